This is an optimization exercise on Yosys and OpenROAD, whose aim is small area, not a production implementation. Only simulation tests tie the RTL to the original design; equivalence was not proved. Order is by start time. A run may have started before the one above it ended, and the first run may already hold edits. The series may have gaps, and a smaller design here may also do less where the tests do not look.

$ cat design/flow/config.mk
export PLATFORM = sky130hd
export DESIGN_NAME = DE1_SoC
export DESIGN_NICKNAME = DE1_SoC
export VERILOG_FILES = /design/flow/design.v
export SDC_FILE = /design/flow/constraint.sdc
export NUM_CORES = 4
export LEC_CHECK = 0
export CAP_MARGIN = 20
export CORE_MARGIN = 2
export CORE_UTILIZATION = 40
export SLEW_MARGIN = 20
$ cat design/flow/constraint.sdc
create_clock -name core_clock -period 10.0 [get_ports {CLOCK_50}]
set_input_delay 2.0000 -clock core_clock [delete_from_list [all_inputs] [get_ports {CLOCK_50}]]
set_output_delay 2.0000 -clock core_clock [all_outputs]
set_load 0.01 [all_outputs]
$ cat design/flow/design.v
package game_types;
    typedef enum logic [3:0] {
        S_IDLE,
        S_SET_D3, S_SET_D2, S_SET_D1, S_SET_D0,
        S_GUESS_D3, S_GUESS_D2, S_GUESS_D1, S_GUESS_D0,
        S_SHOW_RESULT,
        S_WIN,
        S_LOSE
    } state_t;
endpackage
module debouncer(clk, reset_n, key_in, key_pulse);
	input logic clk, reset_n, key_in;
	output logic key_pulse;
	logic [2:0] btn_sync;
	logic btn_stable, btn_prev;
	always_ff @(posedge clk or negedge reset_n) begin
		if(!reset_n) begin
			btn_sync <= 3'b111;
			btn_prev <= 1'b0;
		end else begin
			btn_sync <= {btn_sync[1:0], key_in};
			btn_prev <= btn_stable;
		end
	end
	assign btn_stable = (btn_sync == 3'b000);
	assign key_pulse = btn_stable && !btn_prev;
endmodule
module priority_encoder (
    input  logic [9:0] sw,
    output logic [3:0] hex_val,
    output logic valid
);
    always_comb begin
        valid = 1'b1;
        hex_val = 4'd0;
        if      (sw[9]) hex_val = 4'd9;
        else if (sw[8]) hex_val = 4'd8;
        else if (sw[7]) hex_val = 4'd7;
        else if (sw[6]) hex_val = 4'd6;
        else if (sw[5]) hex_val = 4'd5;
        else if (sw[4]) hex_val = 4'd4;
        else if (sw[3]) hex_val = 4'd3;
        else if (sw[2]) hex_val = 4'd2;
        else if (sw[1]) hex_val = 4'd1;
        else if (sw[0]) hex_val = 4'd0;
        else begin
            valid = 1'b0;
            hex_val = 4'd0;
        end
    end
endmodule
module lfsr_generator (
    input  logic        clk,
    input  logic        reset_n,
    output logic [3:0]  rand_digit
);
    logic [15:0] lfsr_reg;
    always_ff @(posedge clk or negedge reset_n) begin
        if (!reset_n) begin
            lfsr_reg <= 16'hACE1;
        end else begin
            logic feedback;
            feedback = lfsr_reg[0] ^ lfsr_reg[2] ^ lfsr_reg[3] ^ lfsr_reg[5];
            lfsr_reg <= {feedback, lfsr_reg[15:1]};
        end
    end
    assign rand_digit = lfsr_reg[3:0] % 10; 
endmodule
module hex_decoder (
    input  logic [3:0] hex_in,
    output logic [6:0] hex_out
);
    always_comb begin
        case (hex_in)
            4'h0: hex_out = 7'b1000000;  
            4'h1: hex_out = 7'b1111001;  
            4'h2: hex_out = 7'b0100100;  
            4'h3: hex_out = 7'b0110000;  
            4'h4: hex_out = 7'b0011001;  
            4'h5: hex_out = 7'b0010010;  
            4'h6: hex_out = 7'b0000010;  
            4'h7: hex_out = 7'b1111000;  
            4'h8: hex_out = 7'b0000000;  
            4'h9: hex_out = 7'b0010000;  
            4'hA: hex_out = 7'b0001000;  
            4'hB: hex_out = 7'b0000011;  
            4'hC: hex_out = 7'b1110111;  
            4'hD: hex_out = 7'b1000111;  
            4'hE: hex_out = 7'b0000110;  
            4'hF: hex_out = 7'b1111111;  
            default: hex_out = 7'b1111111;
        endcase
    end
endmodule
import game_types::*;
module game_core (
    input logic clk,
    input logic reset_n,
    input logic p0_pulse,
    input logic p1_pulse,
    input logic [3:0] sw_val,
    input logic sw_valid,
    input logic [3:0] lfsr_val,
    output game_types::state_t current_state,
    output logic [3:0][3:0] target,
    output logic [3:0][3:0] guess,
    output logic [3:0] candidate,
    output logic [2:0] chances,
    output logic [3:0] is_random
);
    logic is_duplicate;
    assign candidate = sw_valid ? sw_val : lfsr_val;
    always_comb begin
        is_duplicate = 1'b0;
        case (current_state)
            S_SET_D2:   if (candidate == target[3]) is_duplicate = 1'b1;
            S_SET_D1:   if (candidate == target[3] || candidate == target[2]) is_duplicate = 1'b1;
            S_SET_D0:   if (candidate == target[3] || candidate == target[2] || candidate == target[1]) is_duplicate = 1'b1;
            S_GUESS_D2: if (candidate == guess[3]) is_duplicate = 1'b1;
            S_GUESS_D1: if (candidate == guess[3] || candidate == guess[2]) is_duplicate = 1'b1;
            S_GUESS_D0: if (candidate == guess[3] || candidate == guess[2] || candidate == guess[1]) is_duplicate = 1'b1;
            default:    is_duplicate = 1'b0;
        endcase
    end
    always_ff @(posedge clk or negedge reset_n) begin
        if (!reset_n) begin
            current_state <= S_IDLE;
            chances <= 5;
            is_random <= 4'b0000;
            for(int i=0; i<4; i++) begin target[i] <= 0; guess[i] <= 0; end
        end else begin
            case (current_state)
                S_IDLE: begin
                    if (p0_pulse) begin 
                        current_state <= S_SET_D3; 
                        chances <= 5;
                        is_random <= 4'b0000;
                    end
                end
                S_SET_D3: if (p0_pulse) begin 
                    target[3] <= candidate; 
                    is_random[3] <= !sw_valid;
                    current_state <= S_SET_D2; 
                end
                S_SET_D2: begin
                    if (p0_pulse && !is_duplicate) begin 
                        target[2] <= candidate; 
                        is_random[2] <= !sw_valid;
                        current_state <= S_SET_D1; 
                    end
                    else if (p1_pulse) current_state <= S_SET_D3;
                end
                S_SET_D1: begin
                    if (p0_pulse && !is_duplicate) begin 
                        target[1] <= candidate; 
                        is_random[1] <= !sw_valid;
                        current_state <= S_SET_D0; 
                    end
                    else if (p1_pulse) current_state <= S_SET_D2;
                end
                S_SET_D0: begin
                    if (p0_pulse && !is_duplicate) begin 
                        target[0] <= candidate; 
                        is_random[0] <= !sw_valid;
                        current_state <= S_GUESS_D3; 
                    end
                    else if (p1_pulse) current_state <= S_SET_D1;
                end
                S_GUESS_D3: begin
                    if (p0_pulse && sw_valid) begin guess[3] <= candidate; current_state <= S_GUESS_D2; end
                end
                S_GUESS_D2: begin
                    if (p0_pulse && sw_valid && !is_duplicate) begin guess[2] <= candidate; current_state <= S_GUESS_D1; end
                    else if (p1_pulse) current_state <= S_GUESS_D3;
                end
                S_GUESS_D1: begin
                    if (p0_pulse && sw_valid && !is_duplicate) begin guess[1] <= candidate; current_state <= S_GUESS_D0; end
                    else if (p1_pulse) current_state <= S_GUESS_D2;
                end
                S_GUESS_D0: begin
                    if (p0_pulse && sw_valid && !is_duplicate) begin
                        guess[0] <= candidate;
                        if ( (guess[3] == target[3] ? 1:0) + 
                             (guess[2] == target[2] ? 1:0) + 
                             (guess[1] == target[1] ? 1:0) + 
                             (candidate == target[0] ? 1:0) == 4 ) begin
                            current_state <= S_WIN;
                        end else begin
                            if (chances == 1) begin
                                chances <= 0;
                                current_state <= S_LOSE;
                            end else begin
                                chances <= chances - 1;
                                current_state <= S_SHOW_RESULT;
                            end
                        end
                    end 
                    else if (p1_pulse) current_state <= S_GUESS_D1;
                end
                S_SHOW_RESULT: if (p0_pulse) current_state <= S_GUESS_D3;
                S_WIN: ;
                S_LOSE: ;
            endcase
        end
    end
endmodule
import game_types::*;
module display_ctrl (
    input game_types::state_t state,
    input logic blink_on,
    input logic [3:0][3:0] target,
    input logic [3:0][3:0] guess,
    input logic [3:0] candidate,
    input logic sw_valid,
    input logic [2:0] chances,
    input logic [3:0] is_random,
    output logic [6:0] HEX5, HEX4, HEX3, HEX2,
    output logic [9:0] LEDR
);
    logic [3:0] char_val [3:0];
    localparam C_L = 4'hD;
    localparam C_O = 4'h0;
    localparam C_S = 4'h5;
    localparam C_E = 4'hE;
    localparam C_A = 4'hA;
    localparam C_b = 4'hB;
    localparam C_U = 4'hC;
    localparam C_BLK = 4'hF;
    always_comb begin
        char_val[3] = C_BLK; char_val[2] = C_BLK; 
        char_val[1] = C_BLK; char_val[0] = C_BLK;
        LEDR = 10'd0;
        if (state == S_GUESS_D3 || state == S_GUESS_D2 || state == S_GUESS_D1 || state == S_GUESS_D0) begin
            case (chances)
                5: begin LEDR[4] = blink_on; LEDR[3:0] = 4'b1111; end
                4: begin LEDR[3] = blink_on; LEDR[2:0] = 3'b111; end
                3: begin LEDR[2] = blink_on; LEDR[1:0] = 2'b11; end
                2: begin LEDR[1] = blink_on; LEDR[0] = 1'b1; end
                1: begin LEDR[0] = blink_on; end
                default: LEDR[4:0] = 5'b0;
            endcase
        end else if (state == S_SHOW_RESULT) begin
            case (chances)
                5: LEDR[4:0] = 5'b11111;
                4: LEDR[4:0] = 5'b01111;
                3: LEDR[4:0] = 5'b00111;
                2: LEDR[4:0] = 5'b00011;
                1: LEDR[4:0] = 5'b00001;
                default: LEDR[4:0] = 5'b0;
            endcase
        end
        case (state)
            S_IDLE: begin
                char_val[3] = 4'd1; char_val[2] = C_A; 
                char_val[1] = 4'd2; char_val[0] = C_b;
                if (blink_on) LEDR = 10'b1111111111;
            end
            S_SET_D3: begin
                char_val[3] = blink_on ? (sw_valid ? candidate : C_U) : C_BLK;
                char_val[2] = C_U; char_val[1] = C_U; char_val[0] = C_U;
            end
            S_SET_D2: begin
                char_val[3] = is_random[3] ? C_U : target[3];
                char_val[2] = blink_on ? (sw_valid ? candidate : C_U) : C_BLK;
                char_val[1] = C_U; char_val[0] = C_U;
            end
            S_SET_D1: begin
                char_val[3] = is_random[3] ? C_U : target[3];
                char_val[2] = is_random[2] ? C_U : target[2];
                char_val[1] = blink_on ? (sw_valid ? candidate : C_U) : C_BLK;
                char_val[0] = C_U;
            end
            S_SET_D0: begin
                char_val[3] = is_random[3] ? C_U : target[3];
                char_val[2] = is_random[2] ? C_U : target[2];
                char_val[1] = is_random[1] ? C_U : target[1];
                char_val[0] = blink_on ? (sw_valid ? candidate : C_U) : C_BLK;
            end
            S_GUESS_D3: begin
                char_val[3] = blink_on ? (sw_valid ? candidate : C_U) : C_BLK;
                char_val[2] = C_U; char_val[1] = C_U; char_val[0] = C_U;
            end
            S_GUESS_D2: begin
                char_val[3] = guess[3];
                char_val[2] = blink_on ? (sw_valid ? candidate : C_U) : C_BLK;
                char_val[1] = C_U; char_val[0] = C_U;
            end
            S_GUESS_D1: begin
                char_val[3] = guess[3]; char_val[2] = guess[2];
                char_val[1] = blink_on ? (sw_valid ? candidate : C_U) : C_BLK;
                char_val[0] = C_U;
            end
            S_GUESS_D0: begin
                char_val[3] = guess[3]; char_val[2] = guess[2]; char_val[1] = guess[1];
                char_val[0] = blink_on ? (sw_valid ? candidate : C_U) : C_BLK;
            end
            S_SHOW_RESULT: begin
                char_val[3] = guess[3]; char_val[2] = guess[2];
                char_val[1] = guess[1]; char_val[0] = guess[0];
                if (guess[3] == target[3]) LEDR[9] = 1'b1;
                else if (guess[3] == target[2] || guess[3] == target[1] || guess[3] == target[0]) LEDR[9] = blink_on;
                if (guess[2] == target[2]) LEDR[8] = 1'b1;
                else if (guess[2] == target[3] || guess[2] == target[1] || guess[2] == target[0]) LEDR[8] = blink_on;
                if (guess[1] == target[1]) LEDR[7] = 1'b1;
                else if (guess[1] == target[3] || guess[1] == target[2] || guess[1] == target[0]) LEDR[7] = blink_on;
                if (guess[0] == target[0]) LEDR[6] = 1'b1;
                else if (guess[0] == target[3] || guess[0] == target[2] || guess[0] == target[1]) LEDR[6] = blink_on;
            end
            S_WIN: begin
                char_val[3] = 4'd4; char_val[2] = C_A; 
                char_val[1] = 4'd0; char_val[0] = C_b;
                if (blink_on) LEDR = 10'b1111111111;
            end
            S_LOSE: begin
                char_val[3] = C_L; char_val[2] = C_O; 
                char_val[1] = C_S; char_val[0] = C_E;
                if (blink_on) LEDR = 10'b1111111111;
            end
        endcase
    end
    hex_decoder h5(char_val[3], HEX5);
    hex_decoder h4(char_val[2], HEX4);
    hex_decoder h3(char_val[1], HEX3);
    hex_decoder h2(char_val[0], HEX2);
endmodule
import game_types::*;
module DE1_SoC (
    input logic CLOCK_50,
    input logic [3:0] KEY,
    input logic [9:0] SW,
    output logic [6:0] HEX5, HEX4, HEX3, HEX2, HEX1, HEX0,
    output logic [9:0] LEDR
);
    assign HEX1 = 7'b1111111;
    assign HEX0 = 7'b1111111;
    logic reset_n;
    logic p0_pulse, p1_pulse;
    logic [3:0] sw_val;
    logic sw_valid;
    logic [3:0] lfsr_val;
    logic blink_on;
    game_types::state_t current_state;
    logic [3:0][3:0] target;
    logic [3:0][3:0] guess;
    logic [3:0] candidate;
    logic [2:0] chances;
    logic [3:0] is_random;
    assign reset_n = KEY[3];
    debouncer db0 (CLOCK_50, reset_n, KEY[0], p0_pulse);
    debouncer db1 (CLOCK_50, reset_n, KEY[1], p1_pulse);
    priority_encoder enc0 (SW, sw_val, sw_valid);
    lfsr_generator lfsr0 (CLOCK_50, reset_n, lfsr_val);
    logic [14:0] cnt_blink;
    always_ff @(posedge CLOCK_50 or negedge reset_n) begin
        if (!reset_n) begin cnt_blink <= 0; blink_on <= 0; end
        else begin
            if (cnt_blink == 25000-1) begin
                cnt_blink <= 0;
                blink_on <= ~blink_on;
            end else cnt_blink <= cnt_blink + 1;
        end
    end
    game_core core_inst (
        .clk(CLOCK_50),
        .reset_n(reset_n),
        .p0_pulse(p0_pulse),
        .p1_pulse(p1_pulse),
        .sw_val(sw_val),
        .sw_valid(sw_valid),
        .lfsr_val(lfsr_val),
        .current_state(current_state),
        .target(target),
        .guess(guess),
        .candidate(candidate),
        .chances(chances),
        .is_random(is_random)
    );
    display_ctrl disp_inst (
        .state(current_state),
        .blink_on(blink_on),
        .target(target),
        .guess(guess),
        .candidate(candidate),
        .sw_valid(sw_valid),
        .chances(chances),
        .is_random(is_random),
        .HEX5(HEX5), .HEX4(HEX4), .HEX3(HEX3), .HEX2(HEX2),
        .LEDR(LEDR)
    );
endmodule
$ cat design/flow/run.sh
#!/bin/bash
# synth_recipe.tcl (not shown) runs the flow's synth.tcl, then flattens the netlist and writes it again
# the make line also repeats each setting of config.mk as NAME=value (left out here)
make -C /OpenROAD-flow-scripts/flow DESIGN_CONFIG=/design/flow/config.mk WORK_HOME=/design/flow/orfs CLKGATE_MAP_FILE= SYNTH_SCRIPT=/design/flow/synth_recipe.tcl finish
==> results.sh, run 1 <==
export IMPL_outcome="no timing/DRC/antenna violations"
export IMPL_cts_htree_levels=3
export IMPL_post_place_ws_ns=1.690
export IMPL_setup_ws_ns=1.543
export IMPL_hold_buffers=0
export IMPL_worstHoldPathCells=0
export IMPL_synth_commonest_cells="xnor2_1, nand2_1, dfrtp_1"
export IMPL_core_area_um2=16640
export IMPL_ys_async_sr_fraction_pct=100.0
export IMPL_netlist_area_um2=6858
export IMPL_critical_path_class="input port to output port"
export IMPL_synthFlopType="dfrtp_1"
export IMPL_clk_latency_ns=0.35
export IMPL_synth_top_cells_by_area="dfrtp_1, xnor2_1, dfstp_2"
export IMPL_min_period_over_period_pct=84.57
export IMPL_dp_hpwl_um=13170
export IMPL_grt_ovfl_total=0
export IMPL_numPortBuffers=51
export IMPL_routed_wl_um=18550
export IMPL_final_util_pct=46.62
export IMPL_root_buffer="clkbuf_16"
export IMPL_critPathRequiredTime_ns=8.00
export IMPL_die_x_um=134.9
export IMPL_clkTransAtPathRegs_ns=0.06
export IMPL_grt_max_degree=83
export IMPL_cp_max_fo=7
export IMPL_grt_pass1_vias=5446
export IMPL_cts_sinks=82
export IMPL_grt_usage_pct=20.66
export IMPL_vias_per_cell=5.693
export IMPL_final_cells=1047
export IMPL_avgSynthCellArea_um2=8.435
export IMPL_period_needed_ns=8.457
export IMPL_initial_core_util_pct=41.21
export IMPL_first_iter_violations=608
export IMPL_hold_viol_final=0
export IMPL_yosysTopAreaCellShare_pct=24.08
export IMPL_syn2layout_area_growth_pct=13.14
export IMPL_ff2ff_path_depth=10
export IMPL_fin_nets=867
export IMPL_arrival_ns=6.46
export IMPL_drive_gt1_share_pct=11.00
export IMPL_cts_made_buffers=9
export IMPL_synth_warnings=9
export IMPL_vias=5961
export IMPL_wl_per_cell_um=17.72
export IMPL_ys_types=85
export IMPL_yosysTopAreaCell="dfrtp_1"
export IMPL_antenna_left=0
export IMPL_routabilityCongestion=0.9298
export IMPL_relSlewSlack_pct=32.24
export IMPL_antenna_cells=0
export IMPL_cts_setup_buffers=0
export IMPL_ys_seq_area_share_pct=30.21
export IMPL_post_route_drc_count=0
export IMPL_rr_endpoint="core_inst.target[6]"
export IMPL_rsz0062_at_grt="no"
export IMPL_slew_violations=0
export IMPL_setup_tns_ns=0
export IMPL_ctsResizeCount=0
export IMPL_synth_most_common_cell="xnor2_1"
export IMPL_fmax_mhz=118.2
export IMPL_rows=47
export IMPL_tightestPinTransition_ns=1.016
export IMPL_drv_cap=0
export IMPL_clk_path_buf_depth=2
export IMPL_dp_cells=1030
export IMPL_fp_dieH_um=134.9
export IMPL_finalSetupViolations=0
export IMPL_tritoncts="built"
export IMPL_ff2ff_setup_slack_ns=5.70
export IMPL_regToRegStartpoint="core_inst.current_state[2]"
export IMPL_synth_edf_count=0
export IMPL_worstSetupStartpointType="input port"
export IMPL_die_area_um2=18210
export IMPL_synth_cells=813
export IMPL_synth_seq_cells=82
export IMPL_worstSetupEndpointType="output port"
export IMPL_worst_hold_path_endpoint="lfsr0.lfsr_reg[11]"
export IMPL_clock_skew_ns=0.005639
export IMPL_antenna_found_initial=0
export IMPL_min_path_type="flop to flop"
export IMPL_detail_route_first_pass_iterations=5
export IMPL_grt_pass1_wl_um=29520
export IMPL_io_pins=67
export IMPL_hp_start="lfsr0.lfsr_reg[12]"
==> routing by layer <==
| metal | global-route usage (%) | part of all wire [%] | vias to the layer above |
|---|---|---|---|
| met1 | 30.40 | 47 | 2808 |
| met4 | 6.887 | 2.4 | 0 |
| li1 | - | - | 2867 |
| met2 | 29.70 | 42 | 253 |
| met3 | 4.880 | 8.7 | 33 |
| met5 | 0 | 0 | - |
==> worst max-delay path, stage by stage <==
cell             delay (ns)
clkdlybuf4s50_1        0.44
or4_1                  0.71
nor3_1                 0.82
o31ai_1                0.37
a21boi_0               0.70
inv_1                  0.23
ha_1                   0.29
nor2_1                 0.15
a21oi_1                0.06
o22ai_1                0.12
clkdlybuf4s50_1        0.56
==> metrics by stage <==
step	cell area [um^2]	hold slack, ns
after floorplan	6907	0.3312
after global placement	7396	0.3350
after detailed placement	7396	0.3364
after CTS	7731	0.3498
after global routing	7759	0.3556
final	7759	0.3467
==> cells in the final DEF, fill, tap and decap left out, types with 8 or more instances in the layout <==
master / instances
xnor2_1: 80
nand2_1: 75
dfrtp_1: 66
o21ai_0: 56
nor2_1: 55
clkdlybuf4s50_1: 50
a21oi_1: 42
inv_1: 37
ha_1: 29
nand3_1: 27
nand4_1: 22
xor2_1: 20
nor3_1: 19
mux2_2: 18
dfstp_2: 16
conb_1: 14
o22ai_1: 12
nor4_1: 11
clkbuf_16: 9
nor2b_1: 8
a21boi_0: 8
==> worst max-delay path by stage <==
stage                          to  startpoint  slack (ns)
after floorplan           HEX2[3]       SW[4]        3.45
after global placement    HEX5[6]       SW[1]        1.75
after detailed placement  HEX5[3]       SW[0]        1.69
after CTS                 HEX5[3]       SW[0]        1.68
after global routing      HEX5[3]       SW[0]        1.29
final                     HEX5[6]       SW[0]        1.54
==> cell families after synthesis <==
family	after synthesis	synth area share [%]
DFF	82	30.21
and+or+nand+nor	262	19.36
other	1	0.05468
xor gates and xnor gates	100	12.77
AOI/OAI and AO/OA	197	19.36
muxes	31	5.692
adders and majority gates	30	5.583
buffers and inverters	110	6.969
==> layout make-up <==
cell class	count	area (um^2)
multi-input combinational	634	4373
sequential	82	2072
inverter	37	138.9
clock buffer	10	239.0
fill	1602	8884
clock inverter	6	96.34
timing repair buffer	58	564.3
tap	220	275.3
Power of run 1 is not shown: the default activity estimate is doubtful for this run.
==> run 2: changes to the inputs <==
==> design/flow/design.v (replaced) <==
module debouncer(clk, reset_n, key_in, key_pulse);
	input logic clk, reset_n, key_in;
	output logic key_pulse;
	logic [2:0] s;
	always_ff @(posedge clk or negedge reset_n) begin
		if (!reset_n) s <= 3'b000;
		else begin
			s[0] <= ~key_in & ~s[2];
			s[1] <= ~key_in & (s[1] | s[0]);
			s[2] <= ~key_in & s[1];
		end
	end
	assign key_pulse = s[2] & s[0];
endmodule
module priority_encoder (
    input  logic [9:0] sw,
    output logic [3:0] hex_val,
    output logic valid
);
    always_comb begin
        valid = 1'b1;
        hex_val = 4'd0;
        if      (sw[9]) hex_val = 4'd9;
        else if (sw[8]) hex_val = 4'd8;
        else if (sw[7]) hex_val = 4'd7;
        else if (sw[6]) hex_val = 4'd6;
        else if (sw[5]) hex_val = 4'd5;
        else if (sw[4]) hex_val = 4'd4;
        else if (sw[3]) hex_val = 4'd3;
        else if (sw[2]) hex_val = 4'd2;
        else if (sw[1]) hex_val = 4'd1;
        else if (sw[0]) hex_val = 4'd0;
        else valid = 1'b0;
    end
endmodule
module lfsr_generator (
    input  logic        clk,
    input  logic        reset_n,
    output logic [3:0]  rand_digit
);
    logic [15:0] lfsr_reg;
    always_ff @(posedge clk or negedge reset_n) begin
        if (!reset_n) lfsr_reg <= 16'hACE1;
        else lfsr_reg <= {lfsr_reg[0] ^ lfsr_reg[2] ^ lfsr_reg[3] ^ lfsr_reg[5], lfsr_reg[15:1]};
    end
    assign rand_digit = lfsr_reg[3:0] % 10;
endmodule
module hex_decoder (
    input  logic [3:0] hex_in,
    output logic [6:0] hex_out
);
    always_comb begin
        case (hex_in)
            4'h0: hex_out = 7'b1000000;  
            4'h1: hex_out = 7'b1111001;  
            4'h2: hex_out = 7'b0100100;  
            4'h3: hex_out = 7'b0110000;  
            4'h4: hex_out = 7'b0011001;  
            4'h5: hex_out = 7'b0010010;  
            4'h6: hex_out = 7'b0000010;  
            4'h7: hex_out = 7'b1111000;  
            4'h8: hex_out = 7'b0000000;  
            4'h9: hex_out = 7'b0010000;  
            4'hA: hex_out = 7'b0001000;  
            4'hB: hex_out = 7'b0000011;  
            4'hC: hex_out = 7'b1110111;  
            4'hD: hex_out = 7'b1000111;  
            4'hE: hex_out = 7'b0000110;  
            default: hex_out = 7'b1111111;  
        endcase
    end
endmodule
module game_core (
    input  logic             clk,
    input  logic             reset_n,
    input  logic             p0_pulse,
    input  logic             p1_pulse,
    input  logic [3:0]       sw_val,
    input  logic             sw_valid,
    input  logic [3:0]       lfsr_val,
    output logic [1:0]       phase,
    output logic [1:0]       pos,
    output logic [2:0]       chances,
    output logic [3:0][3:0]  guess,
    output logic [3:0]       bull,
    output logic [3:0]       cow,
    output logic [3:0]       wdat
);
    localparam [1:0] P_IDLE = 2'd0, P_SET = 2'd1, P_GUESS = 2'd2, P_SHOW = 2'd3;
    logic [3:0][3:0] target;
    logic [3:0] candidate;
    logic [3:0] match, gmatch, later;
    logic set_ph, gs_ph, dup, accept, back, win;
    assign candidate = sw_valid ? sw_val : lfsr_val;
    assign wdat      = sw_valid ? sw_val : 4'hC;
    assign set_ph    = (phase == P_SET);
    assign gs_ph     = (phase == P_GUESS);
    always_comb begin
        for (int j = 0; j < 4; j++) begin
            match[j]  = (candidate == target[j]);
            gmatch[j] = (candidate == guess[j]);
            later[j]  = (j > pos);
        end
    end
    assign dup    = |((set_ph ? match : gmatch) & later);
    assign accept = p0_pulse & (set_ph | (gs_ph & sw_valid)) & ~dup;
    assign back   = p1_pulse & (set_ph | gs_ph) & ~accept & (pos != 2'd3);
    assign win    = bull[3] & bull[2] & bull[1] & match[0];
    always_ff @(posedge clk or negedge reset_n) begin
        if (!reset_n) begin
            phase   <= P_IDLE;
            pos     <= 2'd3;
            chances <= 3'd5;
        end else begin
            if (accept) pos <= pos - 2'd1;
            else if (back) pos <= pos + 2'd1;
            case (phase)
                P_IDLE:  if (p0_pulse) phase <= P_SET;
                P_SET:   if (accept && pos == 2'd0) phase <= P_GUESS;
                P_GUESS: if (accept && pos == 2'd0) begin
                    phase <= P_SHOW;
                    chances <= win ? 3'd7 : chances - 3'd1;
                end
                P_SHOW:  if (p0_pulse && chances != 3'd0 && chances != 3'd7) phase <= P_GUESS;
            endcase
        end
    end
    always_ff @(posedge clk) begin
        for (int k = 0; k < 4; k++) begin
            if (accept && pos == k) begin
                guess[k] <= wdat;
                bull[k]  <= match[k];
                cow[k]   <= |match;
                if (set_ph) target[k] <= candidate;
            end
        end
    end
endmodule
module display_ctrl (
    input  logic [1:0]      phase,
    input  logic [1:0]      pos,
    input  logic [2:0]      chances,
    input  logic            blink_on,
    input  logic [3:0][3:0] guess,
    input  logic [3:0]      bull,
    input  logic [3:0]      cow,
    input  logic [3:0]      wdat,
    output logic [6:0]      HEX5, HEX4, HEX3, HEX2,
    output logic [9:0]      LEDR
);
    localparam [1:0] P_IDLE = 2'd0, P_SET = 2'd1, P_GUESS = 2'd2, P_SHOW = 2'd3;
    localparam [3:0] C_L = 4'hD, C_O = 4'h0, C_S = 4'h5, C_E = 4'hE, C_A = 4'hA,
                     C_b = 4'hB, C_U = 4'hC, C_BLK = 4'hF;
    logic [3:0][3:0] char_val;
    logic lose, won, result;
    assign lose   = (phase == P_SHOW) && chances == 3'd0;
    assign won    = (phase == P_SHOW) && chances == 3'd7;
    assign result = (phase == P_SHOW) && !lose && !won;
    always_comb begin
        LEDR = 10'd0;
        if (phase == P_IDLE || lose || won) begin
            LEDR = {10{blink_on}};
        end else if (phase == P_GUESS) begin
            for (int i = 0; i < 5; i++)
                LEDR[i] = (chances > i + 1) || (chances == i + 1 && blink_on);
        end else if (result) begin
            for (int i = 0; i < 5; i++) LEDR[i] = (chances > i);
            for (int k = 0; k < 4; k++) LEDR[6 + k] = bull[k] | (cow[k] & blink_on);
        end
        case (phase)
            P_IDLE: char_val = {4'd1, C_A, 4'd2, C_b};
            P_SHOW: begin
                if (lose)     char_val = {C_L, C_O, C_S, C_E};
                else if (won) char_val = {4'd4, C_A, 4'd0, C_b};
                else          char_val = guess;
            end
            default: begin
                for (int k = 0; k < 4; k++) begin
                    if (k > pos)       char_val[k] = guess[k];
                    else if (k == pos) char_val[k] = blink_on ? wdat : C_BLK;
                    else               char_val[k] = C_U;
                end
            end
        endcase
    end
    hex_decoder h5(char_val[3], HEX5);
    hex_decoder h4(char_val[2], HEX4);
    hex_decoder h3(char_val[1], HEX3);
    hex_decoder h2(char_val[0], HEX2);
endmodule
module DE1_SoC (
    input  logic       CLOCK_50,
    input  logic [3:0] KEY,
    input  logic [9:0] SW,
    output logic [6:0] HEX5, HEX4, HEX3, HEX2, HEX1, HEX0,
    output logic [9:0] LEDR
);
    assign HEX1 = 7'b1111111;
    assign HEX0 = 7'b1111111;
    logic reset_n;
    logic p0_pulse, p1_pulse;
    logic [3:0] sw_val;
    logic sw_valid;
    logic [3:0] lfsr_val;
    logic blink_on;
    logic [1:0] phase, pos;
    logic [2:0] chances;
    logic [3:0][3:0] guess;
    logic [3:0] bull, cow, wdat;
    assign reset_n = KEY[3];
    debouncer db0 (CLOCK_50, reset_n, KEY[0], p0_pulse);
    debouncer db1 (CLOCK_50, reset_n, KEY[1], p1_pulse);
    priority_encoder enc0 (SW, sw_val, sw_valid);
    lfsr_generator lfsr0 (CLOCK_50, reset_n, lfsr_val);
    logic [14:0] cnt_blink;
    logic wrap;
    assign wrap = (cnt_blink == 15'h2DD5);
    always_ff @(posedge CLOCK_50 or negedge reset_n) begin
        if (!reset_n) begin
            cnt_blink <= 15'h16EA;
            blink_on  <= 1'b0;
        end else begin
            cnt_blink <= {cnt_blink[0] ^ cnt_blink[1] ^ wrap, cnt_blink[14:1]};
            if (wrap) blink_on <= ~blink_on;
        end
    end
    game_core core_inst (
        .clk(CLOCK_50), .reset_n(reset_n),
        .p0_pulse(p0_pulse), .p1_pulse(p1_pulse),
        .sw_val(sw_val), .sw_valid(sw_valid), .lfsr_val(lfsr_val),
        .phase(phase), .pos(pos), .chances(chances),
        .guess(guess), .bull(bull), .cow(cow), .wdat(wdat)
    );
    display_ctrl disp_inst (
        .phase(phase), .pos(pos), .chances(chances), .blink_on(blink_on),
        .guess(guess), .bull(bull), .cow(cow), .wdat(wdat),
        .HEX5(HEX5), .HEX4(HEX4), .HEX3(HEX3), .HEX2(HEX2),
        .LEDR(LEDR)
    );
endmodule
--- a/design/flow/config.mk
+++ b/design/flow/config.mk
@@ -8,4 +8,5 @@
 export CAP_MARGIN = 20
 export CORE_MARGIN = 2
 export CORE_UTILIZATION = 40
+export CTS_BUF_LIST = sky130_fd_sc_hd__clkbuf_2 sky130_fd_sc_hd__clkbuf_4 sky130_fd_sc_hd__clkbuf_8
 export SLEW_MARGIN = 20
==> results.sh, run 2 <==
export IMPL_outcome="no timing/DRC/antenna violations"
export IMPL_ctsResizeCount=0
export IMPL_cp_max_fo=6
export IMPL_rsz0062_at_grt="no"
export IMPL_regToRegStartpoint="lfsr0.lfsr_reg[1]"
export IMPL_routed_wl_um=12880
export IMPL_synth_top_cells_by_area="edfxtp_1, dfrtp_1, dfstp_2"
export IMPL_fmax_mhz=125.0
export IMPL_die_area_um2=14780
export IMPL_synth_commonest_cells="nand2_1, nor2_1, a21oi_1"
export IMPL_fin_nets=659
export IMPL_period_needed_ns=8.002
export IMPL_grt_usage_pct=17.95
export IMPL_cts_setup_buffers=0
export IMPL_cts_sinks=85
export IMPL_tritoncts="built"
export IMPL_ys_types=74
export IMPL_rr_endpoint="core_inst.bull[3]"
export IMPL_avgSynthCellArea_um2=9.806
export IMPL_ys_seq_area_share_pct=42.53
export IMPL_clock_skew_ns=0.01040
export IMPL_first_iter_violations=339
export IMPL_ff2ff_setup_slack_ns=6.68
export IMPL_synth_most_common_cell="nand2_1"
export IMPL_clk_latency_ns=0.34
export IMPL_slew_violations=0
export IMPL_initial_core_util_pct=41.43
export IMPL_tightestPinTransition_ns=0.9263
export IMPL_yosysTopAreaCell="edfxtp_1"
export IMPL_synth_edf_count=40
export IMPL_detail_route_first_pass_iterations=5
export IMPL_fp_dieH_um=121.6
export IMPL_layout_commonest_cell="clkdlybuf4s50_1"
export IMPL_numPortBuffers=51
export IMPL_layout_common_cells="clkdlybuf4s50_1, nand2_1, nor2_1, a21oi_1, edfxtp_1"
export IMPL_clk_path_buf_depth=2
export IMPL_critical_path_class="input port to output port"
export IMPL_antenna_cells=0
export IMPL_min_period_over_period_pct=80.02
export IMPL_synth_seq_cells=85
export IMPL_rows=42
export IMPL_yosysTopAreaCellShare_pct=21.72
export IMPL_dp_hpwl_um=9765
export IMPL_ff2ff_path_depth=10
export IMPL_wl_per_cell_um=16.32
export IMPL_drv_cap=0
export IMPL_arrival_ns=6.00
export IMPL_setup_tns_ns=0
export IMPL_routabilityCongestion=0.8624
export IMPL_hold_buffers=0
export IMPL_grt_pass1_wl_um=21160
export IMPL_grt_pass1_vias=4217
export IMPL_die_x_um=121.6
export IMPL_antenna_found_initial=0
export IMPL_netlist_area_um2=5530
export IMPL_min_path_type="flop to flop"
export IMPL_critPathRequiredTime_ns=8.00
export IMPL_synthFlopType="edfxtp_1"
export IMPL_grt_ovfl_total=0
export IMPL_ys_async_sr_fraction_pct=52.94
export IMPL_crit_end="HEX3[6]"
export IMPL_finalSetupViolations=0
export IMPL_hold_viol_final=0
export IMPL_crit_start="SW[4]"
export IMPL_root_buffer="clkbuf_8"
export IMPL_clkTransAtPathRegs_ns=0.08
export IMPL_syn2layout_area_growth_pct=14.77
export IMPL_post_route_drc_count=0
export IMPL_core_area_um2=13350
export IMPL_worstSetupStartpointType="input port"
export IMPL_synth_cells=564
export IMPL_worstSetupEndpointType="output port"
export IMPL_vias=4384
export IMPL_cts_htree_levels=3
export IMPL_drive_gt1_share_pct=9.788
export IMPL_cts_made_buffers=9
export IMPL_vias_per_cell=5.556
export IMPL_grt_max_degree=46
export IMPL_synth_warnings=7
export IMPL_antenna_left=0
export IMPL_io_pins=67
export IMPL_relSlewSlack_pct=38.24
run 2: critical path, cell delays in order:
cell and delay [ns]:
clkdlybuf4s50_1 0.50, or4_4 0.60, o21ai_0 0.60, o21ai_0 0.38, a211oi_1 0.36, a211o_1 0.25
inv_1 0.12, ha_1 0.25, nor2_1 0.14, a21oi_1 0.06, o22ai_1 0.16, clkdlybuf4s50_1 0.57
run 2: how the worst min path moves through the flow:
stage                                 start                end  slack, ns  cells past startpoint
after floorplan           lfsr0.lfsr_reg[4]  lfsr0.lfsr_reg[3]       0.33                      0
after global placement    lfsr0.lfsr_reg[4]  lfsr0.lfsr_reg[3]       0.34                      0
after detailed placement  lfsr0.lfsr_reg[4]  lfsr0.lfsr_reg[3]       0.34                      0
after CTS                 lfsr0.lfsr_reg[9]  lfsr0.lfsr_reg[8]       0.36                      0
after global routing           cnt_blink[6]       cnt_blink[5]       0.36                      0
final                     lfsr0.lfsr_reg[9]  lfsr0.lfsr_reg[8]       0.35                      0
run 2: per-layer routing:
metal	global-route usage (%)	vias to the layer above	routed length [um]
li1	-	2126	-
met1	23.83	2072	5765
met2	30.20	166	6150
met3	2.996	20	693
met4	5.532	0	266
met5	0	-	0
run 2: cells by family (layout without fill, tap and decap cells):
group | Yosys count | after routing | synth area share [%]
simple gates | 172 | 172 | 16.61
xor+xnor | 23 | 23 | 3.642
buf+inv | 70 | 106 | 5.724
mux | 21 | 21 | 4.547
flops | 85 | 85 | 42.53
fa+ha+maj | 36 | 36 | 8.145
other cells | 1 | 14 | 0.06781
compound gates | 156 | 156 | 18.73
run 2: final cells by class:
| class | count | area [um^2] |
|---|---|---|
| well taps | 176 | 220.2 |
| clock inverters | 5 | 58.81 |
| inverters | 39 | 146.4 |
| clock buffers | 11 | 145.1 |
| flip-flops and latches | 85 | 2352 |
| repair buffers | 51 | 508.0 |
| multi-input cells | 422 | 2917 |
| fillers | 1218 | 7000 |
run 2: metrics by stage:
step                      utilization (%)  cells  cell area, um^2  worst slack, ns  hold WS, ns
final                               47.55    789             6347            1.998       0.3526
after global routing                47.55    789             6347            1.764       0.3609
after CTS                           47.49    789             6339            2.048       0.3556
after detailed placement            45.96    773             6135            2.069       0.3364
after global placement              45.96    773             6135            2.133       0.3352
after floorplan                         -    577             5579            3.728       0.3312
Power of run 2 is not shown: the default activity estimate is doubtful for this run.
==> run 3: changes to the inputs <==
==> design/flow/flow/run.sh (new file) <==
#!/bin/bash
# Own layout flow: the standard ORFS flow (standard.sh) with these changes:
#  - synthesis without half/full-adder cell extraction and with ABC's area script
#    (registers are mapped exactly as in the standard synthesis);
#  - input/output port buffers use the smallest buffer cell (buf_1);
#  - the clock tree uses small clock buffers.
set -uo pipefail
bash standard.sh ADDER_MAP_FILE= ABC_AREA=1 synth > synth.log 2>&1 || exit 1
bash standard.sh \
  "BUFFER_PORTS_ARGS=-buffer_cell sky130_fd_sc_hd__buf_1" \
  "CTS_BUF_LIST=sky130_fd_sc_hd__clkbuf_2 sky130_fd_sc_hd__clkbuf_4 sky130_fd_sc_hd__clkbuf_8" \
  finish > layout.log 2>&1
==> design/flow/standard.sh (new file) <==
#!/bin/bash
# synth_recipe.tcl (not shown) runs the flow's synth.tcl, then flattens the netlist and writes it again
# the make line also repeats each setting of config.mk as NAME=value (left out here)
make -C /OpenROAD-flow-scripts/flow DESIGN_CONFIG=/design/flow/config.mk WORK_HOME=/design/flow/orfs CLKGATE_MAP_FILE= SYNTH_SCRIPT=/design/flow/synth_recipe.tcl "${@:-finish}"
--- a/design/flow/config.mk
+++ b/design/flow/config.mk
@@ -8,5 +8,4 @@
 export CAP_MARGIN = 20
 export CORE_MARGIN = 2
 export CORE_UTILIZATION = 40
-export CTS_BUF_LIST = sky130_fd_sc_hd__clkbuf_2 sky130_fd_sc_hd__clkbuf_4 sky130_fd_sc_hd__clkbuf_8
 export SLEW_MARGIN = 20
removed: design/flow/run.sh
==> results.sh, run 3 <==
export IMPL_timing_hold_ws_ns=0.3602
export IMPL_worstHoldPathCells=0
export IMPL_worstSetupStartpointType="input port"
export IMPL_hold_viol_final=0
export IMPL_synth_commonest_cells="nand2_1, inv_1, nor2_1"
export IMPL_synthFlopType="edfxtp_1"
export IMPL_avgSynthCellArea_um2=8.159
export IMPL_ff2ff_path_depth=13
export IMPL_die_area_um2=13200
export IMPL_numPortBuffers=51
export IMPL_regToRegStartpoint="lfsr0.lfsr_reg[3]"
export IMPL_final_util_pct=45.04
export IMPL_routabilityCongestion=0.8976
export IMPL_vias_per_cell=5.170
export IMPL_fp_dieH_um=114.9
export IMPL_ctsResizeCount=0
export IMPL_tritoncts="built"
export IMPL_rsz0062_at_grt="no"
export IMPL_yosysTopAreaCell="edfxtp_1"
export IMPL_cpPeakStageDelay_ns=0.43
export IMPL_grt_usage_pct=18.31
export IMPL_critPathRequiredTime_ns=8.00
export IMPL_ys_seq_area_share_pct=47.81
export IMPL_cts_made_buffers=9
export IMPL_finalSetupViolations=0
export IMPL_ys_async_sr_fraction_pct=52.94
export IMPL_first_iter_violations=308
export IMPL_antenna_found_initial=0
export IMPL_root_buffer="clkbuf_8"
export IMPL_multi_input_area_um2=2087
export IMPL_cp_common_cell="nand2_1"
export IMPL_routed_wl_um=11500
export IMPL_grt_pass1_vias=3968
export IMPL_clock_skew_ns=0.01436
export IMPL_fmax_mhz=161.9
export IMPL_seqCellArea_um2=2352
export IMPL_dp_hpwl_um=8673
export IMPL_setup_tns_ns=0
export IMPL_crit_family="simple AND/OR/NAND/NOR gates"
export IMPL_ys_types=46
export IMPL_hp_start="lfsr0.lfsr_reg[9]"
export IMPL_path_buf_inv=3
export IMPL_cp_max_fo=7
export IMPL_fillers=1193
export IMPL_cts_htree_levels=3
export IMPL_fin_nets=675
export IMPL_path_cells="buf_1 -> inv_1 -> nand2_1 -> nand2_1 -> nand2_1 -> nand2_1 -> nand2_1 -> nand2_1 -> nand2_2 -> nand2_1 -> nor2_1 -> o21ai_1 -> nand2_1 -> nand2_1 -> nand2_1 -> nand2_1 -> nor2_1 -> a31oi_1 -> buf_1"
export IMPL_synth_edf_count=40
export IMPL_min_path_type="flop to flop"
export IMPL_period_needed_ns=6.177
export IMPL_yosysTopAreaCellShare_pct=24.42
export IMPL_clk_latency_ns=0.36
export IMPL_initial_core_util_pct=40.96
export IMPL_grt_ovfl_total=0
export IMPL_rr_endpoint="core_inst.target[11]"
export IMPL_rows=40
export IMPL_wl_per_cell_um=14.16
export IMPL_final_cells=812
export IMPL_cts_sinks=85
export IMPL_core_area_um2=12010
export IMPL_post_route_drc_count=0
export IMPL_relSlewSlack_pct=39.94
export IMPL_cpMaxStageDelayCell="o21ai_1"
export IMPL_synth_most_common_cell="nand2_1"
export IMPL_grt_max_degree=46
export IMPL_dp_cells=796
export IMPL_ff2ff_setup_slack_ns=7.32
export IMPL_worst_hold_path_endpoint="lfsr0.lfsr_reg[8]"
export IMPL_clkTransAtPathRegs_ns=0.09
export IMPL_synth_cells=603
export IMPL_cts_setup_buffers=0
export IMPL_antenna_cells=0
export IMPL_netlist_area_um2=4920
export IMPL_detail_route_first_pass_iterations=5
export IMPL_arrival_ns=4.18
export IMPL_slew_violations=0
export IMPL_worstSetupEndpointType="output port"
export IMPL_layout_common_cells="nand2_1, inv_1, nor2_1, buf_1, edfxtp_1"
export IMPL_hold_buffers=0
export IMPL_synth_top_cells_by_area="edfxtp_1, dfrtp_1, dfstp_2"
export IMPL_grt_pass1_wl_um=19080
export IMPL_layout_commonest_cell="nand2_1"
export IMPL_synth_warnings=7
export IMPL_syn2layout_area_growth_pct=9.970
export IMPL_antenna_left=0
export IMPL_drive_gt1_share_pct=12.63
export IMPL_outcome="no timing/DRC/antenna violations"
export IMPL_tightestPinTransition_ns=0.9008
export IMPL_synth_seq_cells=85
export IMPL_drv_cap=0
export IMPL_critical_path_class="input port to output port"
export IMPL_vias=4198
export IMPL_clk_path_buf_depth=2
export IMPL_io_pins=67
export IMPL_die_x_um=114.9
export IMPL_min_period_over_period_pct=61.77
==> run 3: cell count changes after synthesis, moves of 13 or more <==
cell,change
clkbuf_1,-15
nand3_1,+33
nand2_1,+89
mux2i_1,-15
ha_1,-36
nor2_1,+16
inv_1,+59
a21oi_1,-13
==> run 3: area by class of cell <==
| cell class | count | area share, % |
|---|---|---|
| clock buffer | 9 | 2.290 |
| multi-input combinational | 405 | 38.58 |
| clock inverter | 7 | 1.203 |
| tap | 147 | 3.400 |
| timing repair buffer | 51 | 3.562 |
| inverter | 108 | 7.493 |
| sequential | 85 | 43.48 |
==> run 3: logic make-up after synthesis <==
family                    share of synthesized area (%)
and+or+nand+nor                                   26.86
buffers and inverters                             10.76
AOI/OAI and AO/OA                                 11.65
DFF                                               47.81
xor gates and xnor gates                          2.849
other                                           0.07622
==> run 3: layer usage <==
layer / vias to the layer above / track usage (%) / share of wire, %
li1: 2052 / - / -
met1: 1967 / 24.91 / 46
met2: 155 / 29.65 / 46
met3: 24 / 2.425 / 5.9
met4: 0 / 7.550 / 2.4
met5: - / 0 / 0
==> run 3: worst max path at each step <==
stage / startpoint / slack (ns) / cells past startpoint / endpoint
finish: SW[2] / 3.82 / 19 / HEX3[3]
global route: SW[4] / 3.49 / 17 / HEX4[4]
CTS: SW[4] / 3.84 / 16 / HEX2[4]
detailed placement: SW[2] / 3.84 / 19 / HEX3[3]
global placement: SW[2] / 3.90 / 19 / HEX3[3]
floorplan: SW[4] / 4.39 / 15 / HEX3[3]
==> run 3: worst reg2reg max path, stage by stage, from the launching register on <==
cell,delay (ns)
dfrtp_1,0.44
o21ai_0,0.22
nand3_2,0.20
nand2_4,0.22
nand2_1,0.08
nand2_1,0.08
nor2_2,0.04
nand2_1,0.11
nand2_1,0.06
nand2_1,0.08
nor2_2,0.06
nor2_4,0.12
nand2_4,0.09
nor3_1,0.51
==> run 3: per-stage QoR <==
step / instance area (um^2) / setup slack, ns
detailed placement: 5221 / 3.843
global route: 5410 / 3.493
global placement: 5221 / 3.895
finish: 5410 / 3.823
floorplan: 4969 / 4.390
CTS: 5410 / 3.836
Power of run 3 is not shown: the default activity estimate is doubtful for this run.
==> run 4: changes to the inputs <==
--- a/design/flow/design.v
+++ b/design/flow/design.v
@@ -1,3 +1,9 @@
+package game_types;
+    localparam logic [3:0] C_0 = 4'd7,  C_1 = 4'd10, C_2 = 4'd1,  C_3 = 4'd9,
+                           C_4 = 4'd4,  C_5 = 4'd2,  C_6 = 4'd0,  C_7 = 4'd8,
+                           C_8 = 4'd5,  C_9 = 4'd6,  C_A = 4'd11, C_b = 4'd15,
+                           C_U = 4'd14, C_L = 4'd3,  C_E = 4'd13, C_BLK = 4'd12;
+endpackage
 module debouncer(clk, reset_n, key_in, key_pulse);
 	input logic clk, reset_n, key_in;
 	output logic key_pulse;
@@ -19,18 +25,20 @@
 );
     always_comb begin
         valid = 1'b1;
-        hex_val = 4'd0;
-        if      (sw[9]) hex_val = 4'd9;
-        else if (sw[8]) hex_val = 4'd8;
-        else if (sw[7]) hex_val = 4'd7;
-        else if (sw[6]) hex_val = 4'd6;
-        else if (sw[5]) hex_val = 4'd5;
-        else if (sw[4]) hex_val = 4'd4;
-        else if (sw[3]) hex_val = 4'd3;
-        else if (sw[2]) hex_val = 4'd2;
-        else if (sw[1]) hex_val = 4'd1;
-        else if (sw[0]) hex_val = 4'd0;
-        else valid = 1'b0;
+        if      (sw[9]) hex_val = game_types::C_9;
+        else if (sw[8]) hex_val = game_types::C_8;
+        else if (sw[7]) hex_val = game_types::C_7;
+        else if (sw[6]) hex_val = game_types::C_6;
+        else if (sw[5]) hex_val = game_types::C_5;
+        else if (sw[4]) hex_val = game_types::C_4;
+        else if (sw[3]) hex_val = game_types::C_3;
+        else if (sw[2]) hex_val = game_types::C_2;
+        else if (sw[1]) hex_val = game_types::C_1;
+        else if (sw[0]) hex_val = game_types::C_0;
+        else begin
+            valid = 1'b0;
+            hex_val = game_types::C_U;
+        end
     end
 endmodule
 module lfsr_generator (
@@ -43,7 +51,20 @@
         if (!reset_n) lfsr_reg <= 16'hACE1;
         else lfsr_reg <= {lfsr_reg[0] ^ lfsr_reg[2] ^ lfsr_reg[3] ^ lfsr_reg[5], lfsr_reg[15:1]};
     end
-    assign rand_digit = lfsr_reg[3:0] % 10;
+    always_comb begin
+        case (lfsr_reg[3:0])
+            4'd0, 4'd10: rand_digit = game_types::C_0;
+            4'd1, 4'd11: rand_digit = game_types::C_1;
+            4'd2, 4'd12: rand_digit = game_types::C_2;
+            4'd3, 4'd13: rand_digit = game_types::C_3;
+            4'd4, 4'd14: rand_digit = game_types::C_4;
+            4'd5, 4'd15: rand_digit = game_types::C_5;
+            4'd6:        rand_digit = game_types::C_6;
+            4'd7:        rand_digit = game_types::C_7;
+            4'd8:        rand_digit = game_types::C_8;
+            default:     rand_digit = game_types::C_9;
+        endcase
+    end
 endmodule
 module hex_decoder (
     input  logic [3:0] hex_in,
@@ -51,22 +72,22 @@
 );
     always_comb begin
         case (hex_in)
-            4'h0: hex_out = 7'b1000000;  
-            4'h1: hex_out = 7'b1111001;  
-            4'h2: hex_out = 7'b0100100;  
-            4'h3: hex_out = 7'b0110000;  
-            4'h4: hex_out = 7'b0011001;  
-            4'h5: hex_out = 7'b0010010;  
-            4'h6: hex_out = 7'b0000010;  
-            4'h7: hex_out = 7'b1111000;  
-            4'h8: hex_out = 7'b0000000;  
-            4'h9: hex_out = 7'b0010000;  
-            4'hA: hex_out = 7'b0001000;  
-            4'hB: hex_out = 7'b0000011;  
-            4'hC: hex_out = 7'b1110111;  
-            4'hD: hex_out = 7'b1000111;  
-            4'hE: hex_out = 7'b0000110;  
-            default: hex_out = 7'b1111111;  
+            game_types::C_0:   hex_out = 7'b1000000;
+            game_types::C_1:   hex_out = 7'b1111001;
+            game_types::C_2:   hex_out = 7'b0100100;
+            game_types::C_3:   hex_out = 7'b0110000;
+            game_types::C_4:   hex_out = 7'b0011001;
+            game_types::C_5:   hex_out = 7'b0010010;
+            game_types::C_6:   hex_out = 7'b0000010;
+            game_types::C_7:   hex_out = 7'b1111000;
+            game_types::C_8:   hex_out = 7'b0000000;
+            game_types::C_9:   hex_out = 7'b0010000;
+            game_types::C_A:   hex_out = 7'b0001000;
+            game_types::C_b:   hex_out = 7'b0000011;
+            game_types::C_U:   hex_out = 7'b1110111;
+            game_types::C_L:   hex_out = 7'b1000111;
+            game_types::C_E:   hex_out = 7'b0000110;
+            default:           hex_out = 7'b1111111;
         endcase
     end
 endmodule
@@ -92,7 +113,7 @@
     logic [3:0] match, gmatch, later;
     logic set_ph, gs_ph, dup, accept, back, win;
     assign candidate = sw_valid ? sw_val : lfsr_val;
-    assign wdat      = sw_valid ? sw_val : 4'hC;
+    assign wdat      = sw_val;   
     assign set_ph    = (phase == P_SET);
     assign gs_ph     = (phase == P_GUESS);
     always_comb begin
@@ -149,8 +170,6 @@
     output logic [9:0]      LEDR
 );
     localparam [1:0] P_IDLE = 2'd0, P_SET = 2'd1, P_GUESS = 2'd2, P_SHOW = 2'd3;
-    localparam [3:0] C_L = 4'hD, C_O = 4'h0, C_S = 4'h5, C_E = 4'hE, C_A = 4'hA,
-                     C_b = 4'hB, C_U = 4'hC, C_BLK = 4'hF;
     logic [3:0][3:0] char_val;
     logic lose, won, result;
     assign lose   = (phase == P_SHOW) && chances == 3'd0;
@@ -168,17 +187,17 @@
             for (int k = 0; k < 4; k++) LEDR[6 + k] = bull[k] | (cow[k] & blink_on);
         end
         case (phase)
-            P_IDLE: char_val = {4'd1, C_A, 4'd2, C_b};
+            P_IDLE: char_val = {game_types::C_1, game_types::C_A, game_types::C_2, game_types::C_b};
             P_SHOW: begin
-                if (lose)     char_val = {C_L, C_O, C_S, C_E};
-                else if (won) char_val = {4'd4, C_A, 4'd0, C_b};
+                if (lose)     char_val = {game_types::C_L, game_types::C_0, game_types::C_5, game_types::C_E};
+                else if (won) char_val = {game_types::C_4, game_types::C_A, game_types::C_0, game_types::C_b};
                 else          char_val = guess;
             end
             default: begin
                 for (int k = 0; k < 4; k++) begin
                     if (k > pos)       char_val[k] = guess[k];
-                    else if (k == pos) char_val[k] = blink_on ? wdat : C_BLK;
-                    else               char_val[k] = C_U;
+                    else if (k == pos) char_val[k] = blink_on ? wdat : game_types::C_BLK;
+                    else               char_val[k] = game_types::C_U;
                 end
             end
         endcase
==> design/flow/flow/run.sh (replaced) <==
#!/bin/bash
# Own layout flow: the standard ORFS flow (standard.sh) with these changes:
#  1. synthesis without half/full-adder cell extraction and with ABC's area
#     script; registers are mapped exactly as in the standard synthesis;
#  2. the combinational logic of that netlist is re-mapped by ABC for area
#     (registers untouched); the result is used only if Yosys proves it
#     equivalent to the synthesized netlist;
#  3. input/output port buffers use the smallest buffer cell (buf_1) and the
#     clock tree uses small clock buffers.
# Each tool's full output goes to its own log file in this folder.
set -uo pipefail
YOSYS=$(command -v yosys || echo /OpenROAD-flow-scripts/tools/install/yosys/bin/yosys)
RES=orfs/results/${FLOW_PLATFORM}/DE1_SoC/base
export LIB=${FLOW_HOME}/platforms/sky130hd/lib/sky130_fd_sc_hd__tt_025C_1v80.lib

bash standard.sh ADDER_MAP_FILE= ABC_AREA=1 synth > synth.log 2>&1 || exit 1

cp $RES/1_2_yosys.v synth_netlist.v
export IN=synth_netlist.v OUT=remap_netlist.v ABC_SCRIPT=flow/remap.abc
if "$YOSYS" -c flow/remap.tcl > remap.log 2>&1 && \
   "$YOSYS" -c flow/equiv.tcl > equiv.log 2>&1 && \
   grep -q "Equivalence successfully proven" equiv.log; then
  cp remap_netlist.v $RES/1_2_yosys.v
  rm -f $RES/1_synth.odb $RES/1_synth.sdc
  echo "using re-mapped netlist" > remap_used.log
else
  echo "re-mapping failed or not proven; using the synthesized netlist" > remap_used.log
fi

bash standard.sh \
  "BUFFER_PORTS_ARGS=-buffer_cell sky130_fd_sc_hd__buf_1" \
  "CTS_BUF_LIST=${CTS_BUFS:-sky130_fd_sc_hd__clkbuf_2 sky130_fd_sc_hd__clkbuf_4 sky130_fd_sc_hd__clkbuf_8}" \
  finish > layout.log 2>&1
==> design/flow/flow/equiv.tcl (new file) <==
# Prove the re-mapped netlist equivalent to the synthesized one (registers
# paired by name), with every cell read as its function in the library.
yosys read_liberty -ignore_miss_func $::env(LIB)
yosys read_verilog $::env(IN)
yosys rename $::env(FLOW_TOP) gold
yosys read_verilog $::env(OUT)
yosys rename $::env(FLOW_TOP) gate
yosys hierarchy -check
yosys flatten
yosys opt_clean
yosys async2sync
yosys equiv_make gold gate eq
yosys hierarchy -top eq
yosys equiv_simple -undef
yosys equiv_induct -undef
yosys equiv_status
==> design/flow/flow/remap.abc (new file) <==
strash
dc2
dch -f
amap
==> design/flow/flow/remap.tcl (new file) <==
# Re-map the combinational logic of a mapped netlist with ABC; sequential
# cells and tie cells are kept as they are (black boxes).
yosys read_liberty -ignore_miss_func $::env(LIB)
yosys read_verilog $::env(IN)
yosys hierarchy -top $::env(FLOW_TOP)
yosys setattr -mod -set blackbox 1 sky130_fd_sc_hd__df* sky130_fd_sc_hd__edf* sky130_fd_sc_hd__sdf* sky130_fd_sc_hd__conb_1
yosys flatten
yosys opt_clean
yosys abc -liberty $::env(LIB) -dont_use *probe* -dont_use *lpflow* -dont_use *clkdly* -dont_use *dlygate* -dont_use *dlymetal* -script $::env(ABC_SCRIPT)
yosys opt_clean
yosys tee -o remap_stat.log stat -liberty $::env(LIB)
yosys write_verilog -noattr $::env(OUT)
==> results.sh, run 4 <==
export IMPL_initial_core_util_pct=40.49
export IMPL_detail_route_first_pass_iterations=5
export IMPL_slew_violations=0
export IMPL_arrival_ns=4.56
export IMPL_antenna_left=0
export IMPL_synth_cells=456
export IMPL_hold_buffers=0
export IMPL_fmax_mhz=152.5
export IMPL_netlist_area_um2=4124
export IMPL_setup_tns_ns=0
export IMPL_worstSetupStartpointType="input port"
export IMPL_rsz0062_at_grt="no"
export IMPL_grt_pass1_wl_um=15850
export IMPL_period_needed_ns=6.558
export IMPL_min_path_type="flop to flop"
export IMPL_core_area_um2=10180
export IMPL_antenna_cells=0
export IMPL_vias=3595
export IMPL_clkTransAtPathRegs_ns=0.09
export IMPL_critPathRequiredTime_ns=8.00
export IMPL_tightestPinTransition_ns=0.8276
export IMPL_worstSetupEndpointType="output port"
export IMPL_routabilityCongestion=0.9112
export IMPL_path_cells="buf_1 -> or2_0 -> nor2_1 -> nor2_1 -> o41ai_1 -> buf_4 -> nor2_1 -> nor3_1 -> a2111oi_0 -> buf_4 -> clkinv_1 -> nor2_1 -> nor2_1 -> o21ai_0 -> o31ai_1 -> buf_1"
export IMPL_relSlewSlack_pct=44.24
export IMPL_first_iter_violations=309
export IMPL_outcome="no timing/DRC/antenna violations"
export IMPL_io_pins=67
export IMPL_drv_cap=0
export IMPL_tritoncts="built"
export IMPL_vias_per_cell=5.326
export IMPL_grt_ovfl_total=0
export IMPL_drive_gt1_share_pct=7.421
export IMPL_critical_path_class="input port to output port"
export IMPL_cts_htree_levels=3
export IMPL_avgSynthCellArea_um2=9.044
export IMPL_grt_usage_pct=18.34
export IMPL_post_route_drc_count=0
export IMPL_cts_made_buffers=9
export IMPL_cts_sinks=85
export IMPL_layout_commonest_cell="nor2_1"
export IMPL_grt_max_degree=46
export IMPL_rows=37
export IMPL_cpMaxStageDelayCell="a2111oi_0"
export IMPL_die_x_um=105.5
export IMPL_hold_viol_final=0
export IMPL_syn2layout_area_growth_pct=15.17
export IMPL_grt_pass1_vias=3159
export IMPL_routed_wl_um=9954
export IMPL_wl_per_cell_um=14.75
export IMPL_fp_dieH_um=105.5
export IMPL_synth_warnings=7
export IMPL_finalSetupViolations=0
export IMPL_cpPeakStageDelay_ns=0.61
export IMPL_min_period_over_period_pct=65.58
export IMPL_clock_skew_ns=0.009137
export IMPL_layout_common_cells="nor2_1, clkinv_1, buf_1, edfxtp_1, o21ai_0"
export IMPL_numPortBuffers=51
export IMPL_antenna_found_initial=0
export IMPL_clk_path_buf_depth=2
export IMPL_die_area_um2=11140
export IMPL_cp_common_cell="nor2_1"
export IMPL_dp_hpwl_um=7414
export IMPL_clk_latency_ns=0.36
export IMPL_root_buffer="clkbuf_8"
export IMPL_ctsResizeCount=0
export IMPL_cp_max_fo=6
export IMPL_cts_setup_buffers=0
export IMPL_fin_nets=549
[run 4: through the flow]
| step | cells | hold slack, ns | worst slack [ns] | utilization [%] | area, um^2 |
|---|---|---|---|---|---|
| finish | 675 | 0.3585 | 3.442 | 46.63 | 4750 |
| global placement | 659 | 0.3368 | 3.327 | 44.75 | 4558 |
| floorplan | 469 | 0.3312 | 3.946 | - | 4173 |
| detailed placement | 659 | 0.3373 | 3.190 | 44.75 | 4558 |
| CTS | 675 | 0.3598 | 3.447 | 46.62 | 4748 |
| global route | 675 | 0.3642 | 3.204 | 46.63 | 4750 |
[run 4: routing by layer]
metal  part of all wire (%)  vias to the layer above  wire length (um)  GRT usage, %
met4                    1.1                        0               112         5.263
li1                       -                     1782                 -             -
met1                     48                     1687              4762         26.62
met2                     44                      115              4426         27.33
met3                    6.6                       11               652         4.576
met5                      0                        -                 0             0
[run 4: final timing paths]
check                                   from              endpoint  slack (ns)  depth (start not counted)
min in group asynchronous             KEY[3]              blink_on        1.71                          2
setup / recovery                       SW[3]               HEX4[0]        3.44                         16
hold / removal             lfsr0.lfsr_reg[8]     lfsr0.lfsr_reg[7]        0.36                          0
setup reg to reg           lfsr0.lfsr_reg[3]  core_inst.target[10]        5.34                         11
hold reg to reg            lfsr0.lfsr_reg[8]     lfsr0.lfsr_reg[7]        0.36                          0
max in group asynchronous             KEY[3]     lfsr0.lfsr_reg[0]        7.90                          2
[run 4: worst max-delay path: cells and delay by family]
family / cells / cell delay, ns
AOI/OAI and AO/OA: 4 / 1.01
buffers and inverters: 5 / 0.76
and+or+nand+nor: 7 / 0.80
[run 4: area by class of cell]
class / count / area (um^2)
inverter: 62 / 232.7
clock buffer: 10 / 137.6
timing repair buffer: 54 / 215.2
clock inverter: 6 / 52.55
fill: 987 / 5435
multi-input combinational: 322 / 1589
sequential: 85 / 2352
tap: 136 / 170.2
Power of run 4 is not shown: the default activity estimate is doubtful for this run.
==> run 5: changes to the inputs <==
--- a/design/flow/config.mk
+++ b/design/flow/config.mk
@@ -7,5 +7,5 @@
 export LEC_CHECK = 0
 export CAP_MARGIN = 20
 export CORE_MARGIN = 2
-export CORE_UTILIZATION = 40
+export CORE_UTILIZATION = 65
 export SLEW_MARGIN = 20
==> results.sh, run 5 <==
export IMPL_grt_max_degree=35
export IMPL_crit_family="compound AO/OA/AOI/OAI gates"
export IMPL_cpMaxStageDelayCell="a2111oi_0"
export IMPL_hold_buffers=0
export IMPL_worstSetupEndpointType="flop"
export IMPL_finalSetupViolations=0
export IMPL_initial_core_util_pct=66.08
export IMPL_worstHoldPathCells=0
export IMPL_layout_common_cells="nor2_1, clkinv_1, buf_1, edfxtp_1, o21ai_0"
export IMPL_cts_htree_levels=3
export IMPL_worstSetupStartpointType="input port"
export IMPL_cts_sinks=85
export IMPL_slew_violations=0
export IMPL_setup_tns_ns=0
export IMPL_dp_cells=599
export IMPL_antenna_cells=0
export IMPL_routed_wl_um=9315
export IMPL_path_buf_inv=4
export IMPL_detail_route_first_pass_iterations=7
export IMPL_clk_path_buf_depth=2
export IMPL_synth_warnings=7
export IMPL_io_pins=67
export IMPL_die_x_um=83.65
export IMPL_netlist_area_um2=4124
export IMPL_grt_usage_pct=28.09
export IMPL_critPathRequiredTime_ns=10.00
export IMPL_antenna_found_initial=0
export IMPL_ff2ff_path_depth=11
export IMPL_cts_made_buffers=9
export IMPL_cts_setup_buffers=0
export IMPL_clock_skew_ns=0.01413
export IMPL_wl_per_cell_um=15.15
export IMPL_drive_gt1_share_pct=7.249
export IMPL_cp_common_cell="clkinv_1"
export IMPL_cpPeakStageDelay_ns=0.83
export IMPL_tightestPinTransition_ns=1.064
export IMPL_post_route_drc_count=0
export IMPL_fmax_mhz=147.7
export IMPL_clk_latency_ns=0.37
export IMPL_rows=29
export IMPL_relSlewSlack_pct=27.24
export IMPL_post_place_ws_ns=3.011
export IMPL_fp_dieH_um=83.65
export IMPL_grt_ovfl_total=0
export IMPL_vias_per_cell=5.922
export IMPL_period_needed_ns=6.772
export IMPL_cp_max_fo=12
export IMPL_syn2layout_area_growth_pct=13.44
export IMPL_hold_viol_final=0
export IMPL_core_area_um2=6241
export IMPL_min_path_type="flop to flop"
export IMPL_avgSynthCellArea_um2=9.044
export IMPL_dp_hpwl_um=7096
export IMPL_tritoncts="built"
export IMPL_ctsResizeCount=0
export IMPL_min_period_over_period_pct=67.72
export IMPL_fin_nets=548
export IMPL_die_area_um2=6997
export IMPL_grt_pass1_vias=3315
export IMPL_critical_path_class="input port to flop"
export IMPL_rsz0062_at_grt="no"
export IMPL_arrival_ns=6.77
export IMPL_outcome="no timing/DRC/antenna violations"
export IMPL_final_cells=615
export IMPL_first_iter_violations=235
export IMPL_antenna_left=0
export IMPL_clkTransAtPathRegs_ns=0.09
export IMPL_root_buffer="clkbuf_8"
export IMPL_layout_commonest_cell="nor2_1"
export IMPL_routabilityCongestion=0.9195
export IMPL_path_cells="buf_1 -> or2_0 -> nor2_1 -> nand4_1 -> clkinv_1 -> o21ai_0 -> o21ai_0 -> clkinv_1 -> a21oi_1 -> nor4_1 -> a21oi_1 -> a32oi_1 -> a2111oi_0 -> clkinv_1 -> nor3_1"
export IMPL_timing_hold_ws_ns=0.3621
export IMPL_grt_pass1_wl_um=15460
export IMPL_setup_ws_ns=3.228
export IMPL_vias=3642
export IMPL_drv_cap=0
export IMPL_numPortBuffers=51
export IMPL_synth_cells=456
export IMPL_path_depth=15
## run 5: layout make-up
class                      instances  area [um^2]
sequential                        85         2352
tap                               77        96.34
fill                             440         1563
inverter                          62        232.7
timing repair buffer              53        207.7
clock inverter                     6        68.82
clock buffer                      10        131.4
multi-input combinational        322         1589
## run 5: worst paths after layout
kind | start | end | slack, ns
min in group asynchronous | KEY[3] | cnt_blink[0] | 1.49
setup reg to reg | lfsr0.lfsr_reg[3] | core_inst.target[9] | 4.88
hold / removal | lfsr0.lfsr_reg[11] | lfsr0.lfsr_reg[10] | 0.36
setup / recovery | SW[3] | core_inst.target[9] | 3.23
max in group asynchronous | KEY[3] | core_inst.pos[0] | 7.74
hold reg to reg | lfsr0.lfsr_reg[11] | lfsr0.lfsr_reg[10] | 0.36
## run 5: per-stage QoR
stage	instance area (um^2)	utilization, %
4_1_cts	4677	74.94
6_report	4678	74.96
3_5_place_dp	4477	71.73
5_1_grt	4678	74.96
2_1_floorplan	4173	-
3_3_place_gp	4477	71.73
## run 5: routing by layer
layer | up-vias | GRT usage, % | routed length, um | share of wire [%]
met5 | - | 0 | 0 | 0
met1 | 1706 | 37.46 | 4002 | 43
met4 | 0 | 8.944 | 198 | 2.1
met3 | 18 | 6.825 | 713 | 7.7
li1 | 1762 | - | - | -
met2 | 156 | 45.96 | 4401 | 47
Power of run 5 is not shown: the default activity estimate is doubtful for this run.
==> run 6: changes to the inputs <==
--- a/design/flow/design.v
+++ b/design/flow/design.v
@@ -1,8 +1,10 @@
 package game_types;
-    localparam logic [3:0] C_0 = 4'd7,  C_1 = 4'd10, C_2 = 4'd1,  C_3 = 4'd9,
-                           C_4 = 4'd4,  C_5 = 4'd2,  C_6 = 4'd0,  C_7 = 4'd8,
-                           C_8 = 4'd5,  C_9 = 4'd6,  C_A = 4'd11, C_b = 4'd15,
-                           C_U = 4'd14, C_L = 4'd3,  C_E = 4'd13, C_BLK = 4'd12;
+    localparam logic [3:0] C_0 = 4'd7,  C_1 = 4'd10, C_2 = 4'd13,  C_3 = 4'd9,
+                           C_4 = 4'd11,  C_5 = 4'd2,  C_6 = 4'd4,  C_7 = 4'd8,
+                           C_8 = 4'd5,  C_9 = 4'd0,  C_A = 4'd15, C_b = 4'd6,
+                           C_U = 4'd14, C_L = 4'd3,  C_E = 4'd1, C_BLK = 4'd12;
+    localparam logic [2:0] K5 = 3'd5, K4 = 3'd4, K3 = 3'd3, K2 = 3'd2, K1 = 3'd1,
+                           K0 = 3'd0, KW = 3'd7;
 endpackage
 module debouncer(clk, reset_n, key_in, key_pulse);
 	input logic clk, reset_n, key_in;
@@ -131,7 +133,7 @@
         if (!reset_n) begin
             phase   <= P_IDLE;
             pos     <= 2'd3;
-            chances <= 3'd5;
+            chances <= game_types::K5;
         end else begin
             if (accept) pos <= pos - 2'd1;
             else if (back) pos <= pos + 2'd1;
@@ -140,9 +142,16 @@
                 P_SET:   if (accept && pos == 2'd0) phase <= P_GUESS;
                 P_GUESS: if (accept && pos == 2'd0) begin
                     phase <= P_SHOW;
-                    chances <= win ? 3'd7 : chances - 3'd1;
+                    if (win) chances <= game_types::KW;
+                    else case (chances)
+                        game_types::K5: chances <= game_types::K4;
+                        game_types::K4: chances <= game_types::K3;
+                        game_types::K3: chances <= game_types::K2;
+                        game_types::K2: chances <= game_types::K1;
+                        default:        chances <= game_types::K0;
+                    endcase
                 end
-                P_SHOW:  if (p0_pulse && chances != 3'd0 && chances != 3'd7) phase <= P_GUESS;
+                P_SHOW:  if (p0_pulse && chances != game_types::K0 && chances != game_types::KW) phase <= P_GUESS;
             endcase
         end
     end
@@ -172,18 +181,30 @@
     localparam [1:0] P_IDLE = 2'd0, P_SET = 2'd1, P_GUESS = 2'd2, P_SHOW = 2'd3;
     logic [3:0][3:0] char_val;
     logic lose, won, result;
-    assign lose   = (phase == P_SHOW) && chances == 3'd0;
-    assign won    = (phase == P_SHOW) && chances == 3'd7;
+    assign lose   = (phase == P_SHOW) && chances == game_types::K0;
+    assign won    = (phase == P_SHOW) && chances == game_types::KW;
     assign result = (phase == P_SHOW) && !lose && !won;
     always_comb begin
         LEDR = 10'd0;
         if (phase == P_IDLE || lose || won) begin
             LEDR = {10{blink_on}};
         end else if (phase == P_GUESS) begin
-            for (int i = 0; i < 5; i++)
-                LEDR[i] = (chances > i + 1) || (chances == i + 1 && blink_on);
+            case (chances)
+                game_types::K5: LEDR[4:0] = {blink_on, 4'b1111};
+                game_types::K4: LEDR[4:0] = {1'b0, blink_on, 3'b111};
+                game_types::K3: LEDR[4:0] = {2'b00, blink_on, 2'b11};
+                game_types::K2: LEDR[4:0] = {3'b000, blink_on, 1'b1};
+                game_types::K1: LEDR[4:0] = {4'b0000, blink_on};
+                default:        LEDR[4:0] = 5'bxxxxx;
+            endcase
         end else if (result) begin
-            for (int i = 0; i < 5; i++) LEDR[i] = (chances > i);
+            case (chances)
+                game_types::K4: LEDR[4:0] = 5'b01111;
+                game_types::K3: LEDR[4:0] = 5'b00111;
+                game_types::K2: LEDR[4:0] = 5'b00011;
+                game_types::K1: LEDR[4:0] = 5'b00001;
+                default:        LEDR[4:0] = 5'bxxxxx;
+            endcase
             for (int k = 0; k < 4; k++) LEDR[6 + k] = bull[k] | (cow[k] & blink_on);
         end
         case (phase)
==> design/flow/flow/run.sh (replaced) <==
#!/bin/bash
# Own layout flow: the standard ORFS flow (standard.sh) with these changes:
#  1. synthesis without half/full-adder cell extraction and with ABC's area
#     script; registers are mapped exactly as in the standard synthesis;
#  2. the combinational logic of that netlist is re-mapped by ABC for area
#     with a few scripts (registers untouched); the smallest result that
#     Yosys proves equivalent to the synthesized netlist is used;
#  3. input/output port buffers use the smallest buffer cell (buf_1) and the
#     clock tree uses small clock buffers.
# Each tool's full output goes to its own log file in this folder.
set -uo pipefail
YOSYS=$(command -v yosys || echo /OpenROAD-flow-scripts/tools/install/yosys/bin/yosys)
RES=orfs/results/${FLOW_PLATFORM}/DE1_SoC/base
export LIB=${FLOW_HOME}/platforms/sky130hd/lib/sky130_fd_sc_hd__tt_025C_1v80.lib

bash standard.sh ADDER_MAP_FILE= ABC_AREA=1 synth > synth.log 2>&1 || exit 1

cp $RES/1_2_yosys.v synth_netlist.v
export IN=synth_netlist.v
: > remap_areas.log
for s in flow/r*.abc; do
  n=$(basename $s .abc)
  OUT=remap_$n.v ABC_SCRIPT=$s "$YOSYS" -c flow/remap.tcl > remap_$n.log 2>&1 || continue
  mv remap_stat.log remap_stat_$n.log
  a=$(grep "Chip area" remap_stat_$n.log | awk '{print $NF}')
  [ -n "$a" ] && echo "$a $n" >> remap_areas.log
done
echo "not re-mapped; using the synthesized netlist" > remap_used.log
for n in $(sort -n remap_areas.log | awk '{print $2}'); do
  if OUT=remap_$n.v "$YOSYS" -c flow/equiv.tcl > equiv_$n.log 2>&1 && \
     grep -q "Equivalence successfully proven" equiv_$n.log; then
    cp remap_$n.v $RES/1_2_yosys.v
    rm -f $RES/1_synth.odb $RES/1_synth.sdc
    echo "using re-mapped netlist remap_$n.v" > remap_used.log
    break
  fi
done

bash standard.sh \
  "BUFFER_PORTS_ARGS=-buffer_cell sky130_fd_sc_hd__buf_1" \
  "CTS_BUF_LIST=sky130_fd_sc_hd__clkbuf_2 sky130_fd_sc_hd__clkbuf_4 sky130_fd_sc_hd__clkbuf_8" \
  finish > layout.log 2>&1
==> design/flow/flow/r1.abc (new file) <==
strash
dc2
dch -f
amap
==> design/flow/flow/r2.abc (new file) <==
strash
fraig
dc2
dch -f
amap
==> design/flow/flow/r3.abc (new file) <==
strash
dc2
resub
rewrite
refactor
dch -f
amap
==> design/flow/flow/r4.abc (new file) <==
strash
dch
amap
==> design/flow/flow/r5.abc (new file) <==
strash
dc2
dch -f
amap
strash
dc2
dch -f
amap
--- a/design/flow/config.mk
+++ b/design/flow/config.mk
@@ -7,5 +7,5 @@
 export LEC_CHECK = 0
 export CAP_MARGIN = 20
 export CORE_MARGIN = 2
-export CORE_UTILIZATION = 65
+export CORE_UTILIZATION = 40
 export SLEW_MARGIN = 20
removed: design/flow/flow/remap.abc
==> results.sh, run 6 <==
export IMPL_drv_cap=0
export IMPL_relSlewSlack_pct=35.33
export IMPL_cts_htree_levels=3
export IMPL_worstSetupEndpointType="output port"
export IMPL_grt_pass1_vias=3081
export IMPL_core_area_um2=9774
export IMPL_syn2layout_area_growth_pct=15.75
export IMPL_critical_path_class="input port to output port"
export IMPL_avgSynthCellArea_um2=9.383
export IMPL_antenna_cells=0
export IMPL_path_cells="buf_1 -> or2_0 -> a211oi_1 -> o21ai_0 -> nor2_1 -> a31oi_1 -> nor4_1 -> clkinv_1 -> o21ai_0 -> nor2_1 -> nor2_1 -> buf_1"
export IMPL_cpMaxStageDelayCell="nor4_1"
export IMPL_grt_pass1_wl_um=15180
export IMPL_min_period_over_period_pct=65.80
export IMPL_fillers=923
export IMPL_cts_made_buffers=9
export IMPL_tightestPinTransition_ns=0.9618
export IMPL_hold_buffers=0
export IMPL_seqCellArea_um2=2352
export IMPL_critPathRequiredTime_ns=8.00
export IMPL_synth_warnings=7
export IMPL_tritoncts="built"
export IMPL_fin_nets=524
export IMPL_path_buf_inv=3
export IMPL_ff2ff_setup_slack_ns=4.94
export IMPL_post_route_drc_count=0
export IMPL_clk_path_buf_depth=2
export IMPL_cp_max_fo=4
export IMPL_antenna_left=0
export IMPL_initial_core_util_pct=41.37
export IMPL_die_area_um2=10930
export IMPL_dp_hpwl_um=7170
export IMPL_crit_start="SW[6]"
export IMPL_clkTransAtPathRegs_ns=0.08
export IMPL_grt_ovfl_total=0
export IMPL_numPortBuffers=51
export IMPL_routabilityCongestion=0.8975
export IMPL_period_needed_ns=6.580
export IMPL_rows=36
export IMPL_outcome="no timing/DRC/antenna violations"
export IMPL_finalSetupViolations=0
export IMPL_synth_cells=431
export IMPL_fmax_mhz=152.0
export IMPL_crit_family="simple AND/OR/NAND/NOR gates"
export IMPL_layout_commonest_cell="nor2_1"
export IMPL_io_pins=67
export IMPL_slew_violations=0
export IMPL_grt_max_degree=46
export IMPL_worstSetupStartpointType="input port"
export IMPL_clock_skew_ns=0.01479
export IMPL_grt_usage_pct=17.67
export IMPL_hold_viol_final=0
export IMPL_cp_common_cell="nor2_1"
export IMPL_fp_dieH_um=104.5
export IMPL_cts_sinks=85
export IMPL_clk_latency_ns=0.36
export IMPL_wl_per_cell_um=14.34
export IMPL_ctsResizeCount=0
export IMPL_die_x_um=104.5
export IMPL_cpPeakStageDelay_ns=0.54
export IMPL_regToRegStartpoint="lfsr0.lfsr_reg[3]"
export IMPL_arrival_ns=4.58
export IMPL_hp_start="lfsr0.lfsr_reg[6]"
export IMPL_root_buffer="clkbuf_8"
export IMPL_antenna_found_initial=0
export IMPL_drive_gt1_share_pct=7.782
export IMPL_detail_route_first_pass_iterations=5
export IMPL_multi_input_area_um2=1545
export IMPL_cts_setup_buffers=0
export IMPL_setup_tns_ns=0
export IMPL_min_path_type="flop to flop"
export IMPL_routed_wl_um=9280
export IMPL_rsz0062_at_grt="no"
export IMPL_vias=3397
export IMPL_vias_per_cell=5.250
export IMPL_netlist_area_um2=4044
export IMPL_first_iter_violations=247
export IMPL_layout_common_cells="nor2_1, clkinv_1, buf_1, o21ai_0, edfxtp_1"
[run 6: cell types whose count changed in the layout (fill, tap and decap cells not counted), sizes merged, moves of 6 or more]
cell,delta
nor2,-14
o22ai,-12
o221ai,+8
o21ai,+9
clkinv,-9
nor3,-9
a21oi,-6
[run 6: worst paths after layout]
path,end,depth (start not counted)
setup / recovery,HEX2[1],12
min in group asynchronous,cnt_blink[14],1
hold reg to reg,lfsr0.lfsr_reg[5],0
setup reg to reg,core_inst.chances[2],18
hold / removal,lfsr0.lfsr_reg[5],0
max in group asynchronous,db1.s[2],1
[run 6: routing by layer]
layer / track usage (%) / up-vias / wire [um]
met4: 7.529 / 0 / 190
met2: 26.80 / 120 / 4127
li1: - / 1694 / -
met3: 3.993 / 18 / 595
met1: 24.44 / 1565 / 4366
met5: 0 / - / 0
[run 6: area by class of cell]
cell class | count | area share, %
Sequential cell | 85 | 50.25
Multi-Input combinational cell | 307 | 33.01
Timing Repair Buffer | 54 | 4.598
Inverter | 52 | 4.170
Tap cell | 133 | 3.555
Clock buffer | 10 | 2.940
Clock inverter | 6 | 1.470
[run 6: through the flow]
stage               hold slack (ns)  util [%]  cell area, um^2  instances  setup slack [ns]
floorplan                    0.3312         -             4093        444             4.099
global placement             0.3346     45.78             4474        631             3.131
detailed placement           0.3375     45.78             4474        631             3.114
CTS                          0.3548     47.89             4681        647             3.423
global route                 0.3613     47.89             4681        647             2.868
finish                       0.3549     47.89             4681        647             3.420
Power of run 6 is not shown: the default activity estimate is doubtful for this run.
==> run 7: changes to the inputs <==
--- a/design/flow/flow/run.sh
+++ b/design/flow/flow/run.sh
@@ -3,7 +3,7 @@
 #  1. synthesis without half/full-adder cell extraction and with ABC's area
 #     script; registers are mapped exactly as in the standard synthesis;
 #  2. the combinational logic of that netlist is re-mapped by ABC for area
-#     with a few scripts (registers untouched); the smallest result that
+#     with a few scripts, some of them randomised (registers untouched); the smallest result that
 #     Yosys proves equivalent to the synthesized netlist is used;
 #  3. input/output port buffers use the smallest buffer cell (buf_1) and the
 #     clock tree uses small clock buffers.
@@ -20,10 +20,14 @@
 : > remap_areas.log
 for s in flow/r*.abc; do
   n=$(basename $s .abc)
-  OUT=remap_$n.v ABC_SCRIPT=$s "$YOSYS" -c flow/remap.tcl > remap_$n.log 2>&1 || continue
-  mv remap_stat.log remap_stat_$n.log
-  a=$(grep "Chip area" remap_stat_$n.log | awk '{print $NF}')
-  [ -n "$a" ] && echo "$a $n" >> remap_areas.log
+  ( OUT=remap_$n.v STAT=remap_stat_$n.log ABC_SCRIPT=$s "$YOSYS" -c flow/remap.tcl > remap_$n.log 2>&1 ) &
+  while [ $(jobs -r | wc -l) -ge 4 ]; do sleep 1; done
+done
+wait
+for s in flow/r*.abc; do
+  n=$(basename $s .abc)
+  a=$(grep -s "Chip area" remap_stat_$n.log | awk '{print $NF}')
+  [ -n "$a" ] && [ -s remap_$n.v ] && echo "$a $n" >> remap_areas.log
 done
 echo "not re-mapped; using the synthesized netlist" > remap_used.log
 for n in $(sort -n remap_areas.log | awk '{print $2}'); do
==> design/flow/flow/rd1.abc (new file) <==
strash
&get -n
&deepsyn -T 25 -S 1
&put
dch -f
amap
==> design/flow/flow/rd11.abc (new file) <==
strash
&get -n
&deepsyn -T 25 -S 11
&put
dch -f
amap
==> design/flow/flow/rd3.abc (new file) <==
strash
&get -n
&deepsyn -T 25 -S 3
&put
dch -f
amap
==> design/flow/flow/rd42.abc (new file) <==
strash
&get -n
&deepsyn -T 25 -S 42
&put
dch -f
amap
==> design/flow/flow/rd7.abc (new file) <==
strash
&get -n
&deepsyn -T 25 -S 7
&put
dch -f
amap
==> design/flow/flow/rd77.abc (new file) <==
strash
&get -n
&deepsyn -T 25 -S 77
&put
dch -f
amap
--- a/design/flow/flow/remap.tcl
+++ b/design/flow/flow/remap.tcl
@@ -8,5 +8,5 @@
 yosys opt_clean
 yosys abc -liberty $::env(LIB) -dont_use *probe* -dont_use *lpflow* -dont_use *clkdly* -dont_use *dlygate* -dont_use *dlymetal* -script $::env(ABC_SCRIPT)
 yosys opt_clean
-yosys tee -o remap_stat.log stat -liberty $::env(LIB)
+yosys tee -o $::env(STAT) stat -liberty $::env(LIB)
 yosys write_verilog -noattr $::env(OUT)
==> results.sh, run 7 <==
export IMPL_netlist_area_um2=3954
export IMPL_fp_dieH_um=103.4
export IMPL_vias=3309
export IMPL_die_x_um=103.4
export IMPL_min_period_over_period_pct=66.68
export IMPL_detail_route_first_pass_iterations=5
export IMPL_antenna_found_initial=0
export IMPL_tightestPinTransition_ns=0.9666
export IMPL_wl_per_cell_um=14.60
export IMPL_fmax_mhz=150.0
export IMPL_layout_common_cells="nor2_1, clkinv_1, buf_1, edfxtp_1, nand2_1"
export IMPL_grt_pass1_wl_um=14330
export IMPL_worstSetupEndpointType="output port"
export IMPL_finalSetupViolations=0
export IMPL_vias_per_cell=5.244
export IMPL_cts_htree_levels=3
export IMPL_rows=36
export IMPL_cts_sinks=85
export IMPL_grt_pass1_vias=2848
export IMPL_setup_ws_ns=3.332
export IMPL_arrival_ns=4.67
export IMPL_synth_cells=412
export IMPL_critical_path_class="input port to output port"
export IMPL_core_area_um2=9684
export IMPL_synth_warnings=7
export IMPL_period_needed_ns=6.668
export IMPL_ctsResizeCount=0
export IMPL_initial_core_util_pct=40.83
export IMPL_hold_viol_final=0
export IMPL_hold_buffers=0
export IMPL_relSlewSlack_pct=35.56
export IMPL_root_buffer="clkbuf_8"
export IMPL_layout_commonest_cell="nor2_1"
export IMPL_cts_made_buffers=9
export IMPL_drv_cap=0
export IMPL_fin_nets=508
export IMPL_grt_usage_pct=17.87
export IMPL_drive_gt1_share_pct=8.635
export IMPL_clk_latency_ns=0.36
export IMPL_fillers=930
export IMPL_tritoncts="built"
export IMPL_syn2layout_area_growth_pct=15.98
export IMPL_clock_skew_ns=0.02424
export IMPL_cts_setup_buffers=0
export IMPL_io_pins=67
export IMPL_post_place_ws_ns=3.390
export IMPL_worstSetupStartpointType="input port"
export IMPL_outcome="no timing/DRC/antenna violations"
export IMPL_routabilityCongestion=0.8573
export IMPL_min_path_type="flop to flop"
export IMPL_clkTransAtPathRegs_ns=0.10
export IMPL_antenna_cells=0
export IMPL_grt_max_degree=46
export IMPL_antenna_left=0
export IMPL_multi_input_area_um2=1471
export IMPL_die_area_um2=10700
export IMPL_numPortBuffers=51
export IMPL_rsz0062_at_grt="no"
export IMPL_setup_tns_ns=0
export IMPL_clk_path_buf_depth=2
export IMPL_slew_violations=0
export IMPL_seqCellArea_um2=2352
export IMPL_routed_wl_um=9214
export IMPL_first_iter_violations=152
export IMPL_critPathRequiredTime_ns=8.00
export IMPL_avgSynthCellArea_um2=9.597
export IMPL_grt_ovfl_total=0
export IMPL_dp_hpwl_um=6930
export IMPL_post_route_drc_count=0
export IMPL_cp_max_fo=5
## run 7: layout make-up
class | count | share of cell area (%)
Multi-Input combinational cell | 290 | 32.09
Clock buffer | 9 | 2.701
Inverter | 50 | 4.093
Tap cell | 133 | 3.629
Clock inverter | 7 | 1.010
Sequential cell | 85 | 51.30
Timing Repair Buffer | 57 | 5.184
## run 7: worst paths after layout
path | depth (start not counted) | slack, ns | start | end
worst min register to register | 0 | 0.35 | cnt_blink[10] | cnt_blink[9]
min in group asynchronous | 1 | 1.79 | KEY[3] | db1.s[1]
worst max-delay path | 16 | 3.33 | SW[1] | HEX5[0]
worst min-delay path | 0 | 0.35 | cnt_blink[10] | cnt_blink[9]
worst max register to register | 18 | 6.10 | lfsr0.lfsr_reg[0] | core_inst.chances[1]
max in group asynchronous | 1 | 7.60 | KEY[3] | cnt_blink[8]
## run 7: through the flow
step                instances  area, um^2  hold WS (ns)  utilization [%]
finish                    631        4586        0.3486            47.35
global route              631        4586        0.3683            47.35
CTS                       631        4584        0.3553            47.34
detailed placement        615        4414        0.3373            45.58
global placement          615        4414        0.3363            45.58
floorplan                 425        4003        0.3312                -
## run 7: worst max-delay path, cell delays in order
cell	delay [ns]
buf_1	0.08
nor2b_1	0.14
nor4_1	0.09
nor4_1	0.19
nor2_1	0.07
nor2_1	0.40
clkinv_1	0.17
nor2_1	0.33
a31oi_1	0.15
o21ai_0	0.17
clkinv_1	0.20
nor2_1	0.21
nor2_1	0.08
nand2_1	0.12
a221oi_1	0.08
buf_1	0.17
## run 7: metal layers
layer / vias to the layer above / routed length [um] / track usage (%)
met5: - / 0 / 0
met4: 0 / 136 / 6.680
met3: 8 / 545 / 3.562
met2: 109 / 4241 / 27.84
met1: 1563 / 4290 / 24.88
li1: 1629 / - / -
Power of run 7 is not shown: the default activity estimate is doubtful for this run.
==> run 8: changes to the inputs <==
--- a/design/flow/config.mk
+++ b/design/flow/config.mk
@@ -8,4 +8,6 @@
 export CAP_MARGIN = 20
 export CORE_MARGIN = 2
 export CORE_UTILIZATION = 40
+export CTS_CLUSTER_DIAMETER = 200
+export CTS_CLUSTER_SIZE = 30
 export SLEW_MARGIN = 20
==> results.sh, run 8 <==
export IMPL_critPathRequiredTime_ns=8.00
export IMPL_min_path_type="flop to flop"
export IMPL_netlist_area_um2=3954
export IMPL_setup_tns_ns=0
export IMPL_numPortBuffers=51
export IMPL_finalSetupViolations=0
export IMPL_crit_start="SW[1]"
export IMPL_vias_per_cell=5.244
export IMPL_cts_sinks=85
export IMPL_seqCellArea_um2=2352
export IMPL_cp_max_fo=5
export IMPL_detail_route_first_pass_iterations=5
export IMPL_critical_path_class="input port to output port"
export IMPL_layout_commonest_cell="nor2_1"
export IMPL_layout_common_cells="nor2_1, clkinv_1, buf_1, edfxtp_1, nand2_1"
export IMPL_cts_made_buffers=9
export IMPL_antenna_cells=0
export IMPL_grt_ovfl_total=0
export IMPL_wl_per_cell_um=14.60
export IMPL_post_place_ws_ns=3.390
export IMPL_rows=36
export IMPL_setup_ws_ns=3.332
export IMPL_hold_viol_final=0
export IMPL_vias=3309
export IMPL_dp_hpwl_um=6930
export IMPL_grt_max_degree=46
export IMPL_multi_input_area_um2=1471
export IMPL_synth_cells=412
export IMPL_post_route_drc_count=0
export IMPL_clock_skew_ns=0.02424
export IMPL_io_pins=67
export IMPL_clk_latency_ns=0.36
export IMPL_core_area_um2=9684
export IMPL_period_needed_ns=6.668
export IMPL_cts_setup_buffers=0
export IMPL_tritoncts="built"
export IMPL_syn2layout_area_growth_pct=15.98
export IMPL_synth_warnings=7
export IMPL_tightestPinTransition_ns=0.9666
export IMPL_clk_path_buf_depth=2
export IMPL_worstSetupStartpointType="input port"
export IMPL_fillers=930
export IMPL_fmax_mhz=150.0
export IMPL_routabilityCongestion=0.8573
export IMPL_die_area_um2=10700
export IMPL_relSlewSlack_pct=35.56
export IMPL_grt_pass1_vias=2848
export IMPL_die_x_um=103.4
export IMPL_ff2ff_path_depth=18
export IMPL_clkTransAtPathRegs_ns=0.10
export IMPL_drv_cap=0
export IMPL_antenna_found_initial=0
export IMPL_ctsResizeCount=0
export IMPL_grt_usage_pct=17.87
export IMPL_antenna_left=0
export IMPL_ff2ff_setup_slack_ns=6.10
export IMPL_avgSynthCellArea_um2=9.597
export IMPL_outcome="no timing/DRC/antenna violations"
export IMPL_drive_gt1_share_pct=8.635
export IMPL_worstSetupEndpointType="output port"
export IMPL_initial_core_util_pct=40.83
export IMPL_routed_wl_um=9214
export IMPL_crit_end="HEX5[0]"
export IMPL_cts_htree_levels=3
export IMPL_rr_endpoint="core_inst.chances[1]"
export IMPL_hold_buffers=0
export IMPL_grt_pass1_wl_um=14330
export IMPL_regToRegStartpoint="lfsr0.lfsr_reg[0]"
export IMPL_fin_nets=508
export IMPL_min_period_over_period_pct=66.68
export IMPL_slew_violations=0
export IMPL_arrival_ns=4.67
export IMPL_rsz0062_at_grt="no"
export IMPL_first_iter_violations=152
export IMPL_root_buffer="clkbuf_8"
export IMPL_fp_dieH_um=103.4
-- run 8: metal layers --
layer / global-route usage (%) / wire length (um) / part of all wire, %
met5: 0 / 0 / 0
met4: 6.680 / 136 / 1.5
met3: 3.562 / 545 / 5.9
met2: 27.84 / 4241 / 46
met1: 24.88 / 4290 / 47
-- run 8: area by class of cell --
type                            instances  area share, %
Sequential cell                        85          51.30
Multi-Input combinational cell        290          32.09
Timing Repair Buffer                   57          5.184
Inverter                               50          4.093
Tap cell                              133          3.629
Clock buffer                            9          2.701
Clock inverter                          7          1.010
-- run 8: worst min path at each step --
stage | start | end | slack, ns | cells after the start
4_1_cts | cnt_blink[7] | cnt_blink[6] | 0.36 | 0
3_5_place_dp | lfsr0.lfsr_reg[4] | lfsr0.lfsr_reg[3] | 0.34 | 0
3_3_place_gp | lfsr0.lfsr_reg[4] | lfsr0.lfsr_reg[3] | 0.34 | 0
5_1_grt | lfsr0.lfsr_reg[7] | lfsr0.lfsr_reg[6] | 0.37 | 0
6_report | cnt_blink[10] | cnt_blink[9] | 0.35 | 0
2_1_floorplan | lfsr0.lfsr_reg[4] | lfsr0.lfsr_reg[3] | 0.33 | 0
-- run 8: critical path: stages --
cell      delay, ns
buf_1          0.08
nor2b_1        0.14
nor4_1         0.09
nor4_1         0.19
nor2_1         0.07
nor2_1         0.40
clkinv_1       0.17
nor2_1         0.33
a31oi_1        0.15
o21ai_0        0.17
clkinv_1       0.20
nor2_1         0.21
nor2_1         0.08
nand2_1        0.12
a221oi_1       0.08
buf_1          0.17
-- run 8: metrics by stage --
stage | hold slack (ns) | instances | util (%) | area [um^2]
floorplan | 0.3312 | 425 | - | 4003
global placement | 0.3363 | 615 | 45.58 | 4414
detailed placement | 0.3373 | 615 | 45.58 | 4414
CTS | 0.3553 | 631 | 47.34 | 4584
global route | 0.3683 | 631 | 47.35 | 4586
finish | 0.3486 | 631 | 47.35 | 4586
Power of run 8 is not shown: the default activity estimate is doubtful for this run.
==> run 9: changes to the inputs <==
--- a/design/flow/design.v
+++ b/design/flow/design.v
@@ -3,8 +3,8 @@
                            C_4 = 4'd11,  C_5 = 4'd2,  C_6 = 4'd4,  C_7 = 4'd8,
                            C_8 = 4'd5,  C_9 = 4'd0,  C_A = 4'd15, C_b = 4'd6,
                            C_U = 4'd14, C_L = 4'd3,  C_E = 4'd1, C_BLK = 4'd12;
-    localparam logic [2:0] K5 = 3'd5, K4 = 3'd4, K3 = 3'd3, K2 = 3'd2, K1 = 3'd1,
-                           K0 = 3'd0, KW = 3'd7;
+    localparam logic [2:0] K5 = 3'd5, K4 = 3'd1, K3 = 3'd3, K2 = 3'd7, K1 = 3'd6,
+                           K0 = 3'd0, KW = 3'd4;
 endpackage
 module debouncer(clk, reset_n, key_in, key_pulse);
 	input logic clk, reset_n, key_in;
@@ -109,7 +109,7 @@
     output logic [3:0]       cow,
     output logic [3:0]       wdat
 );
-    localparam [1:0] P_IDLE = 2'd0, P_SET = 2'd1, P_GUESS = 2'd2, P_SHOW = 2'd3;
+    localparam [1:0] P_IDLE = 2'd0, P_SET = 2'd1, P_GUESS = 2'd3, P_SHOW = 2'd2;
     logic [3:0][3:0] target;
     logic [3:0] candidate;
     logic [3:0] match, gmatch, later;
@@ -178,7 +178,7 @@
     output logic [6:0]      HEX5, HEX4, HEX3, HEX2,
     output logic [9:0]      LEDR
 );
-    localparam [1:0] P_IDLE = 2'd0, P_SET = 2'd1, P_GUESS = 2'd2, P_SHOW = 2'd3;
+    localparam [1:0] P_IDLE = 2'd0, P_SET = 2'd1, P_GUESS = 2'd3, P_SHOW = 2'd2;
     logic [3:0][3:0] char_val;
     logic lose, won, result;
     assign lose   = (phase == P_SHOW) && chances == game_types::K0;
--- a/design/flow/flow/run.sh
+++ b/design/flow/flow/run.sh
@@ -9,6 +9,8 @@
 #     clock tree uses small clock buffers.
 # Each tool's full output goes to its own log file in this folder.
 set -uo pipefail
+# keep temporary files (Yosys/ABC) inside this work folder
+export TMPDIR=$PWD/tmp; mkdir -p "$TMPDIR"
 YOSYS=$(command -v yosys || echo /OpenROAD-flow-scripts/tools/install/yosys/bin/yosys)
 RES=orfs/results/${FLOW_PLATFORM}/DE1_SoC/base
 export LIB=${FLOW_HOME}/platforms/sky130hd/lib/sky130_fd_sc_hd__tt_025C_1v80.lib
--- a/design/flow/config.mk
+++ b/design/flow/config.mk
@@ -8,6 +8,4 @@
 export CAP_MARGIN = 20
 export CORE_MARGIN = 2
 export CORE_UTILIZATION = 40
-export CTS_CLUSTER_DIAMETER = 200
-export CTS_CLUSTER_SIZE = 30
 export SLEW_MARGIN = 20
==> results.sh, run 9 <==
export IMPL_hold_buffers=0
export IMPL_detail_route_first_pass_iterations=5
export IMPL_setup_tns_ns=0
export IMPL_worstHoldPathCells=0
export IMPL_clk_path_buf_depth=2
export IMPL_dp_hpwl_um=6736
export IMPL_worst_hold_path_endpoint="lfsr0.lfsr_reg[10]"
export IMPL_final_util_pct=47.65
export IMPL_antenna_found_initial=0
export IMPL_clock_skew_ns=0.01417
export IMPL_tritoncts="built"
export IMPL_io_pins=67
export IMPL_path_cells="buf_1 -> nor3_1 -> nand3_1 -> a21oi_1 -> nor3_1 -> buf_4 -> or2_0 -> o21ai_0 -> clkinv_1 -> o21ai_0 -> o21ai_0 -> buf_1"
export IMPL_rsz0062_at_grt="no"
export IMPL_vias_per_cell=5.196
export IMPL_cp_max_fo=6
export IMPL_grt_max_degree=46
export IMPL_hold_viol_final=0
export IMPL_min_period_over_period_pct=64.90
export IMPL_period_needed_ns=6.490
export IMPL_critical_path_class="input port to output port"
export IMPL_fin_nets=504
export IMPL_seqCellArea_um2=2352
export IMPL_layout_common_cells="nor2_1, buf_1, clkinv_1, edfxtp_1, o21ai_0"
export IMPL_root_buffer="clkbuf_8"
export IMPL_final_cells=627
export IMPL_synth_cells=407
export IMPL_routabilityCongestion=0.8306
export IMPL_drv_cap=0
export IMPL_fp_dieH_um=103.1
export IMPL_worstSetupStartpointType="input port"
export IMPL_grt_pass1_vias=2888
export IMPL_slew_violations=0
export IMPL_antenna_cells=0
export IMPL_outcome="no timing/DRC/antenna violations"
export IMPL_relSlewSlack_pct=27.52
export IMPL_rr_endpoint="core_inst.guess[2]"
export IMPL_initial_core_util_pct=40.75
export IMPL_regToRegStartpoint="lfsr0.lfsr_reg[3]"
export IMPL_grt_ovfl_total=0
export IMPL_synth_warnings=7
export IMPL_cts_sinks=85
export IMPL_rows=36
export IMPL_vias=3258
export IMPL_post_route_drc_count=0
export IMPL_die_x_um=103.1
export IMPL_netlist_area_um2=3928
export IMPL_drive_gt1_share_pct=8.907
export IMPL_cts_made_buffers=9
export IMPL_avgSynthCellArea_um2=9.650
export IMPL_cp_common_cell="o21ai_0"
export IMPL_tightestPinTransition_ns=1.060
export IMPL_cts_htree_levels=3
export IMPL_first_iter_violations=215
export IMPL_cts_setup_buffers=0
export IMPL_syn2layout_area_growth_pct=16.95
export IMPL_antenna_left=0
export IMPL_clkTransAtPathRegs_ns=0.09
export IMPL_ff2ff_path_depth=16
export IMPL_worstSetupEndpointType="output port"
export IMPL_layout_commonest_cell="nor2_1"
export IMPL_die_area_um2=10630
export IMPL_grt_pass1_wl_um=14170
export IMPL_clk_latency_ns=0.37
export IMPL_multi_input_area_um2=1459
export IMPL_crit_family="compound AO/OA/AOI/OAI gates"
export IMPL_grt_usage_pct=17.55
export IMPL_finalSetupViolations=0
export IMPL_cpMaxStageDelayCell="o21ai_0"
export IMPL_core_area_um2=9639
export IMPL_min_path_type="flop to flop"
export IMPL_wl_per_cell_um=14.26
export IMPL_numPortBuffers=51
export IMPL_dp_cells=611
export IMPL_fillers=942
export IMPL_hp_start="lfsr0.lfsr_reg[11]"
export IMPL_fmax_mhz=154.1
export IMPL_arrival_ns=4.49
export IMPL_critPathRequiredTime_ns=8.00
export IMPL_cpPeakStageDelay_ns=0.51
export IMPL_ff2ff_setup_slack_ns=5.58
export IMPL_routed_wl_um=8941
export IMPL_path_buf_inv=4
export IMPL_ctsResizeCount=0
[run 9: cell types whose count changed in the layout (fill, tap and decap cells not counted), sizes merged, moves of 5 or more]
cell / delta
a21oi: -5
nand2: -8
nor2: +10
clkinv: -5
o21ai: +5
[run 9: worst max-delay path by stage]
stage,startpoint,endpoint,slack (ns),depth (start not counted)
4_1_cts,SW[3],HEX5[4],3.47,12
5_1_grt,SW[3],HEX5[1],3.22,13
2_1_floorplan,SW[6],HEX2[0],4.18,10
3_5_place_dp,SW[3],HEX5[4],3.48,12
3_3_place_gp,SW[3],HEX5[1],3.62,13
6_report,SW[3],HEX5[4],3.51,12
[run 9: layer usage]
layer	vias up	GRT usage, %	routed length [um]
li1	1611	-	-
met1	1536	24.34	4192
met2	103	27.72	4177
met3	8	3.932	499
met4	0	5.263	72
met5	-	0	0
[run 9: stage by stage]
stage,cell area [um^2],setup slack [ns],hold slack (ns)
after global placement,4388,3.620,0.3366
after detailed placement,4388,3.485,0.3379
after floorplan,3976,4.183,0.3312
after CTS,4593,3.472,0.3535
after global routing,4593,3.225,0.3594
final,4593,3.510,0.3546
[run 9: final cells by class]
| class | count | share of cell area [%] |
|---|---|---|
| Multi-Input combinational cell | 291 | 31.76 |
| Timing Repair Buffer | 58 | 5.339 |
| Sequential cell | 85 | 51.21 |
| Inverter | 44 | 3.596 |
| Clock inverter | 7 | 1.771 |
| Tap cell | 133 | 3.623 |
| Clock buffer | 9 | 2.697 |
Power of run 9 is not shown: the default activity estimate is doubtful for this run.
==> run 10: changes to the inputs <==
--- a/design/flow/flow/run.sh
+++ b/design/flow/flow/run.sh
@@ -6,7 +6,7 @@
 #     with a few scripts, some of them randomised (registers untouched); the smallest result that
 #     Yosys proves equivalent to the synthesized netlist is used;
 #  3. input/output port buffers use the smallest buffer cell (buf_1) and the
-#     clock tree uses small clock buffers.
+#     clock tree uses clkbuf_8 buffers and no dummy loads.
 # Each tool's full output goes to its own log file in this folder.
 set -uo pipefail
 # keep temporary files (Yosys/ABC) inside this work folder
@@ -44,5 +44,5 @@
 
 bash standard.sh \
   "BUFFER_PORTS_ARGS=-buffer_cell sky130_fd_sc_hd__buf_1" \
-  "CTS_BUF_LIST=sky130_fd_sc_hd__clkbuf_2 sky130_fd_sc_hd__clkbuf_4 sky130_fd_sc_hd__clkbuf_8" \
+  "CTS_ARGS=-sink_clustering_enable -repair_clock_nets -dont_use_dummy_load -buf_list sky130_fd_sc_hd__clkbuf_8" \
   finish > layout.log 2>&1
==> design/flow/flow/rd5.abc (new file) <==
strash
&get -n
&deepsyn -T 25 -S 5
&put
dch -f
amap
==> design/flow/flow/rd9.abc (new file) <==
strash
&get -n
&deepsyn -T 25 -S 9
&put
dch -f
amap
==> results.sh, run 10 <==
export IMPL_initial_core_util_pct=40.75
export IMPL_clk_latency_ns=0.36
export IMPL_root_buffer="clkbuf_8"
export IMPL_clock_skew_ns=0.03094
export IMPL_hold_viol_final=0
export IMPL_post_route_drc_count=0
export IMPL_slew_violations=0
export IMPL_seqCellArea_um2=2352
export IMPL_clkTransAtPathRegs_ns=0.09
export IMPL_arrival_ns=4.49
export IMPL_detail_route_first_pass_iterations=6
export IMPL_fin_nets=504
export IMPL_dp_hpwl_um=6736
export IMPL_rsz0062_at_grt="no"
export IMPL_fmax_mhz=154.2
export IMPL_wl_per_cell_um=14.36
export IMPL_rows=36
export IMPL_grt_ovfl_total=0
export IMPL_first_iter_violations=206
export IMPL_netlist_area_um2=3928
export IMPL_min_path_type="flop to flop"
export IMPL_relSlewSlack_pct=28.15
export IMPL_finalSetupViolations=0
export IMPL_layout_commonest_cell="nor2_1"
export IMPL_worstSetupStartpointType="input port"
export IMPL_clk_path_buf_depth=2
export IMPL_antenna_left=0
export IMPL_synth_warnings=7
export IMPL_drive_gt1_share_pct=7.598
export IMPL_min_period_over_period_pct=64.86
export IMPL_worstSetupEndpointType="output port"
export IMPL_grt_max_degree=46
export IMPL_routed_wl_um=8906
export IMPL_hold_buffers=0
export IMPL_cts_made_buffers=9
export IMPL_fin_area_um2=4512
export IMPL_core_area_um2=9639
export IMPL_ctsResizeCount=0
export IMPL_grt_pass1_wl_um=14190
export IMPL_cp_max_fo=6
export IMPL_numPortBuffers=51
export IMPL_grt_usage_pct=17.59
export IMPL_cts_setup_buffers=0
export IMPL_final_cells=620
export IMPL_dpl_cell_area_um2=4388
export IMPL_avgSynthCellArea_um2=9.650
export IMPL_vias=3242
export IMPL_synth_cells=407
export IMPL_fp_dieH_um=103.1
export IMPL_syn2layout_area_growth_pct=14.88
export IMPL_period_needed_ns=6.486
export IMPL_grt_pass1_vias=2887
export IMPL_critPathRequiredTime_ns=8.00
export IMPL_fillers=951
export IMPL_tritoncts="built"
export IMPL_setup_tns_ns=0
export IMPL_die_area_um2=10630
export IMPL_critical_path_class="input port to output port"
export IMPL_vias_per_cell=5.229
export IMPL_die_x_um=103.1
export IMPL_antenna_found_initial=0
export IMPL_multi_input_area_um2=1459
export IMPL_dp_cells=611
export IMPL_tightestPinTransition_ns=1.051
export IMPL_outcome="no timing/DRC/antenna violations"
export IMPL_antenna_cells=0
export IMPL_cts_htree_levels=3
export IMPL_io_pins=67
export IMPL_routabilityCongestion=0.8306
export IMPL_cts_sinks=85
export IMPL_layout_common_cells="nor2_1, buf_1, clkinv_1, edfxtp_1, o21ai_0"
export IMPL_drv_cap=0
## run 10: critical path, stage by stage
cell      delay [ns]
buf_1           0.09
nor3_1          0.23
nand3_1         0.11
a21oi_1         0.16
nor3_1          0.06
buf_4           0.17
or2_0           0.28
o21ai_0         0.51
clkinv_1        0.20
o21ai_0         0.34
o21ai_0         0.17
buf_1           0.16
## run 10: stage by stage
step / setup slack [ns] / utilization (%) / hold WS [ns]
after floorplan: 4.183 / - / 0.3312
after global placement: 3.620 / 45.52 / 0.3366
after detailed placement: 3.485 / 45.52 / 0.3379
after CTS: 3.472 / 46.81 / 0.3328
after global routing: 3.226 / 46.81 / 0.3351
final: 3.514 / 46.81 / 0.3359
## run 10: path summary, 6_finish.rpt
check / slack, ns / to / start / depth (start not counted)
max reg2reg: 5.61 / core_inst.guess[1] / lfsr0.lfsr_reg[3] / 16
max in group asynchronous: 7.59 / lfsr0.lfsr_reg[2] / KEY[3] / 1
min reg2reg: 0.34 / lfsr0.lfsr_reg[10] / lfsr0.lfsr_reg[11] / 0
max: 3.51 / HEX5[4] / SW[3] / 12
min in group asynchronous: 1.78 / cnt_blink[11] / KEY[3] / 1
min: 0.34 / lfsr0.lfsr_reg[10] / lfsr0.lfsr_reg[11] / 0
## run 10: final cells by class
type | instances | area share [%]
inverters | 44 | 3.661
repair buffers | 58 | 5.435
multi-input cells | 291 | 32.33
clock buffers | 9 | 2.745
flip-flops and latches | 85 | 52.14
well taps | 133 | 3.688
## run 10: routing by layer
layer  global-route usage, %  routed length [um]  part of all wire [%]  vias to the layer above
li1                        -                   -                     -                     1603
met1                   24.56                4189                    47                     1531
met2                   27.82                4184                    47                      100
met3                   3.661                 454                   5.1                        8
met4                   5.263                  78                  0.88                        0
met5                       0                   0                     0                        -
Power of run 10 is not shown: the default activity estimate is doubtful for this run.
==> run 11: changes to the inputs <==
--- a/design/flow/config.mk
+++ b/design/flow/config.mk
@@ -8,4 +8,5 @@
 export CAP_MARGIN = 20
 export CORE_MARGIN = 2
 export CORE_UTILIZATION = 40
+export GPL_TIMING_DRIVEN = 0
 export SLEW_MARGIN = 20
==> results.sh, run 11 <==
export IMPL_synth_cells=407
export IMPL_clock_skew_ns=0.03269
export IMPL_cpPeakStageDelay_ns=0.80
export IMPL_hold_buffers=0
export IMPL_globalRouteMet1Util_pct=24.58
export IMPL_path_cells="buf_1 -> nor3_1 -> nand3_1 -> a21oi_1 -> nor3_1 -> or2_0 -> nor2_1 -> a21oi_1 -> clkinv_1 -> nor2_1 -> nand2_1 -> a211oi_1 -> buf_1"
export IMPL_slew_violations=0
export IMPL_period_needed_ns=6.724
export IMPL_worstHoldPathCells=0
export IMPL_tightestPinTransition_ns=1.076
export IMPL_dp_hpwl_um=6818
export IMPL_layout_common_cells="nor2_1, buf_1, clkinv_1, edfxtp_1, o21ai_0"
export IMPL_ctsResizeCount=0
export IMPL_path_buf_inv=3
export IMPL_fillers=953
export IMPL_cpMaxStageDelayCell="nor3_1"
export IMPL_detail_route_first_pass_iterations=5
export IMPL_drv_cap=0
export IMPL_numPortBuffers=51
export IMPL_drive_gt1_share_pct=6.445
export IMPL_io_pins=67
export IMPL_initial_core_util_pct=40.75
export IMPL_cts_sinks=85
export IMPL_antenna_found_initial=0
export IMPL_rows=36
export IMPL_avgSynthCellArea_um2=9.650
export IMPL_die_area_um2=10630
export IMPL_cts_htree_levels=3
export IMPL_root_buffer="clkbuf_8"
export IMPL_cts_made_buffers=9
export IMPL_dpl_cell_area_um2=4355
export IMPL_antenna_left=0
export IMPL_core_area_um2=9639
export IMPL_layout_commonest_cell="nor2_1"
export IMPL_synth_warnings=7
export IMPL_use_met2_pct=28.27
export IMPL_relSlewSlack_pct=26.39
export IMPL_hold_viol_final=0
export IMPL_critical_path_class="input port to output port"
export IMPL_fin_area_um2=4479
export IMPL_ff2ff_path_depth=17
export IMPL_clk_path_buf_depth=2
export IMPL_arrival_ns=4.72
export IMPL_netlist_area_um2=3928
export IMPL_antenna_cells=0
export IMPL_fmax_mhz=148.7
export IMPL_fp_dieH_um=103.1
export IMPL_rsz0062_at_grt="no"
export IMPL_grt_pass1_wl_um=14310
export IMPL_min_period_over_period_pct=67.24
export IMPL_crit_family="simple AND/OR/NAND/NOR gates"
export IMPL_critPathRequiredTime_ns=8.00
export IMPL_grt_max_degree=32
export IMPL_worstSetupEndpointType="output port"
export IMPL_tritoncts="built"
export IMPL_vias=3216
export IMPL_grt_busiest_layer="met2"
export IMPL_vias_per_cell=5.238
export IMPL_clk_latency_ns=0.36
export IMPL_wl_per_cell_um=14.81
export IMPL_post_route_drc_count=0
export IMPL_fin_nets=498
export IMPL_routed_wl_um=9094
export IMPL_cts_setup_buffers=0
export IMPL_grt_usage_pct=17.79
export IMPL_grt_use_met3_pct=3.864
export IMPL_outcome="no timing/DRC/antenna violations"
export IMPL_first_iter_violations=166
export IMPL_finalSetupViolations=0
export IMPL_syn2layout_area_growth_pct=14.05
export IMPL_cp_max_fo=6
export IMPL_grt_ovfl_total=0
export IMPL_path_depth=13
export IMPL_setup_tns_ns=0
export IMPL_min_path_type="flop to flop"
export IMPL_die_x_um=103.1
export IMPL_worstSetupStartpointType="input port"
export IMPL_clkTransAtPathRegs_ns=0.10
export IMPL_routabilityCongestion=0.8469
export IMPL_grt_pass1_vias=2880
[run 11: area by class of cell]
type	instances	area (um^2)	area share [%]
Multi-Input combinational cell	291	1459	32.57
Inverter	44	165.2	3.687
Tap cell	133	166.4	3.715
Sequential cell	85	2352	52.51
Clock buffer	9	123.9	2.765
Timing Repair Buffer	52	212.7	4.749
[run 11: final timing paths]
path / startpoint / end / slack [ns]
worst max-delay path: SW[3] / HEX2[0] / 3.28
worst min-delay path: lfsr0.lfsr_reg[6] / lfsr0.lfsr_reg[5] / 0.33
worst max register to register: lfsr0.lfsr_reg[3] / core_inst.chances[1] / 5.51
worst min register to register: lfsr0.lfsr_reg[6] / lfsr0.lfsr_reg[5] / 0.33
max in group asynchronous: KEY[3] / core_inst.pos[0] / 7.86
min in group asynchronous: KEY[3] / cnt_blink[11] / 1.54
[run 11: through the flow]
step	std cells	worst slack (ns)	hold WS, ns	utilization, %
after floorplan	420	4.183	0.3312	-
after global placement	604	3.097	0.3371	44.96
after detailed placement	605	3.268	0.3387	45.18
after CTS	614	3.262	0.3385	46.47
after global routing	614	3.009	0.3409	46.47
final	614	3.276	0.3329	46.47
[run 11: per-layer routing]
metal	wire length, um	share of wire [%]
met1	4256	47
met5	0	0
met3	461	5.1
met4	132	1.5
met2	4244	47
Power of run 11 is not shown: the default activity estimate is doubtful for this run.
==> run 12: changes to the inputs <==
--- a/design/flow/flow/run.sh
+++ b/design/flow/flow/run.sh
@@ -43,6 +43,7 @@
 done
 
 bash standard.sh \
+  SKIP_REPAIR_TIE_FANOUT=1 \
   "BUFFER_PORTS_ARGS=-buffer_cell sky130_fd_sc_hd__buf_1" \
   "CTS_ARGS=-sink_clustering_enable -repair_clock_nets -dont_use_dummy_load -buf_list sky130_fd_sc_hd__clkbuf_8" \
   finish > layout.log 2>&1
==> results.sh, run 12 <==
export IMPL_dpl_cell_area_um2=4308
export IMPL_min_path_type="flop to flop"
export IMPL_grt_ovfl_total=0
export IMPL_avgSynthCellArea_um2=9.650
export IMPL_grt_pass1_wl_um=14460
export IMPL_clkTransAtPathRegs_ns=0.09
export IMPL_fmax_mhz=149.0
export IMPL_synth_warnings=7
export IMPL_routabilityCongestion=0.8520
export IMPL_core_area_um2=9639
export IMPL_timing_hold_ws_ns=0.3315
export IMPL_rows=36
export IMPL_worstSetupStartpointType="input port"
export IMPL_io_pins=67
export IMPL_antenna_left=0
export IMPL_drive_gt1_share_pct=6.624
export IMPL_synth_cells=407
export IMPL_outcome="no timing/DRC/antenna violations"
export IMPL_die_area_um2=10630
export IMPL_tritoncts="built"
export IMPL_cts_sinks=85
export IMPL_grt_max_degree=32
export IMPL_root_buffer="clkbuf_8"
export IMPL_grt_pass1_vias=2920
export IMPL_drv_cap=0
export IMPL_ff2ff_setup_slack_ns=5.63
export IMPL_dp_hpwl_um=6818
export IMPL_arrival_ns=4.71
export IMPL_period_needed_ns=6.711
export IMPL_critical_path_class="input port to output port"
export IMPL_setup_tns_ns=0
export IMPL_vias=3188
export IMPL_tightestPinTransition_ns=1.079
export IMPL_hold_viol_final=0
export IMPL_clk_latency_ns=0.36
export IMPL_fp_dieH_um=103.1
export IMPL_vias_per_cell=5.304
export IMPL_layout_common_cells="nor2_1, buf_1, clkinv_1, edfxtp_1, o21ai_0"
export IMPL_cts_htree_levels=3
export IMPL_ctsResizeCount=0
export IMPL_layout_commonest_cell="nor2_1"
export IMPL_critPathRequiredTime_ns=8.00
export IMPL_routed_wl_um=8988
export IMPL_first_iter_violations=209
export IMPL_antenna_cells=0
export IMPL_worstSetupEndpointType="output port"
export IMPL_wl_per_cell_um=14.96
export IMPL_fin_nets=485
export IMPL_numPortBuffers=51
export IMPL_finalSetupViolations=0
export IMPL_min_period_over_period_pct=67.11
export IMPL_antenna_found_initial=0
export IMPL_cp_max_fo=6
export IMPL_fin_area_um2=4432
export IMPL_die_x_um=103.1
export IMPL_clk_path_buf_depth=2
export IMPL_netlist_area_um2=3928
export IMPL_hold_buffers=0
export IMPL_clock_skew_ns=0.03640
export IMPL_grt_usage_pct=18.13
export IMPL_relSlewSlack_pct=27.54
export IMPL_cts_made_buffers=9
export IMPL_post_route_drc_count=0
export IMPL_initial_core_util_pct=40.75
export IMPL_syn2layout_area_growth_pct=12.84
export IMPL_rsz0062_at_grt="no"
export IMPL_slew_violations=0
export IMPL_cts_setup_buffers=0
export IMPL_detail_route_first_pass_iterations=4
export IMPL_fillers=965
==> run 12: path summary, 6_finish.rpt <==
path                                    start            endpoint  depth (start not counted)
max                                     SW[8]             HEX5[1]                         10
max in group asynchronous              KEY[3]   lfsr0.lfsr_reg[6]                          2
min in group asynchronous              KEY[3]            db0.s[1]                          1
max reg2reg                 lfsr0.lfsr_reg[3]  core_inst.guess[0]                         13
min reg2reg                lfsr0.lfsr_reg[11]  lfsr0.lfsr_reg[10]                          0
min                        lfsr0.lfsr_reg[11]  lfsr0.lfsr_reg[10]                          0
==> run 12: cell type report <==
cell class	count	area, um^2	share of cell area (%)
flip-flops and latches	85	2352	53.08
multi-input cells	278	1411	31.85
repair buffers	52	212.7	4.800
well taps	133	166.4	3.755
inverters	44	165.2	3.727
clock buffers	9	123.9	2.795
==> run 12: routing by layer <==
metal | share of wire (%) | up-vias | GRT usage, % | wire [um]
li1 | - | 1581 | - | -
met1 | 47 | 1513 | 24.77 | 4203
met2 | 47 | 81 | 29.02 | 4198
met3 | 4.9 | 13 | 3.051 | 439
met4 | 1.6 | 0 | 6.984 | 147
met5 | 0 | - | 0 | 0
==> run 12: per-stage QoR <==
stage,cells,worst slack [ns],util (%)
6_report,601,3.289,45.98
4_1_cts,601,3.351,45.98
5_1_grt,601,3.003,45.98
3_3_place_gp,591,3.114,44.46
2_1_floorplan,407,4.183,-
3_5_place_dp,592,3.333,44.69
==> run 12: worst max-delay path, cell delays in order <==
cell,delay (ns)
buf_1,0.13
clkinv_1,0.09
o21ai_0,0.82
nand2_1,0.29
o21ai_0,0.54
clkinv_1,0.21
o21ai_0,0.30
nor2_1,0.07
nor2_1,0.10
buf_1,0.15
Power of run 12 is not shown: the default activity estimate is doubtful for this run.

[static timing again, ports no longer ideal]
In the flow no input, the clock included, has a driving cell. The finished layouts below were timed again as built, in two steps. Step 1: set_driving_cell puts a clkbuf_16 on CLOCK_50 and a buf_2 on each other input, an assumption about the parent block. Step 2 times the ports against the registers' clock, not the clock port: input delays grow and output delays shrink by t, the midpoint of the rising clock arrivals with the driver on. Three values: ideal, step 1, step 2; two values: the first two.
run | t, ns | setup slack, ns | worst slew at a driven data input, ns
run 1 | 0.388 | 1.543 / 1.519 / 1.519 | 0.04
run 2 | 0.362 | 1.998 / 1.976 / 1.976 | 0.04
run 3 | 0.389 | 3.823 / 3.803 / 3.803 | 0.04
run 4 | 0.389 | 3.442 / 3.421 / 3.421 | 0.04
run 5 | 0.394 | 3.228 / 3.239 / 2.846 | 0.04
run 6 | 0.383 | 3.420 / 3.399 / 3.083 | 0.04
run 7 | 0.379 | 3.332 / 3.309 / 3.309 | 0.04
run 8 | 0.379 | 3.332 / 3.309 / 3.309 | 0.04
run 9 | 0.388 | 3.510 / 3.490 / 3.490 | 0.04
run 10 | 0.371 | 3.514 / 3.494 / 3.494 | 0.04
run 11 | 0.372 | 3.276 / 3.254 / 3.250 | 0.04
run 12 | 0.373 | 3.289 / 3.268 / 3.268 | 0.04
After both steps every run listed still meets setup and hold. For run 5, which loses most, drivers alone change the setup slack by +0.011 ns; drivers and shift together by -0.382 ns.
